Source: an optimization exercise on an open RTL-to-GDS flow (aim: a short achievable clock period and few clock cycles). Production flows keep margins and buffers that such runs may drop.
Function was checked by simulation only, so behaviour that the tests miss may differ from the original.
The runs stand in the order in which they began. Some may have run side by side, so a run need not build on the results above it, and the first need not be the original design.
The series may have gaps, and a smaller design here may also do less where the tests do not look.
No activity file was given, so power comes from the tool's default toggle rates.

$ cat flow/run.sh
#!/bin/bash
# synth_recipe.tcl (not shown) runs the flow's synth.tcl, then flattens the netlist and writes it again
# the make line also repeats each setting of config.mk as NAME=value (left out here)
make -C /OpenROAD-flow-scripts/flow DESIGN_CONFIG=/design/flow/config.mk WORK_HOME=/design/flow/orfs CLKGATE_MAP_FILE= SYNTH_SCRIPT=/design/flow/synth_recipe.tcl finish
$ cat flow/config.mk
export PLATFORM = sky130hd
export DESIGN_NAME = Reptile
export DESIGN_NICKNAME = Reptile
export VERILOG_FILES = /design/flow/design.v
export SDC_FILE = /design/flow/constraint.sdc
export NUM_CORES = 4
export LEC_CHECK = 0
export CAP_MARGIN = 20
export CORE_MARGIN = 2
export CORE_UTILIZATION = 40
export SLEW_MARGIN = 20
$ cat flow/constraint.sdc
create_clock -name core_clock -period 7.0 [get_ports {clk}]
set_input_delay 1.4000 -clock core_clock [delete_from_list [all_inputs] [get_ports {clk}]]
set_output_delay 1.4000 -clock core_clock [all_outputs]
set_load 0.01 [all_outputs]
$ cat flow/design.v
module Reptile (
    input  [15:0] data_in,
    output [15:0] data_out,
    input         clk,
    input         rst,
    output        memwt,
    output [11:0] address,
    output [15:0] reg0
);
    reg [11:0] pc;
    reg [11:0] ir;           
    reg        e_ldi, e_ld, e_st, e_alu;
    reg        zeroflag;
    reg [15:0] regbank [7:0];
    wire [15:0] rx = regbank[ir[8:6]];
    wire [15:0] ry = regbank[ir[5:3]];
    reg [15:0] result;
    always @* begin
        case (ir[11:9])
            3'h0: result = rx + ry;
            3'h1: result = rx - ry;
            3'h2: result = rx & ry;
            3'h3: result = rx | ry;
            3'h4: result = rx ^ ry;
            3'h7: case (ir[8:6])
                      3'h0: result = {15'b0, ~|ry};
                      3'h1: result = ry;
                      3'h2: result = ry + 16'd1;
                      3'h3: result = ry - 16'd1;
                      default: result = 16'h0000;
                  endcase
            default: result = 16'h0000;
        endcase
    end
    wire zero_next = e_alu ? ~|result : zeroflag;
    wire port_busy = e_ldi | e_ld | e_st;
    wire [3:0]  op  = data_in[15:12];
    wire [11:0] pc1 = pc + 12'd1;
    wire [11:0] target = pc1 + data_in[11:0];
    assign address  = (e_ld | e_st) ? ry[11:0] : pc;
    assign memwt    = e_st;
    assign data_out = rx;
    assign reg0     = regbank[0];
    always @(posedge clk) begin
        if (e_alu)
            regbank[ir[2:0]] <= result;
        else if (e_ldi | e_ld)
            regbank[ir[2:0]] <= data_in;
    end
    always @(posedge clk) begin
        if (rst) begin
            pc <= 12'd0;
            zeroflag <= 1'b0;
            e_ldi <= 1'b0; e_ld <= 1'b0; e_st <= 1'b0; e_alu <= 1'b0;
        end else begin
            zeroflag <= zero_next;
            if (port_busy) begin
                e_ldi <= 1'b0; e_ld <= 1'b0; e_st <= 1'b0; e_alu <= 1'b0;
                if (e_ldi) pc <= pc1;
            end else begin
                e_ldi <= (op == 4'h1);
                e_ld  <= (op == 4'h2);
                e_st  <= (op == 4'h3);
                e_alu <= (op == 4'h7);
                ir    <= data_in[11:0];
                if (op == 4'h5 || (op == 4'h4 && zero_next))
                    pc <= target;
                else
                    pc <= pc1;
            end
        end
    end
endmodule
==> flow_summary.yaml, run 1 <==
cells_and_area:
  syn_to_final_growth_pct: 14.79
  n_antenna_cell: 0
  final_common_cell: "edfxtp_1"
  mostFrequentLayoutCells: "140 x edfxtp_1, 87 x nor2_1, 71 x ha_1, 62 x mux2i_1, 62 x clkdlybuf4s50_1"
  instances_no_fill: 1521
  fill_cells: 2615
  nets: 1216
  drive_gt1_frac: 0.1653
sta:
  worst_slew_pin_slew_ns: 1.039
  finalMaxSlewViolations: 0
  fmax_mhz: 160.7
  max_slew_margin: 0.3036
  finalHoldViolCount: 0
  fin_skew_ns: 0.02904
  fin_tns_setup_ns: 0
  rsz0062_at_grt: "no"
  min_period_over_period: 0.8888
  setup_viol: 0
  period_minus_slack_ns: 6.221
clock_tree:
  clock_latency_ns: 0.45
  cts_hold_buffers: 0
  postCtsSetupBuffers: 0
  cts_htree_levels: 4
  cts_buffers: 17
  root_buffer: "clkbuf_16"
  ctsResizeCount: 0
  cts_sinks: 163
  cts_tree: "done"
  clk_pin_slew_ns: 0.08
  clockBufferDepth: 2
pwr:
  p_per_area_nw_per_um2: 235.7
  p_leak_nw: 5.099
  ir_drop_v: 0.0001657
  sw_frac_of_total: 0.3510
  pwr-share-seq: 0.369
  p_int_mw: 2.061
  switching_power_mw: 1.115
  p_clk_frac: 0.308
  combPwrFrac: 0.322
setup_path:
  critPathCaptureType: "flop"
  worstPathArrival_ns: 6.53
  crit_required_ns: 7.31
  worstSetupStartpointType: "flop"
  path_class: "flop to flop"
  path_max_fanout: 28
  ff2ff_setup_slack_ns: 0.78
synth:
  syn_nets: 1154
  synth_edf_count: 140
  ys_async_sr_fraction: 0
  ys_seq_elements: 163
  ys.flop_type: "edfxtp_1"
  yosysTopAreaCell: "edfxtp_1"
  synthCells: 1062
  yosysWarnings: 1
  seq_area_frac_synth: 0.3974
  syn-mean-instance-area_um2: 11.05
  syn-cell-area_um2: 11740
  synth.top_cell.area_share: 0.3581
  synth_area_leaders: "edfxtp_1 36%, mux4_2 10%, ha_1 7.6%"
  ys_types: 89
placed_design:
  place_congestion: 1.002
  port_buffers: 62
  place_hpwl_um: 27900
  dpl.cell_count: 1489
detailed_routing:
  vias_per_cell: 6.051
  wl_um: 37020
  drt_iter0_drc: 973
  first_pass_iters: 8
  drc: 0
  final_antenna_net_count: 0
  wire_per_inst_um: 24.34
  vias: 9204
global_route:
  grt_start_max_net_pins: 32
  antenna_found_initial: 0
  grt_pass1_wl_um: 56400
  grt_util_all_layers: 0.2446
  grt_pass1_vias: 9258
  grt_overflow: 0
floorplan:
  io_pins: 63
  die_height_um: 175.3
  core_um2: 28780
  start_util: 0.4079
  num_rows: 62
  die-area_um2: 30730
  die_x_um: 175.3
run:
  maxCapViolCount: 0
status:
  status: "no timing/DRC/antenna violations"
hold_path:
  min_path_type: "flop to flop"
critical path, stage by stage, from the launching register on:
cell       delay [ns]
dfxtp_2          0.61
buf_12           0.28
mux4_2           0.34
mux2i_2          0.21
ha_1             0.19
o21ai_0          0.19
nor4_1           0.50
nor2_1           0.10
xnor2_1          0.15
ha_1             0.34
a21boi_0         0.36
nor2_1           0.13
a211oi_1         0.33
mux2_2           0.37
o221ai_1         0.20
nor3_1           0.09
nand2_1          0.09
or4_1            0.12
o22ai_2          0.10
o21ai_2          0.78
mux2i_1          0.17
a2111oi_0        0.42
flip-flops by register name, summed over array words and instances (netlist names), named ones only:
register / flops
ir: 12
e_ldi: 1
e_alu: 1
e_ld: 1
pc: 12
e_st: 1
regbank: 128
zeroflag: 1
synth_stat cells, types with 16 or more instances:
library cell,number
a21oi_1,54
inv_1,53
mux4_2,52
ha_1,71
dfxtp_1,23
nor3_1,22
xnor2_1,36
clkbuf_1,35
mux2i_1,62
edfxtp_1,140
a211oi_1,16
o21ai_0,47
nand3_1,22
nand2_1,58
mux2_2,22
nor2_1,89
path summary, 6_finish.rpt:
kind,startpoint,to,cells after the start
setup / recovery,flop,pc[9],21
hold / removal,ir[4],flop,1
hold reg to reg,ir[4],flop,1
setup reg to reg,flop,pc[9],21
metrics by stage:
step | instance area (um2) | power, mW | hold WS [ns] | setup WS [ns] | utilization
2_1_floorplan | 11740 | 1.877 | 0.4494 | 1.505 | -
3_3_place_gp | 12870 | 2.195 | 0.4863 | 1.006 | 0.4470
3_5_place_dp | 12870 | 2.200 | 0.4704 | 0.8551 | 0.4470
4_1_cts | 13480 | 3.174 | 0.5049 | 0.8478 | 0.4682
5_1_grt | 13480 | 3.322 | 0.5271 | 0.2471 | 0.4682
6_report | 13480 | 3.176 | 0.4962 | 0.7786 | 0.4682
cell type report:
class                           count  area (um2)  share of cell area
Inverter                           58       220.2             0.01634
Multi-Input combinational cell    782        6564              0.4871
Clock buffer                       17       425.4             0.03157
Clock inverter                     15       183.9             0.01365
Sequential cell                   163        4668              0.3464
Timing Repair Buffer              102       933.4             0.06927
Tap cell                          384       480.5             0.03565
logic make-up (layout without fill, tap and decap cells):
family | after synthesis | in the layout | share of synthesized area
buffers and inverters | 117 | 192 | 0.04551
flip-flops | 163 | 163 | 0.3974
AND/OR/NAND/NOR | 282 | 282 | 0.1186
multiplexers | 141 | 141 | 0.1829
XOR/XNOR | 49 | 49 | 0.03656
AO/OA/AOI/OAI | 235 | 235 | 0.1373
adder cells (fa/ha/maj) | 75 | 75 | 0.08175
metal layers:
layer,track usage,wire length (um),vias to the layer above
li1,-,-,4190
met1,0.3367,16170,4568
met2,0.3962,17310,374
met3,0.03593,2417,72
met4,0.08333,1124,0
met5,0,0,-
power groups by stage:
stage	registers (mW)	logic (mW)	clock network, mW
2_1_floorplan	1.17	0.712	0
3_3_place_gp	1.19	1.00	0
3_5_place_dp	1.19	1.01	0
4_1_cts	1.17	1.01	0.990
5_1_grt	1.18	1.12	1.03
6_report	1.17	1.02	0.979
Testbench counts, summed over its fixed seeds: cycles 180,904.
==> run 2, diff against run 1 <==
--- a/flow/config.mk
+++ b/flow/config.mk
@@ -8,4 +8,5 @@
 export CAP_MARGIN = 20
 export CORE_MARGIN = 2
 export CORE_UTILIZATION = 40
+export SETUP_SLACK_MARGIN = 3.5
 export SLEW_MARGIN = 20
==> run 2 against run 1 <==
  * Cell area grew 21%
  * Setup slack gained 0.83 ns
  * Sequential power is essentially flat
  * Global-route usage grew 1.8 points
  * Total power grew 18%
  * Die area is the same
  * Core utilization grew 9.8 points
  * Clock skew shrank 0.014 ns
  * Via count grew 12%
  * Synthesized area is the same
  * Register-to-register slack gained 0.83 ns
  * Largest cell class unchanged
  * Highest routed layer unchanged
==> flow_summary.yaml, run 2 <==
cells_and_area:
  nets: 1387
  fin_util: 0.5662
  fill_cells: 2292
  largest_register_ffs: 128
  syn_to_final_growth_pct: 38.81
  final_common_cell: "edfxtp_1"
  mostFrequentLayoutCells: "140 x edfxtp_1, 129 x buf_4, 78 x nor2_1, 65 x ha_1, 62 x buf_6"
  drive_gt1_frac: 0.4106
  n_antenna_cell: 0
synth:
  synthCells: 1062
  synth_most_common_cell: "edfxtp_1"
  ys_seq_elements: 163
  seq_area_frac_synth: 0.3974
  syn_nets: 1154
  synth_top_family_by_area: "multiplexers"
  synth_fa_ha_area_frac: 0.08175
  yosysTopAreaCell: "edfxtp_1"
  ys_types: 89
  synth-compound-area-share: 0.1373
  synth_area_leaders: "edfxtp_1 36%, mux4_2 10%, ha_1 7.6%"
  ys_async_sr_fraction: 0
  muxShareOfSynthArea: 0.1829
  synth.top_cell.area_share: 0.3581
  ys.flop_type: "edfxtp_1"
  yosysWarnings: 1
  synthXorXnorAreaFrac: 0.03656
  synth_common_cells: "140 x edfxtp_1, 89 x nor2_1, 71 x ha_1"
  yosys.area_share.simple: 0.1186
  synth_edf_count: 140
  syn-cell-area_um2: 11740
  syn-mean-instance-area_um2: 11.05
floorplan:
  die_height_um: 175.3
  start_util: 0.4079
  die_x_um: 175.3
  core_um2: 28780
  io_pins: 63
  num_rows: 62
  die-area_um2: 30730
setup_path:
  worstPathArrival_ns: 5.73
  crit_required_ns: 7.34
  worstSetupStartpointType: "flop"
  path_max_fanout: 6
  path_class: "flop to flop"
  critPathCaptureType: "flop"
placed_design:
  port_buffers: 62
  place_hpwl_um: 27580
  place_congestion: 0.9794
clock_tree:
  cts_hold_buffers: 0
  cts_tree: "done"
  clk_pin_slew_ns: 0.07
  clockBufferDepth: 2
  clock_latency_ns: 0.43
  cts_buffers: 17
  cts_sinks: 163
  cts_htree_levels: 4
  root_buffer: "clkbuf_16"
pwr:
  sw_frac_of_total: 0.3557
  combPwrFrac: 0.433
  p_int_mw: 2.421
  p_per_area_nw_per_um2: 230.6
  switching_power_mw: 1.337
  pwr-share-seq: 0.309
  p_leak_nw: 6.331
  ir_drop_v: 0.0001440
  p_clk_frac: 0.258
detailed_routing:
  vias: 10350
  vias_per_cell: 6.116
  drt_iter0_drc: 1280
  wire_per_inst_um: 24.55
  first_pass_iters: 6
  drc: 0
  final_antenna_net_count: 0
  wl_um: 41540
sta:
  fmax_mhz: 185.5
  worst_slew_pin_slew_ns: 1.053
  min_period_over_period: 0.7700
  period_minus_slack_ns: 5.390
  fin_tns_setup_ns: 0
  fin_skew_ns: 0.01522
  finalMaxSlewViolations: 0
  rsz0062_at_grt: "yes"
  setup_viol: 0
  hold-worst-slack_ns: 0.4852
  max_slew_margin: 0.2913
  finalHoldViolCount: 0
global_route:
  antenna_found_initial: 0
  grt_pass1_wl_um: 60420
  grt_start_max_net_pins: 32
  grt_util_all_layers: 0.2626
  grt_pass1_vias: 9751
  grt_overflow: 0
status:
  status: "no timing/DRC/antenna violations"
hold_path:
  min_path_type: "flop to flop"
run:
  maxCapViolCount: 0
==> run 2: logic make-up (layout without fill, tap and decap cells) <==
kind of cell               after synthesis  in the layout
and+or+nand+nor                        282            282
xor gates and xnor gates                49             49
buffers and inverters                  117            362
AOI/OAI and AO/OA                      235            236
muxes                                  141            141
adders and majority gates               75             75
DFF                                    163            163
==> run 2: path summary, 6_finish.rpt <==
check,start,to,slack [ns],cells after the start
max,flop,pc[7],1.61,23
max reg2reg,flop,pc[7],1.61,23
min,ir[4],flop,0.49,1
min reg2reg,ir[4],flop,0.49,1
==> run 2: critical path: stages (launching register included) <==
cell	delay, ns
dfxtp_4	0.39
buf_6	0.14
buf_4	0.13
nand2b_1	0.25
o22ai_1	0.59
o21ai_4	0.15
nor4_4	0.33
nand2_2	0.13
nand2_2	0.11
xnor2_2	0.09
ha_1	0.31
and3_1	0.16
o311a_1	0.14
or3_1	0.38
a31o_2	0.26
a31oi_4	0.17
nand2_2	0.07
or4_4	0.49
o22ai_4	0.22
buf_6	0.15
o21ai_4	0.09
buf_6	0.21
mux2i_1	0.12
a211oi_1	0.23
==> run 2: power by group through the flow <==
stage | Sequential (mW) | Clock [mW] | Combinational (mW)
2_1_floorplan | 1.17 | 0 | 0.771
3_3_place_gp | 1.18 | 0 | 1.07
3_5_place_dp | 1.18 | 0 | 1.07
4_1_cts | 1.16 | 0.973 | 1.42
5_1_grt | 1.16 | 1.02 | 1.72
6_report | 1.16 | 0.970 | 1.63
==> run 2: layer usage <==
| layer | up-vias | part of all wire | global-route usage | routed length (um) |
|---|---|---|---|---|
| met5 | - | 0 | 0 | 0 |
| met4 | 0 | 0.035 | 0.09097 | 1452 |
| met3 | 109 | 0.088 | 0.04957 | 3649 |
| met2 | 536 | 0.46 | 0.4124 | 19100 |
| met1 | 5158 | 0.42 | 0.3650 | 17340 |
| li1 | 4545 | - | - | - |
==> run 2: layout make-up <==
type / count / area [um2] / area share
tap: 384 / 480.5 / 0.02949
sequential: 163 / 4678 / 0.2871
clock buffer: 18 / 439.2 / 0.02695
timing repair buffer: 272 / 2605 / 0.1599
multi-input combinational: 783 / 7702 / 0.4727
inverter: 58 / 231.5 / 0.01421
clock inverter: 14 / 157.7 / 0.009675
==> run 2: repair_timing <==
item | CTS | global route
endpoints found under the setup margin | 169 | 168
setup buffers | 110 | 62
cloned | 2 | 0
pin swaps | 64 | 32
resized for setup | 310 | 113
==> run 2: through the flow <==
step	instances	total power [mW]	setup WS (ns)	cell area [um2]
2_1_floorplan	1062	1.936	1.896	11960
3_3_place_gp	1486	2.255	1.063	13020
3_5_place_dp	1486	2.256	1.007	13020
4_1_cts	1630	3.551	1.720	15440
5_1_grt	1692	3.901	1.452	16290
6_report	1692	3.757	1.610	16290
==> run 3, diff against run 2 <==
--- a/flow/config.mk
+++ b/flow/config.mk
@@ -5,6 +5,7 @@
 export SDC_FILE = /design/flow/constraint.sdc
 export NUM_CORES = 4
 export LEC_CHECK = 0
+export ABC_CLOCK_PERIOD_IN_PS = 3000
 export CAP_MARGIN = 20
 export CORE_MARGIN = 2
 export CORE_UTILIZATION = 40
==> run 3 against run 2 <==
  * Final cell count unchanged
  * Cell area unchanged
  * Register-to-register slack about the same
  * Core utilization unchanged
  * Sequential power about the same
  * Setup slack unchanged
  * Total power unchanged
  * Critical path depth unchanged
  * Clock skew unchanged
  * Largest power group unchanged
  * Highest routed layer unchanged
==> flow_summary.yaml, run 3 <==
status:
  status: "no timing/DRC/antenna violations"
setup_path:
  worstPathArrival_ns: 5.73
  crit_buf_inv: 4
  cpLargestDelayFamily: "simple AND/OR/NAND/NOR gates"
  crit_required_ns: 7.34
  path_max_fanout: 6
  worstSetupStartpointType: "flop"
  slowest_stage: "o22ai_1"
  crit_chain: "buf_6, buf_4, nand2b_1, o22ai_1, o21ai_4, nor4_4, nand2_2, nand2_2, xnor2_2, ha_1, and3_1, o311a_1, or3_1, a31o_2, a31oi_4, nand2_2, or4_4, o22ai_4, buf_6, o21ai_4, buf_6, mux2i_1, a211oi_1"
  critPathMaxStageDelay_ns: 0.59
  critPathCaptureType: "flop"
  path_class: "flop to flop"
cells_and_area:
  seqCellArea_um2: 4678
  syn_to_final_growth_pct: 38.81
  final_common_cell: "edfxtp_1"
  largest_register_ffs: 128
  nets: 1387
  instances_no_fill: 1692
  fill_cells: 2292
  drive_gt1_frac: 0.4106
  fin_util: 0.5662
  multi_input_area_um2: 7702
  n_antenna_cell: 0
  design_area_um2: 16290
  mostFrequentLayoutCells: "140 x edfxtp_1, 129 x buf_4, 78 x nor2_1, 65 x ha_1, 62 x buf_6"
placed_design:
  port_buffers: 62
  place_congestion: 0.9794
  dpl.cell_count: 1486
  place_hpwl_um: 27580
  post_dp_cell_area_um2: 13020
  pre_cts_slack_ns: 1.007
synth:
  synth_common_cells: "140 x edfxtp_1, 89 x nor2_1, 71 x ha_1"
  synth-compound-area-share: 0.1373
  ys_async_sr_fraction: 0
  synth.top_cell.area_share: 0.3581
  synth_area_leaders: "edfxtp_1 36%, mux4_2 10%, ha_1 7.6%"
  muxShareOfSynthArea: 0.1829
  synth_most_common_cell: "edfxtp_1"
  syn-mean-instance-area_um2: 11.05
  yosysWarnings: 1
  ys.flop_type: "edfxtp_1"
  synth_top_family_by_area: "multiplexers"
  synth_fa_ha_area_frac: 0.08175
  synthXorXnorAreaFrac: 0.03656
  syn-cell-area_um2: 11740
  ys_seq_elements: 163
  seq_area_frac_synth: 0.3974
  synthCells: 1062
  yosysTopAreaCell: "edfxtp_1"
  synth_edf_count: 140
  ys_types: 89
  yosys.area_share.simple: 0.1186
  syn_nets: 1154
sta:
  period_minus_slack_ns: 5.390
  rsz0062_at_grt: "yes"
  fmax_mhz: 185.5
  setup_viol: 0
  fin_ws_ns: 1.610
  max_slew_margin: 0.2913
  fin_skew_ns: 0.01522
  hold-worst-slack_ns: 0.4852
  finalHoldViolCount: 0
  fin_tns_setup_ns: 0
  finalMaxSlewViolations: 0
  worst_slew_pin_slew_ns: 1.053
  min_period_over_period: 0.7700
clock_tree:
  cts_tree: "done"
  clock_latency_ns: 0.43
  clockBufferDepth: 2
  cts_sinks: 163
  root_buffer: "clkbuf_16"
  cts_htree_levels: 4
  cts_buffers: 17
  clk_pin_slew_ns: 0.07
global_route:
  grt_overflow: 0
  grt_start_max_net_pins: 32
  grt_pass1_vias: 9751
  antenna_found_initial: 0
  grt_util_all_layers: 0.2626
  grt_pass1_wl_um: 60420
detailed_routing:
  vias: 10350
  vias_per_cell: 6.116
  wire_per_inst_um: 24.55
  first_pass_iters: 6
  drt_iter0_drc: 1280
  wl_um: 41540
  final_antenna_net_count: 0
  drc: 0
floorplan:
  start_util: 0.4079
  die-area_um2: 30730
  num_rows: 62
  core_um2: 28780
  die_height_um: 175.3
  die_x_um: 175.3
  io_pins: 63
pwr:
  finalPower_mw: 3.757
  ir_drop_v: 0.0001440
  p_leak_nw: 6.331
  p_per_area_nw_per_um2: 230.6
hold_path:
  min_path_type: "flop to flop"
  min_from: "ir[4]"
run:
  maxCapViolCount: 0
run 3: report_power, final:
part	internal, mW	switching, mW
Sequential	1.13	0.0272
Clock	0.518	0.452
Combinational	0.769	0.858
Total	2.42	1.34
run 3: logic make-up (layout without fill, tap and decap cells):
family                   count (synthesis)  after routing
buffers and inverters                  117            362
multiplexers                           141            141
flip-flops                             163            163
AND/OR/NAND/NOR                        282            282
AO/OA/AOI/OAI                          235            236
XOR/XNOR                                49             49
adder cells (fa/ha/maj)                 75             75
run 3: timing repair:
action | CTS | global route
gates resized for setup | 310 | 113
cloned | 2 | 0
endpoints found under the setup margin | 169 | 168
buffers inserted | 110 | 62
endpoints found under the hold margin | 0 | 0
pin swaps | 64 | 32
hold buffers | 0 | 0
run 3: final cells by class:
type                    count  area share
clock buffers              18     0.02695
well taps                 384     0.02949
repair buffers            272      0.1599
clock inverters            14    0.009675
inverters                  58     0.01421
multi-input cells         783      0.4727
flip-flops and latches    163      0.2871
run 3: path summary, 6_finish.rpt:
path | endpoint | slack, ns | depth (start not counted)
max | pc[7] | 1.61 | 23
min reg2reg | flop | 0.49 | 1
max reg2reg | pc[7] | 1.61 | 23
min | flop | 0.49 | 1
run 3: layer usage:
metal	GRT usage	part of all wire
met2	0.4124	0.46
met5	0	0
met1	0.3650	0.42
met4	0.09097	0.035
met3	0.04957	0.088
run 3: worst reg2reg max path, delay by kind of cell (launching register included):
family                     cells  cell delay, ns
DFF                            1            0.39
xor gates and xnor gates       1            0.09
AOI/OAI and AO/OA              8            1.87
muxes                          1            0.12
and+or+nand+nor                8            1.92
adders and majority gates      1            0.31
buffers and inverters          4            0.63
==> run 4, diff against run 3 <==
==> flow/design.v (replaced) <==
module Reptile (
    input  [15:0] data_in,
    output [15:0] data_out,
    input         clk,
    input         rst,
    output        memwt,
    output [11:0] address,
    output [15:0] reg0
);
    localparam IW = 7;               
    localparam N  = 1 << IW;         
    localparam TW = 12 - IW;         
    localparam [11:0] PFWIN = N - 8;  
    reg [11:0] pc, pcp1, pcp2, pcp3;  
    reg        hit0, hit1;           
    reg [11:0] pf;                   
    reg        jzp;                  
    reg [11:0] jt0, jt1, jt2, jt3;   
    reg        e_alu, e_ld, e_st, e_ldi, e_ldim;
    reg [2:0]  e_f, e_x, e_d;        
    reg [15:0] opx, opy;             
    reg        fwdx, fwdy;           
    reg [15:0] lastw;                
    reg [15:0] imm;                  
    reg [11:0] iaddr;                
    reg        zeroflag;
    reg [15:0] regbank [7:0];
    reg        s_op, s_lw, s_ia, s_pf, s_pc;
    reg            c_val [0:N-1];
    reg [TW-1:0]   c_tag [0:N-1];
    reg [15:0]     c_dat [0:N-1];
    reg [11:0]     c_tgt [0:N-1];    
    reg [5:0]      c_cls [0:N-1];    
    reg        su_v, su_m;
    reg [11:0] su_a, su2_a;
    wire [15:0] rx = fwdx ? lastw : opx;
    wire [15:0] ry = fwdy ? lastw : opy;
    reg [15:0] result;
    always @* begin
        case (e_f)
            3'h0: result = rx + ry;
            3'h1: result = rx - ry;
            3'h2: result = rx & ry;
            3'h3: result = rx | ry;
            3'h4: result = rx ^ ry;
            3'h7: case (e_x)
                      3'h0: result = {15'b0, ~|ry};
                      3'h1: result = ry;
                      3'h2: result = ry + 16'd1;
                      3'h3: result = ry - 16'd1;
                      default: result = 16'h0000;
                  endcase
            default: result = 16'h0000;
        endcase
    end
    wire ry_zero = ~|ry;
    wire z_add = &(~(rx ^ ry ^ {rx[14:0] | ry[14:0], 1'b0}));
    wire z_eq  = (rx == ry);
    wire z_and = ~|(rx & ry);
    wire z_or  = ~|rx & ry_zero;
    reg  z_alu;
    always @* begin
        case (e_f)
            3'h0: z_alu = z_add;
            3'h1: z_alu = z_eq;
            3'h2: z_alu = z_and;
            3'h3: z_alu = z_or;
            3'h4: z_alu = z_eq;
            3'h7: case (e_x)
                      3'h0: z_alu = ~ry_zero;
                      3'h1: z_alu = ry_zero;
                      3'h2: z_alu = &ry;
                      3'h3: z_alu = (ry == 16'd1);
                      default: z_alu = 1'b1;
                  endcase
            default: z_alu = 1'b1;
        endcase
    end
    wire        e_wr  = e_alu | e_ldi | e_ldim | e_ld;
    wire [15:0] wdata = e_alu ? result : e_ldi ? imm : data_in;
    wire        port_e = e_ld | e_st | e_ldim;
    wire [IW-1:0] i0 = pc[IW-1:0];
    wire [IW-1:0] i1 = pcp1[IW-1:0];
    wire        mispred = jzp & zeroflag;
    wire        f_go  = (hit0 | ~port_e) & ~mispred;    
    wire [3:0]  dop   = data_in[15:12];
    wire [5:0]  dcls  = {dop == 4'h5, dop == 4'h4, dop == 4'h1,
                         dop == 4'h2, dop == 4'h3, dop == 4'h7};
    wire [5:0]  fcls  = hit0 ? c_cls[i0] : dcls;
    wire [11:0] fw    = hit0 ? c_dat[i0][11:0] : data_in[11:0];
    wire        f_jmp = fcls[5], f_jz = fcls[4], f_ldi = fcls[3];
    wire        f_mem = fcls[2] | fcls[1];
    wire        f_br  = f_jmp | (f_jz & ~e_alu & zeroflag);
    wire        f_pred = f_jz & e_alu;
    wire [11:0] ct0   = c_tgt[i0];
    wire [11:0] tg0   = hit0 ? ct0 : pcp1 + data_in[11:0];
    wire [11:0] tg1   = hit0 ? ct0 + 12'd1 : pcp2 + data_in[11:0];
    wire [11:0] tg2   = hit0 ? ct0 + 12'd2 : pcp3 + data_in[11:0];
    wire [11:0] tg3   = hit0 ? ct0 + 12'd3 : pcp3 + 12'd1 + data_in[11:0];
    wire [11:0] pf_d   = pf - pc;
    wire        pf_ok  = pf_d < PFWIN;
    wire        pf_ahead = pf_d != 12'd0 && pf_d <= PFWIN;
    wire        demand = ~port_e & ~hit0;
    wire        pfetch = ~port_e & hit0 & pf_ok;
    wire        fill   = demand | pfetch | e_ldim;
    wire [11:0] fa     = e_ldim ? iaddr : hit0 ? pf : pc;
    wire [IW-1:0] fi   = fa[IW-1:0];
    assign address  = ({12{s_op}} & opy[11:0]) | ({12{s_lw}} & lastw[11:0]) |
                      ({12{s_ia}} & iaddr) | ({12{s_pf}} & pf) | ({12{s_pc}} & pc);
    assign memwt    = e_st;
    assign data_out = rx;
    assign reg0     = regbank[0];
    function known;
        input [11:0] a;
        reg [IW-1:0] ix;
        begin
            ix = a[IW-1:0];
            known = (fill && fa == a) ||
                    (c_val[ix] && c_tag[ix] == a[11:IW] && !(fill && fi == ix));
        end
    endfunction
    wire k1 = known(pcp1);
    wire k2 = known(pcp2);
    wire k3 = known(pcp3);
    wire        n_ldim = f_go & f_ldi & ~hit1;
    wire        n_mem  = f_go & f_mem;
    wire        n_fwdx = e_wr & (e_d == fw[8:6]);
    wire        n_fwdy = e_wr & (e_d == fw[5:3]);
    reg         n_hit0;
    always @* begin
        if (mispred)     n_hit0 = 1'b0;
        else if (!f_go)  n_hit0 = hit0;
        else if (f_br)   n_hit0 = 1'b0;
        else if (f_ldi)  n_hit0 = k2;
        else             n_hit0 = k1;
    end
    always @(posedge clk) begin
        if (e_wr) begin
            regbank[e_d] <= wdata;
            lastw <= wdata;
        end
    end
    integer k;
    always @(posedge clk) begin
        if (rst) begin
            for (k = 0; k < N; k = k + 1) c_val[k] <= 1'b0;
        end else if (fill) begin
            c_val[fi] <= 1'b1;
        end else if (su_m) begin
            c_val[su2_a[IW-1:0]] <= 1'b0;
        end
    end
    always @(posedge clk) begin
        if (fill) begin
            c_tag[fi] <= fa[11:IW];
            c_dat[fi] <= data_in;
            c_tgt[fi] <= fa + 12'd1 + data_in[11:0];
            c_cls[fi] <= dcls;
        end
    end
    always @(posedge clk) begin
        su_v  <= e_st & ~rst;
        su_a  <= ry[11:0];
        su_m  <= su_v & ~rst & c_val[su_a[IW-1:0]] & (c_tag[su_a[IW-1:0]] == su_a[11:IW]);
        su2_a <= su_a;
    end
    always @(posedge clk) begin
        if (f_go) begin
            e_f   <= fw[11:9];
            e_x   <= fw[8:6];
            e_d   <= fw[2:0];
            opx   <= regbank[fw[8:6]];
            opy   <= regbank[fw[5:3]];
            fwdx  <= n_fwdx;
            fwdy  <= n_fwdy;
            imm   <= c_dat[i1];
            iaddr <= pcp1;
            jt0 <= tg0; jt1 <= tg1; jt2 <= tg2; jt3 <= tg3;
        end
    end
    always @(posedge clk) begin
        if (rst) begin
            pc <= 12'd0; pcp1 <= 12'd1; pcp2 <= 12'd2; pcp3 <= 12'd3;
            pf <= 12'd0;
            hit0 <= 1'b0;
            hit1 <= 1'b0;
            jzp <= 1'b0;
            zeroflag <= 1'b0;
            e_alu <= 1'b0; e_ld <= 1'b0; e_st <= 1'b0; e_ldi <= 1'b0; e_ldim <= 1'b0;
            s_op <= 1'b0; s_lw <= 1'b0; s_ia <= 1'b0; s_pf <= 1'b0; s_pc <= 1'b1;
        end else begin
            if (e_alu) zeroflag <= z_alu;
            if (demand && !pf_ahead) pf <= pcp1;
            else if (pfetch) pf <= pf + 12'd1;
            hit0 <= n_hit0;
            s_op <= n_mem & ~n_fwdy;
            s_lw <= n_mem & n_fwdy;
            s_ia <= n_ldim;
            s_pf <= ~n_mem & ~n_ldim & n_hit0;
            s_pc <= ~n_mem & ~n_ldim & ~n_hit0;
            if (mispred) begin
                pc <= jt0; pcp1 <= jt1; pcp2 <= jt2; pcp3 <= jt3;
                hit1 <= 1'b0;
            end else if (!f_go) begin
                hit1 <= k1;
            end else if (f_br) begin
                pc <= tg0; pcp1 <= tg1; pcp2 <= tg2; pcp3 <= tg3;
                hit1 <= 1'b0;
            end else if (f_ldi) begin
                pc <= pcp2; pcp1 <= pcp3; pcp2 <= pcp3 + 12'd1; pcp3 <= pcp3 + 12'd2;
                hit1 <= k3;
            end else begin
                pc <= pcp1; pcp1 <= pcp2; pcp2 <= pcp3; pcp3 <= pcp3 + 12'd1;
                hit1 <= k2;
            end
            jzp    <= f_go & f_pred;
            e_alu  <= f_go & fcls[0];
            e_st   <= f_go & fcls[1];
            e_ld   <= f_go & fcls[2];
            e_ldi  <= f_go & f_ldi & hit1;
            e_ldim <= n_ldim;
        end
    end
endmodule
--- a/flow/config.mk
+++ b/flow/config.mk
@@ -5,9 +5,9 @@
 export SDC_FILE = /design/flow/constraint.sdc
 export NUM_CORES = 4
 export LEC_CHECK = 0
-export ABC_CLOCK_PERIOD_IN_PS = 3000
 export CAP_MARGIN = 20
 export CORE_MARGIN = 2
 export CORE_UTILIZATION = 40
 export SETUP_SLACK_MARGIN = 3.5
 export SLEW_MARGIN = 20
+export TNS_END_PERCENT = 5
==> run 4 against run 3 <==
  * Core utilization down 9.1 points
  * Sequential power grew to 37 times the previous value
  * Via count rose to 15 times the previous value
  * Clock skew rose by 0.077 ns
  * Still clean on timing, DRC and antenna
  * Global-route usage up 2.5 points
  * Die area rose to 21 times the previous value
  * Clock power rose to 32 times the previous value
==> flow_summary.yaml, run 4 <==
status:
  status: "no timing/DRC/antenna violations"
sta:
  finalMaxSlewViolations: 0
  max_slew_margin: 0.1593
  finalHoldViolCount: 0
  fin_ws_ns: 2.427
  rsz0062_at_grt: "yes"
  fmax_mhz: 218.7
  period_minus_slack_ns: 4.573
  min_period_over_period: 0.6533
  setup_viol: 0
  worst_slew_pin_slew_ns: 1.257
  fin_tns_setup_ns: 0
  fin_skew_ns: 0.09175
synth:
  syn-mean-instance-area_um2: 19.56
  yosysTopAreaCell: "edfxtp_1"
  synth_most_common_cell: "edfxtp_1"
  ys_seq_elements: 5505
  synth.top_cell.area_share: 0.6387
  syn_nets: 13090
  ys_types: 95
  synth_edf_count: 5383
  ys.flop_type: "edfxtp_1"
  ys_async_sr_fraction: 0
  synth_common_cells: "5,383 x edfxtp_1, 2,605 x mux4_2, 587 x nor2_1"
  synthCells: 12940
  yosysWarnings: 1
  seq_area_frac_synth: 0.6483
  synth_area_leaders: "edfxtp_1 64%, mux4_2 23%, mux2i_1 2.1%"
  syn-cell-area_um2: 253100
cells_and_area:
  nets: 14080
  largest_register_ffs: 2048
  final_common_cell: "edfxtp_1"
  syn_to_final_growth_pct: 18.56
  design_area_um2: 300100
  drive_gt1_frac: 0.3748
  mostFrequentLayoutCells: "5,383 x edfxtp_1, 2,605 x mux4_2, 656 x buf_4, 634 x clkbuf_16, 498 x mux2i_1"
detailed_routing:
  drc: 0
  vias: 152400
  final_antenna_net_count: 0
  vias_per_cell: 6.675
  wl_um: 948000
  wire_per_inst_um: 41.52
  first_pass_iters: 6
  drt_iter0_drc: 24530
placed_design:
  place_congestion: 0.9516
  pre_cts_slack_ns: 0.8137
  port_buffers: 62
  post_dp_cell_area_um2: 268100
  place_hpwl_um: 548700
setup_path:
  crit_required_ns: 7.99
  slowest_stage: "mux4_2"
  crit_buf_inv: 6
  critPathMaxStageDelay_ns: 0.54
  cpMostUsedCell: "mux4_2"
  path_max_fanout: 30
  path_class: "flop to flop"
  reg2reg_to: "opy[13]"
  worstSetupStartpointType: "flop"
  critPathCaptureType: "flop"
  cpLargestDelayFamily: "multiplexers"
  crit_chain: "buf_4, buf_12, buf_4, mux4_2, mux4_2, mux4_2, mux2i_4, nor2_4, a21oi_4, buf_12, clkinvlp_4, nor2_1, buf_6, nand2_1, o221ai_1, a211o_1"
  endpoint: "opy[13]"
  crit_cells: 16
  worstPathArrival_ns: 5.56
  r2r_cells: 16
  ff2ff_setup_slack_ns: 2.43
floorplan:
  die_x_um: 799.5
  core_um2: 631300
  io_pins: 63
  start_util: 0.4009
  die-area_um2: 639100
  die_height_um: 799.5
  num_rows: 292
clock_tree:
  clockBufferDepth: 4
  cts_sinks: 5505
  root_buffer: "clkbuf_16"
  clk_pin_slew_ns: 0.06
  cts_tree: "done"
  cts_buffers: 587
  clock_latency_ns: 1.17
  cts_htree_levels: 6
global_route:
  grt_pass1_wl_um: 1265000
  grt_start_max_net_pins: 129
  grt_pass1_vias: 145200
  grt_overflow: 0
  antenna_found_initial: 54
  grt_util_all_layers: 0.2879
pwr:
  ir_drop_v: 0.0004278
  p_per_area_nw_per_um2: 460.3
  p_leak_nw: 94.86
run:
  maxCapViolCount: 0
hold_path:
  min_path_type: "flop to flop"
run 4: changes by cell type after synthesis, moves of 174 or more:
cell      delta
edfxtp_1  +5243
mux2i_1    +481
buf_1      +174
nor2_1     +498
nand2_1    +421
mux4_2    +2553
clkbuf_1   +411
run 4: routing by layer:
| metal | vias up | global-route usage | wire (um) |
|---|---|---|---|
| li1 | 57260 | - | - |
| met1 | 82120 | 0.3820 | 341600 |
| met2 | 10860 | 0.4312 | 421300 |
| met3 | 2135 | 0.08010 | 118700 |
| met4 | 26 | 0.1583 | 65950 |
| met5 | - | 0.002474 | 410 |
run 4: metrics by stage:
step	utilization	power (mW)	hold slack (ns)	std cells
final	0.4753	138.1	0.4359	22830
after detailed placement	0.4247	95.75	0.4210	21090
after global routing	0.4752	140.8	0.4849	22810
after global placement	0.4246	95.59	0.4405	21080
after CTS	0.4703	134.0	0.4319	22600
after floorplan	-	74.89	0.3290	12940
run 4: how the worst min path moves through the flow:
stage | from | endpoint | slack, ns | depth (start not counted)
after global routing | hit1 | s_ia | 0.48 | 1
after global placement | hit1 | s_ia | 0.44 | 1
after CTS | hit1 | s_ia | 0.43 | 1
after detailed placement | hit1 | s_ia | 0.42 | 1
after floorplan | su_a[0] | su2_a[0] | 0.33 | 0
final | hit1 | s_ia | 0.44 | 1
run 4: cells by family after synthesis:
| family | after synthesis | synth area share |
|---|---|---|
| multiplexers | 3234 | 0.2572 |
| adder cells (fa/ha/maj) | 130 | 0.006634 |
| AO/OA/AOI/OAI | 1181 | 0.03242 |
| buffers and inverters | 1076 | 0.01976 |
| XOR/XNOR | 212 | 0.007336 |
| AND/OR/NAND/NOR | 1601 | 0.02835 |
| flip-flops | 5505 | 0.6483 |
run 4: worst reg2reg max path: stages, from the launching register on:
cell and delay (ns):
dfxtp_4 0.36, buf_4 0.22, buf_12 0.27, buf_4 0.39, mux4_2 0.33, mux4_2 0.53, mux4_2 0.54, mux2i_4 0.34
nor2_4 0.14, a21oi_4 0.18, buf_12 0.18, clkinvlp_4 0.20, nor2_1 0.21, buf_6 0.28, nand2_1 0.09, o221ai_1 0.08
a211o_1 0.12
run 4: what timing repair did:
item	in CTS	in global routing
pin swaps	222	106
endpoints found under the setup margin	7036	6823
setup buffers	385	115
cloned	90	44
hold buffers	0	0
gates resized for setup	754	210
run 4: layout make-up:
| type | instances | area, um2 |
|---|---|---|
| Antenna cell | 66 | 165.2 |
| Fill cell | 51800 | 331200 |
| Clock buffer | 735 | 15580 |
| Tap cell | 8379 | 10480 |
| Timing Repair inverter | 2 | 13.76 |
| Multi-Input combinational cell | 6364 | 87970 |
| Inverter | 164 | 710.7 |
| Sequential cell | 5505 | 164200 |
| Timing Repair Buffer | 1309 | 17760 |
| Clock inverter | 306 | 3172 |
run 4: report_power, final:
part / switching, mW / internal (mW)
logic: 37.2 / 26.7
clock network: 13.6 / 17.4
registers: 2.05 / 41.3
Testbench counts for the RTL of run 4, summed over its fixed seeds: cycles 142,869.
==> run 5, diff against run 4 <==
==> flow/design.v (replaced) <==
module Reptile (
    input  [15:0] data_in,
    output [15:0] data_out,
    input         clk,
    input         rst,
    output        memwt,
    output [11:0] address,
    output [15:0] reg0
);
    localparam IW = 6;               
    localparam N  = 1 << IW;         
    localparam TW = 12 - IW;         
    localparam [11:0] PFWIN = N - 8;  
    localparam EW = 16 + 6 + 12;     
    localparam NFB = 6;              
    localparam NKB = 9;              
    reg [11:0] pc;                   
    reg [11:0] pp [1:8];             
    reg [11:0] pfn [0:8];            
    reg [11:0] pkn [0:8];            
    reg [2:0]  hv;                   
    reg [3:0]  adv;                  
    reg [EW-1:0] fb [0:NFB-1];       
    reg [NKB-1:0] kb;                
    reg        jq;                   
    reg        s_pf;                 
    reg [11:0] pf;                   
    reg        jzp;                  
    reg [11:0] jt;                   
    reg [11:0] addr_o;               
    reg [11:0] addr_n;               
    wire [11:0] addr_q = ~addr_n;
    reg [15:0] dout_q;               
    reg        e_alu, e_ld, e_st, e_ldim;
    reg        e_stn;                
    reg [2:0]  e_f, e_x, e_d;        
    reg [15:0] opx, opy;             
    reg        fwdx, fwdy;           
    reg [15:0] lastw;                
    reg        e_dec;                
    reg        opy1, lastw1;         
    reg        zeroflag;
    reg [15:0] regbank [7:0];
    reg            c_val [0:N-1];
    reg [TW-1:0]   c_tag [0:N-1];
    reg [15:0]     c_dat [0:N-1];
    reg [11:0]     c_tgt [0:N-1];    
    reg [5:0]      c_cls [0:N-1];    
    reg        tq_v;
    reg [IW-1:0] tq_i;
    reg [11:0] tq_a, tq_off;
    wire [11:0] tq_tgt = tq_a + 12'd1 + tq_off;
    reg        su_v, su_m;
    reg [11:0] su_a, su2_a;
    wire [15:0] rx = fwdx ? lastw : opx;
    wire [15:0] ry = fwdy ? lastw : opy;
    reg [15:0] result;
    always @* begin
        case (e_f)
            3'h0: result = rx + ry;
            3'h1: result = rx - ry;
            3'h2: result = rx & ry;
            3'h3: result = rx | ry;
            3'h4: result = rx ^ ry;
            3'h7: case (e_x)
                      3'h0: result = {15'b0, ~|ry};
                      3'h1: result = ry;
                      3'h2: result = ry + 16'd1;
                      3'h3: result = ry - 16'd1;
                      default: result = 16'h0000;
                  endcase
            default: result = 16'h0000;
        endcase
    end
    wire ry_zero = ~|ry;
    wire z_add = &(~(rx ^ ry ^ {rx[14:0] | ry[14:0], 1'b0}));
    wire z_eq  = (rx == ry);
    wire z_and = ~|(rx & ry);
    wire z_or  = ~|rx & ry_zero;
    reg  z_alu;
    always @* begin
        case (e_f)
            3'h0: z_alu = z_add;
            3'h1: z_alu = z_eq;
            3'h2: z_alu = z_and;
            3'h3: z_alu = z_or;
            3'h4: z_alu = z_eq;
            3'h7: case (e_x)
                      3'h0: z_alu = ~ry_zero;
                      3'h1: z_alu = ry_zero;
                      3'h2: z_alu = &ry;
                      3'h3: z_alu = (ry == 16'd1);
                      default: z_alu = 1'b1;
                  endcase
            default: z_alu = 1'b1;
        endcase
    end
    wire        e_wr   = e_alu | e_ldim | e_ld;
    wire [15:0] wdata  = e_alu ? result : data_in;
    wire        port_e = e_ld | ~e_stn | e_ldim;
    assign address  = addr_o;
    assign memwt    = e_st;
    assign data_out = dout_q;
    assign reg0     = regbank[0];
    wire [11:0] pf_d   = pf - pc;
    wire        pf_ok  = pf_d < PFWIN;
    wire        pf_ahead = pf_d != 12'd0 && pf_d <= PFWIN;
    wire        demand = ~port_e & ~hv[0];
    wire        pfetch = s_pf & pf_ok;
    wire        fill   = (~port_e & ~s_pf) | pfetch | e_ldim;
    wire [11:0] fa     = addr_q;
    wire [IW-1:0] fi   = fa[IW-1:0];
    wire [3:0]  dop   = data_in[15:12];
    wire [5:0]  dcls  = {dop == 4'h5, dop == 4'h4, dop == 4'h1,
                         dop == 4'h2, dop == 4'h3, dop == 4'h7};
    wire [11:0] dtgt  = fa + 12'd1 + data_in[11:0];
    function known;
        input [11:0] a;
        reg [IW-1:0] ix;
        begin
            ix = a[IW-1:0];
            known = (fill && fa == a) ||
                    (c_val[ix] && c_tag[ix] == a[11:IW] && !(fill && fi == ix));
        end
    endfunction
    function adj;
        input [11:0] a;
        input        kn;
        begin
            adj = (fill && fa == a) || (kn && !(fill && fi == a[IW-1:0]));
        end
    endfunction
    function [EW-1:0] entry;
        input [11:0] a;
        reg [IW-1:0] ix;
        begin
            ix = a[IW-1:0];
            if (fill && fa == a)
                entry = {data_in, dcls, dtgt};
            else
                entry = {c_dat[ix], c_cls[ix], (tq_v && tq_i == ix) ? tq_tgt : c_tgt[ix]};
        end
    endfunction
    reg [EW-1:0] fe0, fe1, fe2;
    reg [5:0]    kbs;
    always @* begin
        case (1'b1)
            adv[1]:  begin fe0 = fb[1]; fe1 = fb[2]; fe2 = fb[3]; kbs = kb[6:1]; end
            adv[2]:  begin fe0 = fb[2]; fe1 = fb[3]; fe2 = fb[4]; kbs = kb[7:2]; end
            adv[3]:  begin fe0 = fb[3]; fe1 = fb[4]; fe2 = fb[5]; kbs = kb[8:3]; end
            default: begin fe0 = fb[0]; fe1 = fb[1]; fe2 = fb[2]; kbs = kb[5:0]; end
        endcase
    end
    wire [15:0] w1 = fe1[33:18], w2 = fe2[33:18];
    wire [5:0]  c1 = fe1[17:12], c2 = fe2[17:12];
    wire [11:0] pc1 = pp[1];
    wire [11:0] pc2 = pp[2];
    wire [11:0] pc3 = pp[3];
    wire        mispred = jzp & zeroflag;
    wire [5:0]  c0   = hv[0] ? fe0[17:12] : dcls;
    wire [15:0] w0   = hv[0] ? fe0[33:18] : data_in;
    wire [11:0] t0   = hv[0] ? fe0[11:0]  : pc1 + data_in[11:0];
    wire        i0_ldi = c0[3];
    wire        fldi = hv[0] & fe0[15] & hv[1];         
    wire        ldim = i0_ldi & ~fldi;                  
    wire [2:0]  d0   = fe0[20:18];                      
    wire [15:0] imm0 = w1;
    wire        pair = fldi & hv[2] & ~c2[3];
    wire [5:0]  cw = pair ? c2 : fldi ? 6'd0 : c0;
    wire [15:0] ww = pair ? w2 : w0;
    wire [11:0] tw = pair ? fe2[11:0] : t0;
    wire        w_jz  = cw[4];
    wire        z_dec = fwdy ? lastw1 : opy1;
    wire        z_now = e_alu ? z_dec : zeroflag;
    wire        w_br  = cw[5] | (w_jz & z_now & (~e_alu | e_dec));
    wire        w_pred = w_jz & e_alu & ~e_dec;
    wire        w_mem = cw[2] | cw[1];
    function [15:0] opnd;
        input [2:0] r;
        begin
            if (pair && d0 == r)
                opnd = imm0;
            else if (e_wr && e_d == r)
                opnd = wdata;
            else
                opnd = regbank[r];
        end
    endfunction
    wire [2:0] wx = ww[8:6], wy = ww[5:3];
    wire       px = pair & (d0 == wx), py = pair & (d0 == wy);
    wire        f_go  = (hv[0] | ~port_e) & ~mispred;
    wire        f_fall = ~w_br & ~i0_ldi;
    wire        fold_j = hv[1] & f_fall & c1[5];
    wire        fold_n = hv[1] & f_fall & (c1 == 6'd0);
    reg [11:0] n_pc;
    reg [1:0]  n_a;        
    reg        n_jmp;
    always @* begin
        n_jmp = 1'b0;
        n_a = 2'd0;
        if (mispred) begin
            n_pc = jt; n_jmp = 1'b1;
        end else if (!f_go) begin
            n_pc = pc;
        end else if (w_br) begin
            n_pc = tw; n_jmp = 1'b1;
        end else if (fold_j) begin
            n_pc = fe1[11:0]; n_jmp = 1'b1;
        end else if (pair) begin
            n_pc = pc3; n_a = 2'd3;
        end else if (i0_ldi | fold_n) begin
            n_pc = pc2; n_a = 2'd2;
        end else begin
            n_pc = pc1; n_a = 2'd1;
        end
    end
    reg [11:0] n_pp [1:8];
    integer m;
    always @* begin
        for (m = 1; m <= 8; m = m + 1) begin
            if (mispred)      n_pp[m] = jt + m;
            else if (!f_go)   n_pp[m] = pp[m];
            else if (w_br)    n_pp[m] = tw + m;
            else if (fold_j)  n_pp[m] = fe1[11:0] + m;
            else if (n_a == 2'd3) n_pp[m] = (m + 3 <= 8) ? pp[(m + 3 <= 8) ? m + 3 : 8] : pp[8] + (m - 5);
            else if (n_a == 2'd2) n_pp[m] = (m + 2 <= 8) ? pp[(m + 2 <= 8) ? m + 2 : 8] : pp[8] + (m - 6);
            else              n_pp[m] = (m + 1 <= 8) ? pp[(m + 1 <= 8) ? m + 1 : 8] : pp[8] + 12'd1;
        end
    end
    wire [11:0] pc4 = pp[4];
    wire [11:0] pc5 = pp[5];
    wire [5:1] kf = {adj(pc5, kbs[5]), adj(pc4, kbs[4]), adj(pc3, kbs[3]),
                     adj(pc2, kbs[2]), adj(pc1, kbs[1])};
    wire [5:1] kd = {known(~pkn[5]), known(~pkn[4]), known(~pkn[3]), known(~pkn[2]), known(~pkn[1])};
    wire [5:1] ks = jq ? kd : kf;
    reg [2:0] n_hv, n_hvf;
    always @* begin
        if (n_jmp) begin
            n_hv = 3'b000; n_hvf = 3'b000;
        end else case (n_a)
            2'd0: begin n_hv = {ks[2], ks[1], hv[0]}; n_hvf = {kf[2], kf[1], hv[0] & ~jq}; end
            2'd1: begin n_hv = ks[3:1]; n_hvf = kf[3:1]; end
            2'd2: begin n_hv = ks[4:2]; n_hvf = kf[4:2]; end
            default: begin n_hv = ks[5:3]; n_hvf = kf[5:3]; end
        endcase
        if (jq) n_hvf = 3'b000;
    end
    wire        n_ldim = f_go & ldim;
    wire        n_mem  = f_go & w_mem;
    wire [15:0] ra_v   = opnd(wy);
    wire [15:0] rs_v   = opnd(wx);
    wire [11:0] n_pf   = (demand && !pf_ahead) ? pc1 : pfetch ? pf + 12'd1 : pf;
    wire        n_spf  = ~n_mem & ~n_ldim & n_hvf[0];
    wire [11:0] n_addr = n_mem ? ra_v[11:0] : n_ldim ? pc1 : n_hvf[0] ? n_pf : n_pc;
    always @(posedge clk) begin
        if (e_wr) begin
            lastw  <= wdata;
            lastw1 <= (wdata == 16'd1);
        end
        if (fldi && !mispred) begin
            regbank[d0] <= imm0;
            if (e_wr && e_d != d0) regbank[e_d] <= wdata;
        end else if (e_wr) begin
            regbank[e_d] <= wdata;
        end
    end
    integer k;
    always @(posedge clk) begin
        if (rst) begin
            for (k = 0; k < N; k = k + 1) c_val[k] <= 1'b0;
        end else if (fill) begin
            c_val[fi] <= 1'b1;
        end else if (su_m) begin
            c_val[su2_a[IW-1:0]] <= 1'b0;
        end
    end
    always @(posedge clk) begin
        if (fill) begin
            c_tag[fi] <= fa[11:IW];
            c_dat[fi] <= data_in;
            c_cls[fi] <= dcls;
        end
        if (tq_v)
            c_tgt[tq_i] <= tq_tgt;
        tq_v   <= fill;
        tq_i   <= fi;
        tq_a   <= fa;
        tq_off <= data_in[11:0];
    end
    always @(posedge clk) begin
        su_v  <= ~e_stn & ~rst;
        su_a  <= addr_q;
        su_m  <= su_v & ~rst & c_val[su_a[IW-1:0]] & (c_tag[su_a[IW-1:0]] == su_a[11:IW]);
        su2_a <= su_a;
    end
    integer j;
    always @(posedge clk) begin
        for (j = 0; j < NFB; j = j + 1)
            fb[j] <= entry(~pfn[j]);
        adv <= n_jmp ? 4'b0001 : 4'b0001 << n_a;
        for (j = 0; j < NKB; j = j + 1) kb[j] <= known(~pkn[j]);
        for (j = 1; j <= 8; j = j + 1) pp[j] <= rst ? j : n_pp[j];
        for (j = 0; j <= 8; j = j + 1) begin
            pfn[j] <= ~(rst ? j : j == 0 ? n_pc : n_pp[j == 0 ? 1 : j]);
            pkn[j] <= ~(rst ? j : j == 0 ? n_pc : n_pp[j == 0 ? 1 : j]);
        end
        begin
            e_f   <= ww[11:9];
            e_x   <= ww[8:6];
            e_d   <= ww[2:0];
            opx   <= px ? imm0 : regbank[wx];
            opy   <= py ? imm0 : regbank[wy];
            opy1  <= (py ? imm0 : regbank[wy]) == 16'd1;
            fwdx  <= e_wr & (e_d == wx) & ~px;
            fwdy  <= e_wr & (e_d == wy) & ~py;
            dout_q <= rs_v;
            jt <= tw;
        end
    end
    always @(posedge clk) begin
        if (rst) begin
            pc <= 12'd0;
            pf <= 12'd0;
            addr_o <= 12'd0;
            addr_n <= 12'hFFF;
            e_stn <= 1'b1;
            hv <= 3'b000;
            jq <= 1'b1;
            s_pf <= 1'b0;
            jzp <= 1'b0;
            zeroflag <= 1'b0;
            e_alu <= 1'b0; e_ld <= 1'b0; e_st <= 1'b0; e_ldim <= 1'b0;
            e_dec <= 1'b0;
        end else begin
            if (e_alu) zeroflag <= z_alu;
            pf <= n_pf;
            addr_o <= n_addr;
            addr_n <= ~n_addr;
            e_stn  <= ~(f_go & cw[1]);
            pc <= n_pc;
            hv <= n_hv;
            jq <= n_jmp;
            s_pf <= n_spf;
            jzp    <= f_go & w_pred;
            e_alu  <= f_go & cw[0];
            e_dec  <= f_go & cw[0] & (ww[11:6] == 6'o73);
            e_st   <= f_go & cw[1];
            e_ld   <= f_go & cw[2];
            e_ldim <= n_ldim;
        end
    end
endmodule
--- a/flow/config.mk
+++ b/flow/config.mk
@@ -5,6 +5,7 @@
 export SDC_FILE = /design/flow/constraint.sdc
 export NUM_CORES = 4
 export LEC_CHECK = 0
+export ABC_CLOCK_PERIOD_IN_PS = 3000
 export CAP_MARGIN = 20
 export CORE_MARGIN = 2
 export CORE_UTILIZATION = 40
==> run 5 against run 4 <==
  * Critical path type unchanged
  * Clock skew is 0.024 ns lower
  * Sequential power is 31% lower
  * Via count is 38% higher
  * Combinational power is about 60% higher
  * Register-to-register slack better by 0.22 ns
  * Largest cell class is now multi-input combinational cells
==> flow_summary.yaml, run 5 <==
floorplan:
  num_rows: 294
  start_util: 0.4015
  io_pins: 63
  die-area_um2: 650000
  die_height_um: 806.2
  core_um2: 641200
  die_x_um: 806.2
sta:
  fin_ws_ns: 2.650
  finalHoldViolCount: 0
  min_period_over_period: 0.6215
  period_minus_slack_ns: 4.350
  fmax_mhz: 229.9
  rsz0062_at_grt: "yes"
  fin_skew_ns: 0.06813
  max_slew_margin: 0.08702
  fin_tns_setup_ns: 0
  finalMaxSlewViolations: 0
  worst_slew_pin_slew_ns: 1.369
  setup_viol: 0
detailed_routing:
  drc: 0
  first_pass_iters: 15
  wl_um: 1318000
  final_antenna_net_count: 0
  vias: 209800
  vias_per_cell: 8.162
  drt_iter0_drc: 41860
  wire_per_inst_um: 51.27
clock_tree:
  clock_latency_ns: 1.13
  clk_pin_slew_ns: 0.07
  cts_buffers: 388
  cts_htree_levels: 5
  root_buffer: "clkbuf_16"
  cts_sinks: 3346
  clockBufferDepth: 4
  cts_tree: "done"
placed_design:
  port_buffers: 62
  place_hpwl_um: 794200
  place_congestion: 1.058
  pre_cts_slack_ns: 0.8432
run:
  maxCapViolCount: 0
hold_path:
  min_path_type: "flop to flop"
setup_path:
  critPathCaptureType: "flop"
  worstPathArrival_ns: 5.38
  worstSetupStartpointType: "flop"
  crit_required_ns: 8.02
  path_class: "flop to flop"
  path_max_fanout: 9
synth:
  seq_area_frac_synth: 0.3679
  synth_common_cells: "5,046 x mux4_2, 2,769 x edfxtp_1, 945 x clkbuf_1"
  syn-cell-area_um2: 257400
  synth_area_leaders: "mux4_2 44%, edfxtp_1 32%, dfxtp_1 4.5%"
  ys.flop_type: "edfxtp_1"
  synth.top_cell.area_share: 0.4414
  ys_seq_elements: 3346
  ys_types: 112
  synthCells: 16360
  syn_nets: 16510
  synth_most_common_cell: "mux4_2"
  synth_edf_count: 2769
  syn-mean-instance-area_um2: 15.74
  yosysWarnings: 6
  ys_async_sr_fraction: 0
  yosysTopAreaCell: "mux4_2"
global_route:
  grt_util_all_layers: 0.3867
  antenna_found_initial: 101
  grt_start_max_net_pins: 115
  grt_overflow: 0
  grt_pass1_wl_um: 1715000
  grt_pass1_vias: 190300
cells_and_area:
  multi_input_area_um2: 159700
  seqCellArea_um2: 94950
  fill_cells: 54370
  final_common_cell: "mux4_2"
  syn_to_final_growth_pct: 16.70
  largest_register_ffs: 1024
  mostFrequentLayoutCells: "5,046 x mux4_2, 2,769 x edfxtp_1, 911 x buf_4, 642 x nand2_1, 593 x nor2_1"
  nets: 16780
  drive_gt1_frac: 0.4960
pwr:
  p_per_area_nw_per_um2: 513.4
  p_leak_nw: 97.42
  ir_drop_v: 0.0003823
status:
  status: "no timing/DRC/antenna violations"
[run 5: final timing paths]
path	startpoint	end	slack, ns	cells after the start
max	pfn[4][0]	hv[2]	2.65	12
min reg2reg	e_dec	jzp	0.46	1
min	e_dec	jzp	0.46	1
max reg2reg	pfn[4][0]	hv[2]	2.65	12
[run 5: per-layer routing]
metal	track usage	part of all wire
met5	0.03237	0.0036
met4	0.2607	0.091
met3	0.2280	0.19
met2	0.5100	0.39
met1	0.4692	0.32
[run 5: through the flow]
step           area (um2)  power (mW)  hold WS [ns]  instances  utilization
6_report           300400       154.2        0.4568      25700       0.4686
5_1_grt            300100       154.5        0.4667      25580       0.4681
4_1_cts            293800       144.9        0.4478      25250       0.4582
3_5_place_dp       271200       119.0        0.4470      24040       0.4229
3_3_place_gp       270900       118.8        0.4497      24030       0.4225
2_1_floorplan      258000       86.33        0.3631      16360            -
[run 5: logic make-up after synthesis]
kind of cell             Yosys count  synth area share
AO/OA/AOI/OAI                   2095           0.05652
XOR/XNOR                         672           0.02286
adder cells (fa/ha/maj)          136          0.006785
buffers and inverters           1964           0.03068
flip-flops                      3346            0.3679
multiplexers                    5872            0.4747
AND/OR/NAND/NOR                 2272           0.04058
[run 5: critical path, stage by stage (launching register included)]
cell and delay, ns:
dfxtp_4 0.47, buf_12 0.25, buf_4 0.18, mux4_2 0.52, mux4_2 0.50, a22oi_1 0.43, o21ai_1 0.46, xnor2_1 0.23
or2_2 0.33, o41ai_2 0.37, a21o_1 0.24, a22oi_1 0.08, a31oi_1 0.18
[run 5: timing repair]
action / 4_1_cts / 5_1_grt
pin swaps: 166 / 130
gates cloned: 57 / 64
hold buffers: 0 / 0
buffers inserted: 424 / 233
resized for setup: 745 / 635
endpoints found under the setup margin: 3580 / 3391
[run 5: area by class of cell]
cell class,instances,area share
Clock inverter,237,0.009291
Multi-Input combinational cell,11060,0.5316
Antenna cell,150,0.001249
Clock buffer,491,0.03543
Timing Repair Buffer,1621,0.06759
Tap cell,8584,0.03575
Inverter,211,0.003086
Sequential cell,3346,0.3160
[run 5: report_power, final]
part	total (mW)	leakage, nW	internal (mW)	switching, mW
logic	102	60.8	44.1	58.0
registers	30.0	30.1	25.3	4.68
clock network	22.2	6.54	12.5	9.71
Testbench counts for the RTL of run 5, summed over its fixed seeds: cycles 120,785.
==> run 6, diff against run 5 <==
--- a/flow/design.v
+++ b/flow/design.v
@@ -17,6 +17,7 @@
     reg [11:0] pc;                   
     reg [11:0] pp [1:8];             
     reg [11:0] pfn [0:8];            
+    reg [11:0] pfp [0:5];            
     reg [11:0] pkn [0:8];            
     reg [2:0]  hv;                   
     reg [3:0]  adv;                  
@@ -36,74 +37,131 @@
     reg [2:0]  e_f, e_x, e_d;        
     reg [15:0] opx, opy;             
     reg        fwdx, fwdy;           
+    reg        fbx, fby;             
     reg [15:0] lastw;                
     reg        e_dec;                
     reg        opy1, lastw1;         
+    reg        b_alu, b_dec;
+    reg [2:0]  b_f, b_x, b_d;
+    reg [15:0] bopx, bopy;
+    reg        bwx, bwy, bbx, bby;   
+    reg        bopy1;
+    reg [15:0] lastb;                
+    reg        lastb1;
     reg        zeroflag;
     reg [15:0] regbank [7:0];
+    reg [7:0]  r1f;                  
     reg            c_val [0:N-1];
     reg [TW-1:0]   c_tag [0:N-1];
     reg [15:0]     c_dat [0:N-1];
     reg [11:0]     c_tgt [0:N-1];    
     reg [5:0]      c_cls [0:N-1];    
+    reg [N/8-1:0] fpa;               
+    reg [7:0]     fpb;               
+    reg [N/8-1:0] tpa;               
+    reg [7:0]     tpb;
     reg        tq_v;
     reg [IW-1:0] tq_i;
     reg [11:0] tq_a, tq_off;
     wire [11:0] tq_tgt = tq_a + 12'd1 + tq_off;
-    reg        su_v, su_m;
-    reg [11:0] su_a, su2_a;
-    wire [15:0] rx = fwdx ? lastw : opx;
-    wire [15:0] ry = fwdy ? lastw : opy;
-    reg [15:0] result;
-    always @* begin
-        case (e_f)
-            3'h0: result = rx + ry;
-            3'h1: result = rx - ry;
-            3'h2: result = rx & ry;
-            3'h3: result = rx | ry;
-            3'h4: result = rx ^ ry;
-            3'h7: case (e_x)
-                      3'h0: result = {15'b0, ~|ry};
-                      3'h1: result = ry;
-                      3'h2: result = ry + 16'd1;
-                      3'h3: result = ry - 16'd1;
-                      default: result = 16'h0000;
-                  endcase
-            default: result = 16'h0000;
-        endcase
-    end
-    wire ry_zero = ~|ry;
-    wire z_add = &(~(rx ^ ry ^ {rx[14:0] | ry[14:0], 1'b0}));
-    wire z_eq  = (rx == ry);
-    wire z_and = ~|(rx & ry);
-    wire z_or  = ~|rx & ry_zero;
-    reg  z_alu;
-    always @* begin
-        case (e_f)
-            3'h0: z_alu = z_add;
-            3'h1: z_alu = z_eq;
-            3'h2: z_alu = z_and;
-            3'h3: z_alu = z_or;
-            3'h4: z_alu = z_eq;
-            3'h7: case (e_x)
-                      3'h0: z_alu = ~ry_zero;
-                      3'h1: z_alu = ry_zero;
-                      3'h2: z_alu = &ry;
-                      3'h3: z_alu = (ry == 16'd1);
-                      default: z_alu = 1'b1;
-                  endcase
-            default: z_alu = 1'b1;
-        endcase
-    end
+    reg        su_v, su_m, su2_v, su2_vl;
+    reg [11:0] su_a, su2_a, su3_a;
+    reg [TW-1:0] su2_tag;
+    function [15:0] alu;
+        input [2:0] f, x;
+        input [15:0] a, b;
+        begin
+            case (f)
+                3'h0: alu = a + b;
+                3'h1: alu = a - b;
+                3'h2: alu = a & b;
+                3'h3: alu = a | b;
+                3'h4: alu = a ^ b;
+                3'h7: case (x)
+                          3'h0: alu = {15'b0, ~|b};
+                          3'h1: alu = b;
+                          3'h2: alu = b + 16'd1;
+                          3'h3: alu = b - 16'd1;
+                          default: alu = 16'h0000;
+                      endcase
+                default: alu = 16'h0000;
+            endcase
+        end
+    endfunction
+    function alu_z;
+        input [2:0] f, x;
+        input [15:0] a, b;
+        begin
+            case (f)
+                3'h0: alu_z = &(~(a ^ b ^ {a[14:0] | b[14:0], 1'b0}));
+                3'h1: alu_z = (a == b);
+                3'h2: alu_z = ~|(a & b);
+                3'h3: alu_z = ~|a & ~|b;
+                3'h4: alu_z = (a == b);
+                3'h7: case (x)
+                          3'h0: alu_z = |b;
+                          3'h1: alu_z = ~|b;
+                          3'h2: alu_z = &b;
+                          3'h3: alu_z = (b == 16'd1);
+                          default: alu_z = 1'b1;
+                      endcase
+                default: alu_z = 1'b1;
+            endcase
+        end
+    endfunction
+    function sum_is;
+        input [15:0] a, b, k;
+        input c;
+        reg [16:0] r;
+        begin
+            r = {1'b0, a ^ b ^ k};
+            sum_is = (r[0] == c) &&
+                     ((a & b | a & r[15:0] | b & r[15:0]) == r[16:1] ||
+                      ((a & b | a & r[15:0] | b & r[15:0]) ^ r[16:1]) == 16'h8000);
+        end
+    endfunction
+    function alu_1;
+        input [2:0] f, x;
+        input [15:0] a, b;
+        begin
+            case (f)
+                3'h0: alu_1 = sum_is(a, b, 16'd1, 1'b0);
+                3'h1: alu_1 = sum_is(a, ~b, 16'd1, 1'b1);
+                3'h2: alu_1 = ((a & b) == 16'd1);
+                3'h3: alu_1 = ((a | b) == 16'd1);
+                3'h4: alu_1 = ((a ^ b) == 16'd1);
+                3'h7: case (x)
+                          3'h0: alu_1 = ~|b;
+                          3'h1: alu_1 = (b == 16'd1);
+                          3'h2: alu_1 = ~|b;
+                          3'h3: alu_1 = (b == 16'd2);
+                          default: alu_1 = 1'b0;
+                      endcase
+                default: alu_1 = 1'b0;
+            endcase
+        end
+    endfunction
+    reg         fox, foy, box, boy;   
+    wire [15:0] rx = {16{fbx}} & lastb | {16{fwdx}} & lastw | {16{fox}} & opx;
+    wire [15:0] ry = {16{fby}} & lastb | {16{fwdy}} & lastw | {16{foy}} & opy;
+    wire [15:0] result = alu(e_f, e_x, rx, ry);
+    wire        z_alu  = alu_z(e_f, e_x, rx, ry);
+    wire [15:0] brx = {16{bbx}} & lastb | {16{bwx}} & lastw | {16{box}} & bopx;
+    wire [15:0] bry = {16{bby}} & lastb | {16{bwy}} & lastw | {16{boy}} & bopy;
+    wire [15:0] bresult = alu(b_f, b_x, brx, bry);
+    wire        bz_alu  = alu_z(b_f, b_x, brx, bry);
+    wire        a_is1   = e_alu ? alu_1(e_f, e_x, rx, ry) : (data_in == 16'd1);
+    wire        b_is1   = alu_1(b_f, b_x, brx, bry);
     wire        e_wr   = e_alu | e_ldim | e_ld;
     wire [15:0] wdata  = e_alu ? result : data_in;
     wire        port_e = e_ld | ~e_stn | e_ldim;
     assign address  = addr_o;
     assign memwt    = e_st;
     assign data_out = dout_q;
-    assign reg0     = regbank[0];
+    reg [15:0] r0n;                  
+    assign reg0     = ~r0n;
     wire [11:0] pf_d   = pf - pc;
-    wire        pf_ok  = pf_d < PFWIN;
+    reg         pf_ok;
     wire        pf_ahead = pf_d != 12'd0 && pf_d <= PFWIN;
     wire        demand = ~port_e & ~hv[0];
     wire        pfetch = s_pf & pf_ok;
@@ -130,6 +188,26 @@
             adj = (fill && fa == a) || (kn && !(fill && fi == a[IW-1:0]));
         end
     endfunction
+    function [15:0] entry_w;
+        input [11:0] a;
+        begin
+            if (fill && fa == a)
+                entry_w = data_in;
+            else
+                entry_w = c_dat[a[IW-1:0]];
+        end
+    endfunction
+    function [17:0] entry_ct;
+        input [11:0] a;
+        reg [IW-1:0] ix;
+        begin
+            ix = a[IW-1:0];
+            if (fill && fa == a)
+                entry_ct = {dcls, dtgt};
+            else
+                entry_ct = {c_cls[ix], (tq_v && tq_i == ix) ? tq_tgt : c_tgt[ix]};
+        end
+    endfunction
     function [EW-1:0] entry;
         input [11:0] a;
         reg [IW-1:0] ix;
@@ -141,16 +219,14 @@
                 entry = {c_dat[ix], c_cls[ix], (tq_v && tq_i == ix) ? tq_tgt : c_tgt[ix]};
         end
     endfunction
-    reg [EW-1:0] fe0, fe1, fe2;
-    reg [5:0]    kbs;
-    always @* begin
-        case (1'b1)
-            adv[1]:  begin fe0 = fb[1]; fe1 = fb[2]; fe2 = fb[3]; kbs = kb[6:1]; end
-            adv[2]:  begin fe0 = fb[2]; fe1 = fb[3]; fe2 = fb[4]; kbs = kb[7:2]; end
-            adv[3]:  begin fe0 = fb[3]; fe1 = fb[4]; fe2 = fb[5]; kbs = kb[8:3]; end
-            default: begin fe0 = fb[0]; fe1 = fb[1]; fe2 = fb[2]; kbs = kb[5:0]; end
-        endcase
-    end
+    wire [EW-1:0] fe0 = {EW{adv[0]}} & fb[0] | {EW{adv[1]}} & fb[1] |
+                        {EW{adv[2]}} & fb[2] | {EW{adv[3]}} & fb[3];
+    wire [EW-1:0] fe1 = {EW{adv[0]}} & fb[1] | {EW{adv[1]}} & fb[2] |
+                        {EW{adv[2]}} & fb[3] | {EW{adv[3]}} & fb[4];
+    wire [EW-1:0] fe2 = {EW{adv[0]}} & fb[2] | {EW{adv[1]}} & fb[3] |
+                        {EW{adv[2]}} & fb[4] | {EW{adv[3]}} & fb[5];
+    wire [5:0]    kbs = {6{adv[0]}} & kb[5:0] | {6{adv[1]}} & kb[6:1] |
+                        {6{adv[2]}} & kb[7:2] | {6{adv[3]}} & kb[8:3];
     wire [15:0] w1 = fe1[33:18], w2 = fe2[33:18];
     wire [5:0]  c1 = fe1[17:12], c2 = fe2[17:12];
     wire [11:0] pc1 = pp[1];
@@ -170,16 +246,21 @@
     wire [15:0] ww = pair ? w2 : w0;
     wire [11:0] tw = pair ? fe2[11:0] : t0;
     wire        w_jz  = cw[4];
-    wire        z_dec = fwdy ? lastw1 : opy1;
-    wire        z_now = e_alu ? z_dec : zeroflag;
-    wire        w_br  = cw[5] | (w_jz & z_now & (~e_alu | e_dec));
-    wire        w_pred = w_jz & e_alu & ~e_dec;
+    wire        e_any = e_alu | b_alu;
+    wire        l_dec = b_alu ? b_dec : e_dec;
+    wire        z_dec = b_alu ? (bby ? lastb1 : bwy ? lastw1 : bopy1)
+                              : (fby ? lastb1 : fwdy ? lastw1 : opy1);
+    wire        z_now = e_any ? z_dec : zeroflag;
+    wire        w_br  = cw[5] | (w_jz & z_now & (~e_any | l_dec));
+    wire        w_pred = w_jz & e_any & ~l_dec;
     wire        w_mem = cw[2] | cw[1];
     function [15:0] opnd;
         input [2:0] r;
         begin
             if (pair && d0 == r)
                 opnd = imm0;
+            else if (b_alu && b_d == r)
+                opnd = bresult;
             else if (e_wr && e_d == r)
                 opnd = wdata;
             else
@@ -189,7 +270,16 @@
     wire [2:0] wx = ww[8:6], wy = ww[5:3];
     wire       px = pair & (d0 == wx), py = pair & (d0 == wy);
     wire        f_go  = (hv[0] | ~port_e) & ~mispred;
-    wire        f_fall = ~w_br & ~i0_ldi;
+    wire        dual = hv[0] & hv[1] & fe0[12] & c1[0] &
+                       (w1[8:6] != fe0[20:18]) & (w1[5:3] != fe0[20:18]);
+    wire [2:0]  bx = w1[8:6], by = w1[5:3];
+    wire [2:0]  dy   = fe0[23:21];
+    wire        dfold = hv[0] & hv[1] & fe0[12] & (fe0[29:24] == 6'o73) & c1[4] &
+                        ~(e_wr & (e_d == dy)) & ~(b_alu & (b_d == dy));
+    wire        d_tk = dfold & r1f[dy];                     
+    wire        d_jm = dfold & ~r1f[dy] & hv[2] & c2[5];    
+    wire        d_nt = dfold & ~r1f[dy] & ~(hv[2] & c2[5]);
+    wire        f_fall = ~w_br & ~i0_ldi & ~dual;
     wire        fold_j = hv[1] & f_fall & c1[5];
     wire        fold_n = hv[1] & f_fall & (c1 == 6'd0);
     reg [11:0] n_pc;
@@ -204,11 +294,15 @@
             n_pc = pc;
         end else if (w_br) begin
             n_pc = tw; n_jmp = 1'b1;
+        end else if (d_tk) begin
+            n_pc = fe1[11:0]; n_jmp = 1'b1;
+        end else if (d_jm) begin
+            n_pc = fe2[11:0]; n_jmp = 1'b1;
         end else if (fold_j) begin
             n_pc = fe1[11:0]; n_jmp = 1'b1;
         end else if (pair) begin
             n_pc = pc3; n_a = 2'd3;
-        end else if (i0_ldi | fold_n) begin
+        end else if (i0_ldi | fold_n | dual | d_nt) begin
             n_pc = pc2; n_a = 2'd2;
         end else begin
             n_pc = pc1; n_a = 2'd1;
@@ -221,6 +315,8 @@
             if (mispred)      n_pp[m] = jt + m;
             else if (!f_go)   n_pp[m] = pp[m];
             else if (w_br)    n_pp[m] = tw + m;
+            else if (d_tk)    n_pp[m] = fe1[11:0] + m;
+            else if (d_jm)    n_pp[m] = fe2[11:0] + m;
             else if (fold_j)  n_pp[m] = fe1[11:0] + m;
             else if (n_a == 2'd3) n_pp[m] = (m + 3 <= 8) ? pp[(m + 3 <= 8) ? m + 3 : 8] : pp[8] + (m - 5);
             else if (n_a == 2'd2) n_pp[m] = (m + 2 <= 8) ? pp[(m + 2 <= 8) ? m + 2 : 8] : pp[8] + (m - 6);
@@ -255,33 +351,53 @@
     always @(posedge clk) begin
         if (e_wr) begin
             lastw  <= wdata;
-            lastw1 <= (wdata == 16'd1);
+            lastw1 <= a_is1;
+        end
+        if (b_alu) begin
+            lastb  <= bresult;
+            lastb1 <= b_is1;
+        end
+        if (e_wr) begin
+            regbank[e_d] <= wdata;
+            r1f[e_d] <= a_is1;
         end
+        if (b_alu) begin
+            regbank[b_d] <= bresult;
+            r1f[b_d] <= b_is1;
+        end
+        if (e_wr && e_d == 3'd0) r0n <= ~wdata;
+        if (b_alu && b_d == 3'd0) r0n <= ~bresult;
+        if (fldi && !mispred && d0 == 3'd0) r0n <= ~imm0;
         if (fldi && !mispred) begin
             regbank[d0] <= imm0;
-            if (e_wr && e_d != d0) regbank[e_d] <= wdata;
-        end else if (e_wr) begin
-            regbank[e_d] <= wdata;
+            r1f[d0] <= (imm0 == 16'd1);
         end
     end
     integer k;
     always @(posedge clk) begin
-        if (rst) begin
-            for (k = 0; k < N; k = k + 1) c_val[k] <= 1'b0;
-        end else if (fill) begin
-            c_val[fi] <= 1'b1;
-        end else if (su_m) begin
-            c_val[su2_a[IW-1:0]] <= 1'b0;
+        for (k = 0; k < N; k = k + 1) begin
+            if (rst)
+                c_val[k] <= 1'b0;
+            else if (fill & fpa[k / 8] & fpb[k % 8])
+                c_val[k] <= 1'b1;
+            else if (su_m && su3_a[IW-1:0] == k)
+                c_val[k] <= 1'b0;
         end
     end
     always @(posedge clk) begin
-        if (fill) begin
-            c_tag[fi] <= fa[11:IW];
-            c_dat[fi] <= data_in;
-            c_cls[fi] <= dcls;
-        end
-        if (tq_v)
-            c_tgt[tq_i] <= tq_tgt;
+        for (k = 0; k < N; k = k + 1) begin
+            if (fill & fpa[k / 8] & fpb[k % 8]) begin
+                c_tag[k] <= fa[11:IW];
+                c_dat[k] <= data_in;
+                c_cls[k] <= dcls;
+            end
+            if (tq_v & tpa[k / 8] & tpb[k % 8])
+                c_tgt[k] <= tq_tgt;
+        end
+        fpa <= rst ? 1 : 1 << n_addr[IW-1:3];
+        fpb <= rst ? 1 : 1 << n_addr[2:0];
+        tpa <= fpa;
+        tpb <= fpb;
         tq_v   <= fill;
         tq_i   <= fi;
         tq_a   <= fa;
@@ -290,18 +406,23 @@
     always @(posedge clk) begin
         su_v  <= ~e_stn & ~rst;
         su_a  <= addr_q;
-        su_m  <= su_v & ~rst & c_val[su_a[IW-1:0]] & (c_tag[su_a[IW-1:0]] == su_a[11:IW]);
-        su2_a <= su_a;
+        su2_v  <= su_v & ~rst;
+        su2_vl <= c_val[su_a[IW-1:0]];
+        su2_tag <= c_tag[su_a[IW-1:0]];
+        su2_a  <= su_a;
+        su_m   <= su2_v & ~rst & su2_vl & (su2_tag == su2_a[11:IW]);
+        su3_a  <= su2_a;
     end
     integer j;
     always @(posedge clk) begin
         for (j = 0; j < NFB; j = j + 1)
-            fb[j] <= entry(~pfn[j]);
+            fb[j] <= {entry_w(~pfn[j]), entry_ct(pfp[j])};
         adv <= n_jmp ? 4'b0001 : 4'b0001 << n_a;
         for (j = 0; j < NKB; j = j + 1) kb[j] <= known(~pkn[j]);
         for (j = 1; j <= 8; j = j + 1) pp[j] <= rst ? j : n_pp[j];
         for (j = 0; j <= 8; j = j + 1) begin
             pfn[j] <= ~(rst ? j : j == 0 ? n_pc : n_pp[j == 0 ? 1 : j]);
+            if (j <= 5) pfp[j] <= j == 0 ? n_pc : n_pp[j == 0 ? 1 : j];
             pkn[j] <= ~(rst ? j : j == 0 ? n_pc : n_pp[j == 0 ? 1 : j]);
         end
         begin
@@ -311,8 +432,24 @@
             opx   <= px ? imm0 : regbank[wx];
             opy   <= py ? imm0 : regbank[wy];
             opy1  <= (py ? imm0 : regbank[wy]) == 16'd1;
-            fwdx  <= e_wr & (e_d == wx) & ~px;
-            fwdy  <= e_wr & (e_d == wy) & ~py;
+            fbx   <= b_alu & (b_d == wx) & ~px;
+            fby   <= b_alu & (b_d == wy) & ~py;
+            fwdx  <= e_wr & (e_d == wx) & ~px & ~(b_alu & (b_d == wx));
+            fwdy  <= e_wr & (e_d == wy) & ~py & ~(b_alu & (b_d == wy));
+            fox   <= ~(e_wr & (e_d == wx) & ~px) & ~(b_alu & (b_d == wx) & ~px);
+            foy   <= ~(e_wr & (e_d == wy) & ~py) & ~(b_alu & (b_d == wy) & ~py);
+            b_f   <= w1[11:9];
+            b_x   <= w1[8:6];
+            b_d   <= w1[2:0];
+            bopx  <= regbank[bx];
+            bopy  <= regbank[by];
+            bopy1 <= regbank[by] == 16'd1;
+            bwx   <= e_wr & (e_d == bx) & ~(b_alu & (b_d == bx));
+            bwy   <= e_wr & (e_d == by) & ~(b_alu & (b_d == by));
+            bbx   <= b_alu & (b_d == bx);
+            bby   <= b_alu & (b_d == by);
+            box   <= ~(e_wr & (e_d == bx)) & ~(b_alu & (b_d == bx));
+            boy   <= ~(e_wr & (e_d == by)) & ~(b_alu & (b_d == by));
             dout_q <= rs_v;
             jt <= tw;
         end
@@ -321,6 +458,7 @@
         if (rst) begin
             pc <= 12'd0;
             pf <= 12'd0;
+            pf_ok <= 1'b0;
             addr_o <= 12'd0;
             addr_n <= 12'hFFF;
             e_stn <= 1'b1;
@@ -331,9 +469,12 @@
             zeroflag <= 1'b0;
             e_alu <= 1'b0; e_ld <= 1'b0; e_st <= 1'b0; e_ldim <= 1'b0;
             e_dec <= 1'b0;
+            b_alu <= 1'b0; b_dec <= 1'b0;
         end else begin
-            if (e_alu) zeroflag <= z_alu;
+            if (b_alu) zeroflag <= bz_alu;
+            else if (e_alu) zeroflag <= z_alu;
             pf <= n_pf;
+            pf_ok <= pf_d < PFWIN - 12'd2;
             addr_o <= n_addr;
             addr_n <= ~n_addr;
             e_stn  <= ~(f_go & cw[1]);
@@ -344,6 +485,8 @@
             jzp    <= f_go & w_pred;
             e_alu  <= f_go & cw[0];
             e_dec  <= f_go & cw[0] & (ww[11:6] == 6'o73);
+            b_alu  <= f_go & dual;
+            b_dec  <= f_go & dual & (w1[11:6] == 6'o73);
             e_st   <= f_go & cw[1];
             e_ld   <= f_go & cw[2];
             e_ldim <= n_ldim;
==> run 6 against run 5 <==
  * Synthesized cell count is 63% higher
  * Synthesized area is 5.2% lower
  * The run now fails in 5_1_grt
==> flow_summary.yaml, run 6 <==
status:
  status: "aborted with a tool error"
  haltStage: "5_1_grt"
  tool.error: "[ERROR GRT-0116] Global routing finished with congestion. Check the congestion regions in the DRC Viewer."
synth:
  synth_fa_ha_area_frac: 0.01291
  synthXorXnorAreaFrac: 0.02764
  yosysTopAreaCell: "edfxtp_1"
  ys_types: 126
  seq_area_frac_synth: 0.4050
  muxShareOfSynthArea: 0.01558
  ys.flop_type: "edfxtp_1"
  yosys.area_share.simple: 0.1736
  syn_nets: 26900
  synth_top_family_by_area: "compound AO/OA/AOI/OAI gates"
  yosysWarnings: 12
  synth_edf_count: 2738
  synth.top_cell.area_share: 0.3369
  ys_seq_elements: 3567
  synth_common_cells: "6,220 x a22oi_1, 2,738 x edfxtp_1, 1,990 x clkbuf_1"
  syn-mean-instance-area_um2: 9.163
  synthCells: 26630
  syn-cell-area_um2: 244000
  synth-compound-area-share: 0.3189
  ys_async_sr_fraction: 0
  synth_most_common_cell: "a22oi_1"
  synth_area_leaders: "edfxtp_1 34%, a22oi_1 19%, dfxtp_1 6.8%"
floorplan:
  io_pins: 63
  start_util: 0.4018
  die_x_um: 785.0
  die_height_um: 785.0
  num_rows: 286
clock_tree:
  clockBufferDepth: 4
  root_buffer: "clkbuf_16"
  cts_htree_levels: 5
  cts_sinks: 3567
  cts_buffers: 397
placed_design:
  port_buffers: 62
  place_hpwl_um: 2097000
  post_dp_cell_area_um2: 273300
  place_congestion: 1.523
global_route:
  grt_pass1_vias: 382500
  grt_util_all_layers: 1.057
  grt_overflow: 49950
  grt_start_max_net_pins: 112
  grt_pass1_wl_um: 4443000
run 6: how the worst max path moves through the flow:
stage | end | slack [ns] | startpoint | cells past startpoint
3_5_place_dp | pkn[3][0] | 0.48 | data_in[14] | 14
3_3_place_gp | hv[1] | 0.13 | pkn[3][3] | 14
2_1_floorplan | pp[4][11] | 2.34 | data_in[0] | 18
4_1_cts | fb[5][21] | 2.77 | pkn[5][5] | 11
run 6: stage by stage:
stage | power, mW | worst slack, ns | hold slack (ns) | utilization | std cells
after floorplan | 60.51 | 2.344 | 0.3096 | - | 26630
after global placement | 101.7 | 0.1337 | 0.3106 | 0.4488 | 34840
after detailed placement | 101.9 | 0.4770 | 0.3161 | 0.4500 | 34860
after CTS | 129.3 | 2.769 | 0.3220 | 0.4875 | 36110
run 6: cells by family after synthesis:
kind of cell / after synthesis
simple gates: 8379
xor+xnor: 770
buf+inv: 2946
compound gates: 10430
mux: 295
flops: 3567
fa+ha+maj: 247
run 6: power by group through the flow:
stage	Sequential (mW)	Clock [mW]	Combinational (mW)
floorplan	29.0	0	31.5
global placement	33.2	0	68.6
detailed placement	33.1	0	68.8
CTS	32.7	23.2	73.4
run 6: timing repair:
item,4_1_cts
resized for setup,908
pin swaps,304
cloned,15
endpoints found under the setup margin,2304
hold buffers,0
buffers inserted,489
run 6: metal layers:
layer,GRT overflow,GRT usage
met1,8458,1.008
met2,25830,1.180
met3,6494,0.9860
met4,8422,1.068
met5,751,0.8966
Testbench counts for the RTL of run 6, summed over its fixed seeds: cycles 107,787.
==> run 7, diff against run 6 <==
--- a/flow/design.v
+++ b/flow/design.v
@@ -34,7 +34,8 @@
     reg [15:0] dout_q;               
     reg        e_alu, e_ld, e_st, e_ldim;
     reg        e_stn;                
-    reg [2:0]  e_f, e_x, e_d;        
+    reg [8:0]  e_op;                 
+    reg [2:0]  e_d;                  
     reg [15:0] opx, opy;             
     reg        fwdx, fwdy;           
     reg        fbx, fby;             
@@ -42,7 +43,8 @@
     reg        e_dec;                
     reg        opy1, lastw1;         
     reg        b_alu, b_dec;
-    reg [2:0]  b_f, b_x, b_d;
+    reg [8:0]  b_op;
+    reg [2:0]  b_d;
     reg [15:0] bopx, bopy;
     reg        bwx, bwy, bbx, bby;   
     reg        bopy1;
@@ -56,10 +58,6 @@
     reg [15:0]     c_dat [0:N-1];
     reg [11:0]     c_tgt [0:N-1];    
     reg [5:0]      c_cls [0:N-1];    
-    reg [N/8-1:0] fpa;               
-    reg [7:0]     fpb;               
-    reg [N/8-1:0] tpa;               
-    reg [7:0]     tpb;
     reg        tq_v;
     reg [IW-1:0] tq_i;
     reg [11:0] tq_a, tq_off;
@@ -67,46 +65,48 @@
     reg        su_v, su_m, su2_v, su2_vl;
     reg [11:0] su_a, su2_a, su3_a;
     reg [TW-1:0] su2_tag;
-    function [15:0] alu;
+    function [8:0] alu_op;
         input [2:0] f, x;
-        input [15:0] a, b;
         begin
             case (f)
-                3'h0: alu = a + b;
-                3'h1: alu = a - b;
-                3'h2: alu = a & b;
-                3'h3: alu = a | b;
-                3'h4: alu = a ^ b;
-                3'h7: case (x)
-                          3'h0: alu = {15'b0, ~|b};
-                          3'h1: alu = b;
-                          3'h2: alu = b + 16'd1;
-                          3'h3: alu = b - 16'd1;
-                          default: alu = 16'h0000;
-                      endcase
-                default: alu = 16'h0000;
+                3'h0: alu_op = 9'h001;
+                3'h1: alu_op = 9'h002;
+                3'h2: alu_op = 9'h004;
+                3'h3: alu_op = 9'h008;
+                3'h4: alu_op = 9'h010;
+                3'h7: alu_op = (x[2] == 1'b0) ? (9'h020 << x[1:0]) : 9'h000;
+                default: alu_op = 9'h000;
             endcase
         end
     endfunction
+    function [15:0] alu;
+        input [8:0] o;
+        input [15:0] a, b;
+        begin
+            alu = {16{o[0]}} & (a + b) |
+                  {16{o[1]}} & (a - b) |
+                  {16{o[2]}} & (a & b) |
+                  {16{o[3]}} & (a | b) |
+                  {16{o[4]}} & (a ^ b) |
+                  {16{o[5]}} & {15'b0, ~|b} |
+                  {16{o[6]}} & b |
+                  {16{o[7]}} & (b + 16'd1) |
+                  {16{o[8]}} & (b - 16'd1);
+        end
+    endfunction
     function alu_z;
-        input [2:0] f, x;
+        input [8:0] o;
         input [15:0] a, b;
         begin
-            case (f)
-                3'h0: alu_z = &(~(a ^ b ^ {a[14:0] | b[14:0], 1'b0}));
-                3'h1: alu_z = (a == b);
-                3'h2: alu_z = ~|(a & b);
-                3'h3: alu_z = ~|a & ~|b;
-                3'h4: alu_z = (a == b);
-                3'h7: case (x)
-                          3'h0: alu_z = |b;
-                          3'h1: alu_z = ~|b;
-                          3'h2: alu_z = &b;
-                          3'h3: alu_z = (b == 16'd1);
-                          default: alu_z = 1'b1;
-                      endcase
-                default: alu_z = 1'b1;
-            endcase
+            alu_z = o[0] & (&(~(a ^ b ^ {a[14:0] | b[14:0], 1'b0}))) |
+                    (o[1] | o[4]) & (a == b) |
+                    o[2] & ~|(a & b) |
+                    o[3] & ~|a & ~|b |
+                    o[5] & |b |
+                    o[6] & ~|b |
+                    o[7] & &b |
+                    o[8] & (b == 16'd1) |
+                    ~|o;
         end
     endfunction
     function sum_is;
@@ -116,42 +116,34 @@
         begin
             r = {1'b0, a ^ b ^ k};
             sum_is = (r[0] == c) &&
-                     ((a & b | a & r[15:0] | b & r[15:0]) == r[16:1] ||
-                      ((a & b | a & r[15:0] | b & r[15:0]) ^ r[16:1]) == 16'h8000);
+                     (((a & b | a & r[15:0] | b & r[15:0]) ^ r[16:1]) & 16'h7FFF) == 16'd0;
         end
     endfunction
     function alu_1;
-        input [2:0] f, x;
+        input [8:0] o;
         input [15:0] a, b;
         begin
-            case (f)
-                3'h0: alu_1 = sum_is(a, b, 16'd1, 1'b0);
-                3'h1: alu_1 = sum_is(a, ~b, 16'd1, 1'b1);
-                3'h2: alu_1 = ((a & b) == 16'd1);
-                3'h3: alu_1 = ((a | b) == 16'd1);
-                3'h4: alu_1 = ((a ^ b) == 16'd1);
-                3'h7: case (x)
-                          3'h0: alu_1 = ~|b;
-                          3'h1: alu_1 = (b == 16'd1);
-                          3'h2: alu_1 = ~|b;
-                          3'h3: alu_1 = (b == 16'd2);
-                          default: alu_1 = 1'b0;
-                      endcase
-                default: alu_1 = 1'b0;
-            endcase
+            alu_1 = o[0] & sum_is(a, b, 16'd1, 1'b0) |
+                    o[1] & sum_is(a, ~b, 16'd1, 1'b1) |
+                    o[2] & ((a & b) == 16'd1) |
+                    o[3] & ((a | b) == 16'd1) |
+                    o[4] & ((a ^ b) == 16'd1) |
+                    (o[5] | o[7]) & ~|b |
+                    o[6] & (b == 16'd1) |
+                    o[8] & (b == 16'd2);
         end
     endfunction
     reg         fox, foy, box, boy;   
     wire [15:0] rx = {16{fbx}} & lastb | {16{fwdx}} & lastw | {16{fox}} & opx;
     wire [15:0] ry = {16{fby}} & lastb | {16{fwdy}} & lastw | {16{foy}} & opy;
-    wire [15:0] result = alu(e_f, e_x, rx, ry);
-    wire        z_alu  = alu_z(e_f, e_x, rx, ry);
+    wire [15:0] result = alu(e_op, rx, ry);
+    wire        z_alu  = alu_z(e_op, rx, ry);
     wire [15:0] brx = {16{bbx}} & lastb | {16{bwx}} & lastw | {16{box}} & bopx;
     wire [15:0] bry = {16{bby}} & lastb | {16{bwy}} & lastw | {16{boy}} & bopy;
-    wire [15:0] bresult = alu(b_f, b_x, brx, bry);
-    wire        bz_alu  = alu_z(b_f, b_x, brx, bry);
-    wire        a_is1   = e_alu ? alu_1(e_f, e_x, rx, ry) : (data_in == 16'd1);
-    wire        b_is1   = alu_1(b_f, b_x, brx, bry);
+    wire [15:0] bresult = alu(b_op, brx, bry);
+    wire        bz_alu  = alu_z(b_op, brx, bry);
+    wire        a_is1   = e_alu ? alu_1(e_op, rx, ry) : (data_in == 16'd1);
+    wire        b_is1   = alu_1(b_op, brx, bry);
     wire        e_wr   = e_alu | e_ldim | e_ld;
     wire [15:0] wdata  = e_alu ? result : data_in;
     wire        port_e = e_ld | ~e_stn | e_ldim;
@@ -375,29 +367,22 @@
     end
     integer k;
     always @(posedge clk) begin
-        for (k = 0; k < N; k = k + 1) begin
-            if (rst)
-                c_val[k] <= 1'b0;
-            else if (fill & fpa[k / 8] & fpb[k % 8])
-                c_val[k] <= 1'b1;
-            else if (su_m && su3_a[IW-1:0] == k)
-                c_val[k] <= 1'b0;
+        if (rst) begin
+            for (k = 0; k < N; k = k + 1) c_val[k] <= 1'b0;
+        end else if (fill) begin
+            c_val[fi] <= 1'b1;
+        end else if (su_m) begin
+            c_val[su3_a[IW-1:0]] <= 1'b0;
         end
     end
     always @(posedge clk) begin
-        for (k = 0; k < N; k = k + 1) begin
-            if (fill & fpa[k / 8] & fpb[k % 8]) begin
-                c_tag[k] <= fa[11:IW];
-                c_dat[k] <= data_in;
-                c_cls[k] <= dcls;
-            end
-            if (tq_v & tpa[k / 8] & tpb[k % 8])
-                c_tgt[k] <= tq_tgt;
-        end
-        fpa <= rst ? 1 : 1 << n_addr[IW-1:3];
-        fpb <= rst ? 1 : 1 << n_addr[2:0];
-        tpa <= fpa;
-        tpb <= fpb;
+        if (fill) begin
+            c_tag[fi] <= fa[11:IW];
+            c_dat[fi] <= data_in;
+            c_cls[fi] <= dcls;
+        end
+        if (tq_v)
+            c_tgt[tq_i] <= tq_tgt;
         tq_v   <= fill;
         tq_i   <= fi;
         tq_a   <= fa;
@@ -426,8 +411,7 @@
             pkn[j] <= ~(rst ? j : j == 0 ? n_pc : n_pp[j == 0 ? 1 : j]);
         end
         begin
-            e_f   <= ww[11:9];
-            e_x   <= ww[8:6];
+            e_op  <= alu_op(ww[11:9], ww[8:6]);
             e_d   <= ww[2:0];
             opx   <= px ? imm0 : regbank[wx];
             opy   <= py ? imm0 : regbank[wy];
@@ -438,8 +422,7 @@
             fwdy  <= e_wr & (e_d == wy) & ~py & ~(b_alu & (b_d == wy));
             fox   <= ~(e_wr & (e_d == wx) & ~px) & ~(b_alu & (b_d == wx) & ~px);
             foy   <= ~(e_wr & (e_d == wy) & ~py) & ~(b_alu & (b_d == wy) & ~py);
-            b_f   <= w1[11:9];
-            b_x   <= w1[8:6];
+            b_op  <= alu_op(w1[11:9], w1[8:6]);
             b_d   <= w1[2:0];
             bopx  <= regbank[bx];
             bopy  <= regbank[by];
==> run 7 against run 6 <==
  * Now clean on timing, DRC and antenna
  * Synthesized cell count decreased by 31%
  * Synthesized area increased by 12%
==> flow_summary.yaml, run 7 <==
sta:
  fin_tns_setup_ns: 0
  worst_slew_pin_slew_ns: 1.337
  hold-worst-slack_ns: 0.3303
  max_slew_margin: 0.1084
  finalMaxSlewViolations: 0
  setup_viol: 0
  fmax_mhz: 206.9
  fin_skew_ns: 0.1682
  rsz0062_at_grt: "yes"
  finalHoldViolCount: 0
  period_minus_slack_ns: 4.833
  min_period_over_period: 0.6905
pwr:
  pwr-share-seq: 0.196
  p_leak_nw: 103.4
  combPwrFrac: 0.672
  p_int_mw: 89.61
  ir_drop_v: 0.0006678
  p_clk_frac: 0.132
  switching_power_mw: 84.95
  p_per_area_nw_per_um2: 547.9
  sw_frac_of_total: 0.4867
cells_and_area:
  fin_util: 0.4690
  drive_gt1_frac: 0.4691
  final_common_cell: "mux4_2"
  syn_to_final_growth_pct: 17.04
  mostFrequentLayoutCells: "5,153 x mux4_2, 2,802 x edfxtp_1, 1,224 x buf_4, 1,032 x nand2_1, 620 x dfxtp_1"
  nets: 18920
  largest_register_ffs: 1024
clock_tree:
  cts_buffers: 408
  cts_htree_levels: 5
  cts_tree: "done"
  root_buffer: "clkbuf_16"
  clockBufferDepth: 4
  cts_sinks: 3541
  clock_latency_ns: 1.20
  clk_pin_slew_ns: 0.06
detailed_routing:
  wl_um: 1445000
  drc: 0
  drt_iter0_drc: 46500
  first_pass_iters: 14
  vias_per_cell: 8.148
  final_antenna_net_count: 0
  wire_per_inst_um: 51.31
  vias: 229400
setup_path:
  crit_chain: "buf_4, nor2_1, nand2_1, nor2_4, buf_4"
  reg2reg_to: "c_dat[56][13]"
  r2r-start: "addr_n[4]"
  worstPathArrival_ns: 5.52
  worstSetupStartpointType: "flop"
  crit_required_ns: 7.69
  r2r_cells: 5
  path_max_fanout: 12
  ff2ff_setup_slack_ns: 2.17
  critPathCaptureType: "flop"
  path_class: "flop to flop"
  cpMostUsedCell: "buf_4"
  critPathMaxStageDelay_ns: 1.16
  slowest_stage: "nor2_4"
floorplan:
  die_x_um: 829.0
  start_util: 0.4007
  die_height_um: 829.0
  io_pins: 63
  die-area_um2: 687200
  num_rows: 303
  core_um2: 679400
synth:
  ys_async_sr_fraction: 0
  synth_common_cells: "5,153 x mux4_2, 2,802 x edfxtp_1, 1,235 x clkbuf_1"
  synthCells: 18280
  ys_types: 115
  ys.flop_type: "edfxtp_1"
  ys_seq_elements: 3541
  syn-cell-area_um2: 272200
  yosysTopAreaCell: "mux4_2"
  seq_area_frac_synth: 0.3634
  synth_most_common_cell: "mux4_2"
  syn-mean-instance-area_um2: 14.89
  syn_nets: 18540
  yosysWarnings: 7
  synth_edf_count: 2802
  synth.top_cell.area_share: 0.4263
  synth_area_leaders: "mux4_2 43%, edfxtp_1 31%, dfxtp_1 5.4%"
hold_path:
  min_path_type: "flop to flop"
  min_from: "su2_a[2]"
  hold_end: "su3_a[2]"
  hold_depth: 0
status:
  status: "no timing/DRC/antenna violations"
placed_design:
  port_buffers: 62
  place_congestion: 1.076
  place_hpwl_um: 885000
run:
  maxCapViolCount: 0
global_route:
  grt_overflow: 0
  grt_start_max_net_pins: 112
  grt_use_met1: 0.4723
  gr-usage-met2: 0.5343
  antenna_found_initial: 131
  globalRoute.busiestLayer: "met2"
  use_met3: 0.2331
  grt_util_all_layers: 0.4030
  grt_pass1_vias: 209200
  grt_pass1_wl_um: 1900000
-- run 7: cell type report --
cell class              instances  area (um2)
fillers                     57890      360800
multi-input cells           12510      171000
flip-flops and latches       3541       99300
repair buffers               1898       21480
clock buffers                 522       11340
well taps                    8997       11260
clock inverters               231        2547
inverters                     296        1275
diodes                        156       390.4
repair inverters                1       16.27
-- run 7: worst max-delay path by stage --
stage	cells past startpoint	from	end	slack (ns)
5_1_grt	17	lastw[0]	addr_o[10]	2.39
4_1_cts	14	lastw[15]	r1f[3]	2.51
2_1_floorplan	15	data_in[15]	addr_n[7]	2.26
6_report	5	addr_n[4]	c_dat[56][13]	2.17
3_5_place_dp	13	data_in[5]	pkn[1][11]	0.37
3_3_place_gp	13	data_in[0]	r1f[7]	0.21
-- run 7: logic make-up after synthesis --
kind of cell             share of synthesized area
multiplexers                                0.4439
adder cells (fa/ha/maj)                    0.01148
buffers and inverters                      0.03212
AO/OA/AOI/OAI                              0.06875
flip-flops                                  0.3634
AND/OR/NAND/NOR                            0.05291
XOR/XNOR                                   0.02741
-- run 7: power groups by stage --
stage	Sequential, mW	Clock (mW)	Combinational (mW)
final	34.2	23.1	117
after global routing	33.8	23.7	117
after CTS	34.0	22.9	106
after detailed placement	34.9	0	98.0
after global placement	34.9	0	98.0
after floorplan	29.2	0	64.4
-- run 7: metal layers --
layer | vias up | part of all wire
met2 | 26360 | 0.39
met4 | 114 | 0.11
met1 | 116100 | 0.31
li1 | 79470 | -
met3 | 7388 | 0.19
met5 | - | 0.0027
-- run 7: through the flow --
stage	area [um2]	std cells	worst slack (ns)	power [mW]
finish	318600	28150	2.167	174.6
global route	318300	28030	2.390	174.5
CTS	313100	27720	2.506	162.9
detailed placement	287300	26390	0.3725	132.8
global placement	287300	26380	0.2053	132.9
floorplan	272500	18280	2.258	93.60
-- run 7: repair_timing --
action                                  in CTS  in global routing
pin swaps                                  348                128
resized for setup                         1177                467
buffers inserted                           532                226
endpoints found under the setup margin    3066               2903
cloned                                      48                 40
hold endpoints to repair                     0                  0
hold buffers                                 0                  0
-- run 7: worst max-delay path: cells and delay by family, from the launching register on --
kind                   cells  cell delay, ns
AND/OR/NAND/NOR            3            2.84
buffers and inverters      2            0.95
flip-flops                 1            0.50
Testbench counts for the RTL of run 7, summed over its fixed seeds: cycles 107,787.

[re-timing with driven ports]
In the flow no input, the clock included, has a driving cell. The finished layouts below were timed again as built, in two steps. Step 1 (the two cells are an assumption about what drives the block):
set clk [get_ports {clk}]
set_driving_cell -lib_cell sky130_fd_sc_hd__clkbuf_16 $clk
set_driving_cell -lib_cell sky130_fd_sc_hd__buf_2 [delete_from_list [all_inputs] $clk]
Step 2 also shifts input and output timing later by t, the mid clock arrival at the registers, as if the neighbouring blocks saw the same clock. Slacks: ideal / step 1 / step 2; pairs: ideal / step 1.
| run | t (ns) | setup slack, ns | worst hold slack (ns) | cell pins on the clock port's net |
|---|---|---|---|---|
| run 1 | 0.483 | 0.779 / 0.779 / 0.779 | 0.496 / 0.496 / 0.496 | 1 |
| run 2 | 0.477 | 1.610 / 1.610 / 1.610 | 0.485 / 0.485 / 0.485 | 1 |
| run 3 | 0.477 | 1.610 / 1.610 / 1.610 | 0.485 / 0.485 / 0.485 | 1 |
| run 4 | 1.256 | 2.427 / 2.427 / 1.705 | 0.436 / 0.436 / 0.436 | 1 |
| run 5 | 1.228 | 2.650 / 2.650 / 1.669 | 0.457 / 0.457 / 0.457 | 1 |
| run 7 | 1.275 | 2.167 / 2.167 / 1.517 | 0.330 / 0.330 / 0.330 | 1 |
After both steps setup and hold are still met in every run listed. For run 5, which loses most, drivers alone change the setup slack by 0.000 ns; drivers and shift together by -0.981 ns.
